This design comes from an exercise in tuning for a short achievable clock period and few clock cycles on the open sky130 flow, not from production work. Where RTL was checked, it was by simulation tests only, not by an equivalence proof against the original. Runs are listed by start time; runs that overlapped did not see each other's results, and the first one shown may already differ from the original design. The series may have gaps, and a smaller design here may also do less where the tests do not look. Function not checked in run 1: the RTL went through the layout flow alone. No activity file was given, so power comes from the tool's default toggle rates.

$ cat flow/run.sh
#!/bin/bash
set -u
cp standard.sh standard_sh.txt
export SETUP_SLACK_MARGIN=${SETUP_SLACK_MARGIN_OVERRIDE:-6.5}
bash standard.sh synth > synth.log 2>&1 || exit 1
bash standard.sh finish > layout.log 2>&1 || exit 1
$ cat constraint.sdc
create_clock -name core_clock -period 10.0 [get_ports {clk}]
set_input_delay 2.0000 -clock core_clock [delete_from_list [all_inputs] [get_ports {clk}]]
set_output_delay 2.0000 -clock core_clock [all_outputs]
set_load 0.01 [all_outputs]
$ cat design.v
`timescale 1ns / 1ps
module adder #(parameter N = 32)
              (input  logic [N-1:0] a, b,
               input  logic         cin,
               output logic [N-1:0] y);
  localparam int L = $clog2(N);
  logic [N-1:0] g [0:L];
  logic [N-1:0] p [0:L];
  logic [N-1:0] c;
  assign g[0] = a & b;
  assign p[0] = a ^ b;
  genvar k, i;
  generate
    for (k = 0; k < L; k++) begin : lvl
      for (i = 0; i < N; i++) begin : bit_
        if (i >= (1 << k)) begin : comb
          assign g[k+1][i] = g[k][i] | (p[k][i] & g[k][i - (1 << k)]);
          assign p[k+1][i] = p[k][i] & p[k][i - (1 << k)];
        end else begin : pass
          assign g[k+1][i] = g[k][i];
          assign p[k+1][i] = p[k][i];
        end
      end
    end
  endgenerate
  assign c[0] = cin;
  generate
    for (i = 1; i < N; i++) begin : carry
      assign c[i] = g[L][i-1] | (p[L][i-1] & cin);
    end
  endgenerate
  assign y = p[0] ^ c;
endmodule
`timescale 1ns / 1ps
module alu (input  logic [31:0] a, b,
            input  logic [3:0]  op,
            output logic [31:0] y);
  logic [31:0] sum;
  adder #(32) add (a, op[1] ? ~b : b, op[1], sum);
  assign y = op[2] ? (a & b) : op[3] ? (a | b) : sum;
endmodule
module alu_long (input  logic [31:0] a, b,
                 input  logic        sh,
                 output logic [31:0] y);
  logic        lt;
  logic [31:0] nb, gl, pl;
  assign nb = ~b;
  always_comb begin
    gl = a & nb;
    pl = a | nb;
    for (int d = 1; d < 32; d = d * 2)
      for (int k = 0; k < 32; k = k + 2 * d) begin
        gl[k+2*d-1] = gl[k+2*d-1] | (pl[k+2*d-1] & gl[k+d-1]);
        pl[k+2*d-1] = pl[k+2*d-1] & pl[k+d-1];
      end
  end
  assign lt = ~(gl[31] | pl[31]);
  assign y = sh ? ((b[31:5] != 27'd0) ? 32'd0 : (a >> b[4:0])) : {31'd0, lt};
endmodule
`timescale 1ns / 1ps
`timescale 1ns / 1ps
`timescale 1ns / 1ps
`timescale 1ns / 1ps
`timescale 1ns / 1ps
`timescale 1ns / 1ps
module pctarget (input  logic [29:0] pc1,
                 input  logic [15:0] imm,
                 output logic [29:0] y);
  logic [15:0] lo;
  logic [13:0] hi, hiP, hiM;
  logic        c16;
  assign hi = pc1[29:16];
  adder #(14) incr (hi, 14'd1, 1'b0, hiP);
  adder #(14) decr (hi, 14'h3FFF, 1'b0, hiM);
  adder #(16) low (pc1[15:0], imm, 1'b0, lo);
  assign c16 = (pc1[15] & imm[15]) | ((pc1[15] ^ imm[15]) & ~lo[15]);
  assign y = {(imm[15] == c16) ? hi : (c16 ? hiP : hiM), lo};
endmodule
`timescale 1ns / 1ps
module eq32 (input  logic [31:0] a, b,
             output logic        y);
  assign y = (a == b);
endmodule
`timescale 1ns / 1ps
module regfile (input  logic        clk, reset, we,
                input  logic [4:0]  ra1, ra2, ra3, wa,
                input  logic [31:0] wd,
                output logic [31:0] rd1, rd2, rd3);
  logic [31:0] rf [1:31];
  logic [31:1] valid;
  always_ff @(posedge clk, posedge reset)
    if (reset) valid <= '0;
    else if (we) valid[wa] <= 1'b1;
  always_ff @(posedge clk)
    if (we) rf[wa] <= wd;
  assign rd1 = (ra1 != 5'd0 && valid[ra1]) ? rf[ra1] : 32'd0;
  assign rd2 = (ra2 != 5'd0 && valid[ra2]) ? rf[ra2] : 32'd0;
  assign rd3 = (ra3 != 5'd0 && valid[ra3]) ? rf[ra3] : 32'd0;
endmodule
`timescale 1ns / 1ps
`timescale 1ns / 1ps
`timescale 1ns / 1ps
`timescale 1ns / 1ps
`timescale 1ns / 1ps
`timescale 1ns / 1ps
`timescale 1ns / 1ps
`timescale 1ns / 1ps
module top_mips (input  logic        clk, reset,
                 output logic [31:0] imem_addr,
                 input  logic [31:0] imem_rdata,
                 output logic [31:0] dmem_addr, dmem_wdata,
                 output logic        dmem_we,
                 input  logic [31:0] dmem_rdata);
  logic [29:0] pcF;              
  logic        validD, predD;
  logic [31:0] instrD;
  logic [29:0] altD;
  logic        regwriteE, isLoadE, isStoreE, isBeqE, isAddiE, isLongE, predE;
  logic [4:0]  destE;
  logic [5:0]  aluopE;           
  logic [29:0] altE;
  logic [31:0] opAE, opBE, opCE, sdE, negImmE;
  logic        fwdLAE, fwdLBE, fwdCME, fwdSME;
  logic        regwriteM, isLoadM, weM;
  logic [4:0]  destM;
  logic [31:0] aluOutM, cM, wdataM;
  logic        isLongM;
  logic [29:0] pc1F, targetF;
  logic        predF;
  adder #(30) pcinc (pcF, 30'd1, 1'b0, pc1F);
  pctarget tgt (pc1F, imem_rdata[15:0], targetF);
  assign predF = (imem_rdata[31:26] == 6'b000100) &
                 (imem_rdata[15] | (imem_rdata[25:21] == imem_rdata[20:16]));
  logic [5:0] opD, fD;
  logic [4:0] rsD, rtD, rdD, destD;
  logic isRD, isAccD, isAddiD, isLwD, isSwD, isBeqD, useImmD, isLongD, shLtD;
  logic regwriteD, useBD, stall, mispredictE, mispredictD, canResD, eqD;
  logic depA, depB, depC, depMA, depMB, depMC, ldE, fastE;
  logic [5:0] aluopD;
  logic [31:0] resultM, fastM, rfA, rfB, rfC, opAD, opBD, opCD, brAD, brBD, immD;
  assign opD = instrD[31:26];
  assign fD  = instrD[5:0];
  assign rsD = instrD[25:21];
  assign rtD = instrD[20:16];
  assign rdD = instrD[15:11];
  assign isRD    = validD & (opD == 6'b000000);
  assign isAccD  = validD & (opD == 6'b001100);
  assign isAddiD = validD & (opD == 6'b001000);
  assign isLwD   = validD & (opD == 6'b100011);
  assign isSwD   = validD & (opD == 6'b101011);
  assign isBeqD  = validD & (opD == 6'b000100);
  assign useImmD = isAddiD | isLwD | isSwD;
  assign immD    = {{16{instrD[15]}}, instrD[15:0]};
  assign destD     = (isRD | isAccD) ? rdD : rtD;
  assign regwriteD = (isRD | isAccD | isAddiD | isLwD) & (destD != 5'd0);
  assign useBD     = isRD | isAccD | isBeqD;
  always_comb begin
    aluopD = 6'b000001;
    if (isRD | isAccD)
      case (fD)
        6'b100010: aluopD = 6'b000010;
        6'b100100: aluopD = 6'b000100;
        6'b100101: aluopD = 6'b001000;
        6'b101010: aluopD = 6'b010000;
        6'b011110: aluopD = 6'b100000;
        default:   aluopD = 6'b000001;
      endcase
  end
  assign shLtD   = (isRD | isAccD) & (aluopD[4] | aluopD[5]);
  assign isLongD = isAccD | shLtD;
  logic [31:0] sumM;
  adder #(32) accadd (aluOutM, cM, 1'b0, sumM);
  assign fastM   = isLoadM ? dmem_rdata : aluOutM;
  assign resultM = isLoadM ? dmem_rdata : sumM;
  regfile rf (clk, reset, regwriteM, rsD, rtD, rdD, destM, resultM, rfA, rfB, rfC);
  assign depMA = regwriteM & (destM == rsD);
  assign depMB = regwriteM & (destM == rtD);
  assign depMC = regwriteM & (destM == rdD);
  assign opAD = depMA ? resultM : rfA;
  assign opBD = depMB ? resultM : rfB;
  assign opCD = depMC ? resultM : rfC;
  assign brAD = depMA ? fastM : rfA;
  assign brBD = depMB ? fastM : rfB;
  assign ldE   = isLoadE;
  assign fastE = ~isLoadE & ~isLongE;
  assign depA  = regwriteE & (destE == rsD);
  assign depB  = regwriteE & (destE == rtD);
  assign depC  = regwriteE & (destE == rdD);
  assign stall = (ldE & shLtD & (depA | depB)) |
                 (isLongE & ((validD & depA) | (useBD & depB)));
  logic [31:0] aE, bE;
  assign canResD = isBeqD & ~stall &
                   ((rsD == rtD) |
                    (~depA & ~depB & ~(isLongM & (depMA | depMB))) |
                    (isAddiE & depA & (rtD == 5'd0)));
  logic eqAddiD, eqRegD;
  eq32 eqa (aE, negImmE, eqAddiD);
  eq32 eqr (brAD, brBD, eqRegD);
  assign eqD = (rsD == rtD) ? 1'b1 : depA ? eqAddiD : eqRegD;
  assign mispredictD = canResD & (eqD ^ predD);
  logic [31:0] fastE_res, fullE, wdataE;
  logic        eqE;
  assign aE = fwdLAE ? dmem_rdata : opAE;
  assign bE = fwdLBE ? dmem_rdata : opBE;
  logic [31:0] longE;
  alu      exf (aE, bE, aluopE[3:0], fastE_res);
  alu_long exl (opAE, opBE, aluopE[5], longE);
  assign fullE = (aluopE[4] | aluopE[5]) ? longE : fastE_res;
  eq32 eqe (aE, bE, eqE);
  assign mispredictE = isBeqE & (eqE ^ predE);
  always_ff @(posedge clk, posedge reset)
    if (reset) pcF <= 30'd0;
    else if (mispredictE) pcF <= altE;
    else if (mispredictD) pcF <= altD;
    else if (!stall) pcF <= predF ? targetF : pc1F;
  always_ff @(posedge clk, posedge reset)
    if (reset) validD <= 1'b0;
    else if (mispredictE | mispredictD) validD <= 1'b0;
    else if (!stall) validD <= 1'b1;
  always_ff @(posedge clk)
    if (!stall) begin
      instrD <= imem_rdata;
      predD  <= predF;
      altD   <= predF ? pc1F : targetF;
    end
  always_ff @(posedge clk, posedge reset)
    if (reset) begin
      regwriteE <= 1'b0;
      isLoadE   <= 1'b0;
      isStoreE  <= 1'b0;
      isBeqE    <= 1'b0;
      isAddiE   <= 1'b0;
      isLongE   <= 1'b0;
    end else if (mispredictE | stall) begin
      regwriteE <= 1'b0;
      isLoadE   <= 1'b0;
      isStoreE  <= 1'b0;
      isBeqE    <= 1'b0;
      isAddiE   <= 1'b0;
      isLongE   <= 1'b0;
    end else begin
      regwriteE <= regwriteD;
      isLoadE   <= isLwD;
      isStoreE  <= isSwD;
      isBeqE    <= isBeqD & ~canResD;
      isAddiE   <= isAddiD;
      isLongE   <= isLongD;
    end
  always_ff @(posedge clk) begin
    destE   <= destD;
    aluopE  <= aluopD;
    predE   <= predD;
    altE    <= altD;
    opAE    <= (depA & fastE) ? fastE_res : opAD;
    opBE    <= useImmD ? immD : ((depB & fastE) ? fastE_res : opBD);
    opCE    <= ~isAccD ? 32'd0 : ((depC & fastE) ? fastE_res : opCD);
    sdE     <= (depB & fastE) ? fastE_res : opBD;
    negImmE <= -immD;
    fwdLAE  <= depA & ldE;
    fwdLBE  <= depB & ldE & ~useImmD;
    fwdCME  <= depC & ~fastE & isAccD;
    fwdSME  <= depB & ~fastE;
  end
  always_ff @(posedge clk, posedge reset)
    if (reset) begin
      regwriteM <= 1'b0;
      isLoadM   <= 1'b0;
      isLongM   <= 1'b0;
      weM       <= 1'b0;
    end else begin
      regwriteM <= regwriteE;
      isLoadM   <= isLoadE;
      isLongM   <= isLongE;
      weM       <= isStoreE;
    end
  always_ff @(posedge clk) begin
    destM   <= destE;
    aluOutM <= fullE;
    cM      <= fwdCME ? resultM : opCE;
    wdataM  <= fwdSME ? resultM : sdE;
  end
  assign imem_addr  = {pcF, 2'b00};
  assign dmem_addr  = aluOutM;
  assign dmem_wdata = wdataM;
  assign dmem_we    = weM;
endmodule
$ cat config.mk
export PLATFORM = sky130hd
export DESIGN_NAME = top_mips
export DESIGN_NICKNAME = top_mips
export VERILOG_FILES = /design/flow/design.v
export SDC_FILE = /design/flow/constraint.sdc
export NUM_CORES = 4
export LEC_CHECK = 0
export CAP_MARGIN = 20
export CORE_MARGIN = 2
export CORE_UTILIZATION = 40
export SLEW_MARGIN = 20
export SYNTH_HIERARCHICAL = 1
$ cat standard.sh
#!/bin/bash
# synth_recipe.tcl (not shown) runs the flow's synth.tcl, then flattens the netlist and writes it again
# the make line also repeats each setting of config.mk as NAME=value (left out here)
make -C /OpenROAD-flow-scripts/flow DESIGN_CONFIG=/design/flow/config.mk WORK_HOME=/design/flow/orfs CLKGATE_MAP_FILE= SYNTH_SCRIPT=/design/flow/synth_recipe.tcl "${@:-finish}"
==> run notes, run 1 <==
* Detail Route Antenna Nets at 0
* Weighted congestion at the end of routability-driven global placement at 0.962
* Internal cell power at 0.0143 W
* Placed instance area at 0.0921 mm2
* Critical-path maximum fanout at 71
* Max-cap violation count at 0
* Master cell of the clock root buffer: clkbuf_16
* Final setup violation count at 0
* Remaining global-route overflow at 0
* Syn Std Cell Area at 0.0865 mm2
* Type of the worst setup path: reg2reg
* Detailed-routing iteration count for the pre-antenna-repair pass at 9
* Final count of hold timing violations at 0
* Pins Over Slew Limit at 0
* RSZ-0062 raised after global routing: true
* Hpwl dp at 225000 um
* IO buf count at 160
* Buffer levels on the longest clock path at 3
* Average cell area after synthesis at 12.4 um2
* Total wirelength of the detailed-routed design at 376000 um
* Number of rows in the core area at 170
* Clk slew on worst S/H paths at 0.06 ns
* Data required time of the critical path at 10.75 ns
* Initial standard-cell utilization of the core at 40.3%
* Transition time of the tightest slew-check pin at 1.21 ns
* Endpoint type of the worst setup path: register
* Horiz. Die Dim at 469 um
* Number of antenna violations at the first check in global routing at 16
* Average detailed-routed wire length per instance at 35.8 um
* Outcome: complete, no violations
* Total power density per cell area at 203 mW/mm2
* Die height at 469 um
* Clock power share at 29.0%
* Floorplan die area at 0.220 mm2
* Number of clock sinks at 1433
* Area of all placed cells without fillers at 0.107 mm2
* Post-route DRC at 0
* First-pass GRT wire length at 515000 um
* Arrival time of the worst setup path at 6.12 ns
* Leakage power figure at 39.2 nW
* H-tree depth reported by CTS at 4
* Routed vias at 71.0k
* Combinational share of power at 38.0%
* Worst hold slack after final layout at 0.363 ns
* Total negative slack at 0 ns
* Minimum clock period after layout at 5.37 ns
* Core ar. at 0.215 mm2
* CTS tree: yes
* Critical Path Source Type: register
* Via count of the first global-routing pass at 68.3k
* Post-route fraction of the period consumed by the critical path at 53.7%
* Worst max-slew margin expressed relative to the limit at 19.1%
* Util after Layout at 49.6%
* TritonCTS buffer count at 161
* Drt initial violations at 11.7k
* Cell count after synthesis at 6995
* Maximum number of pins on one net before global-route repair at 98
* Switching share of power at 33.8%
* Fraction of layout cells with a size suffix above 1 at 32.7%
* Layout overhead on the synthesized area at 23.2%
* Maximum ir drop on the vdd rail at 0.223 mV
* Sequential Power Share at 32.9%
* Hold/Removal Path Class: reg2reg
* Switching power of the nets at 0.00734 W
* Fin Clk Skew at 0.0393 ns
* Routed via count divided by cell count at 6.76
* Synth warn at 21
* Later-pin clock latency in the skew report at 0.88 ns
* Peak clock frequency supported by timing at 0.186 GHz
* Final nets at 7744
* IO Pins at 163
* GR Util All Layers at 33.0%
[worst paths after layout]
check / start / endpoint / slack [ns] / depth (start not counted)
min reg2reg: altD[5]$_DFFE_PN_ / altE[5]$_DFF_P_ / 0.36 / 0
min in group asynchronous: reset / rf.valid[1]$_DFFE_PP0P_ / 1.62 / 2
max in group asynchronous: reset / isLoadM$_DFF_PP0_ / 7.76 / 3
min: altD[5]$_DFFE_PN_ / altE[5]$_DFF_P_ / 0.36 / 0
max reg2reg: instrD[21]$_DFFE_PN_ / pcF[21]$_DFFE_PP0P_ / 4.63 / 19
max: instrD[21]$_DFFE_PN_ / pcF[21]$_DFFE_PP0P_ / 4.63 / 19
[flip-flops by register name (all words and copies together) (netlist names), 5 cells and up]
register and cells:
rf.rf 992, aluOutM 32, cM 32, instrD 32, negImmE 32, opAE 32
opBE 32, opCE 32, sdE 32, wdataM 32, rf.valid 31, altD 30
altE 30, pcF 30, aluopE 5, destE 5, destM 5
[critical path, stage by stage (launching register included)]
cell	delay (ns)
edfxtp_1	0.46
buf_4	0.19
buf_4	0.14
buf_16	0.18
mux4_2	0.52
mux2i_1	0.08
a2111oi_0	0.73
nor2_2	0.25
nor2_2	0.14
nor2_1	0.07
a21oi_1	0.16
xor2_1	0.11
nor4_2	0.31
nand4_1	0.20
nor2_4	0.23
a221o_2	0.29
xnor2_4	0.15
buf_12	0.22
or3_1	0.31
a31o_1	0.23
[power groups by stage]
stage                     combinational (W)  sequential [W]  clock (W)
after floorplan                     0.00443         0.00719          0
after global placement              0.00599         0.00728          0
after detailed placement            0.00606         0.00729          0
after CTS                           0.00747         0.00714    0.00631
after global routing                0.00871         0.00716    0.00654
final                               0.00825         0.00714    0.00630
[final cells by class]
class	count	area [um2]
Timing Repair Buffer	784	8420
Tap cell	2838	3550
Antenna cell	9	22.5
Fill cell	18300	108000
Multi-Input combinational cell	4992	48600
Sequential cell	1433	39800
Timing Repair inverter	24	180
Inverter	124	549
Clock inverter	101	1190
Clock buffer	191	4330
[per-stage QoR]
stage,setup slack [ns],instances,power [W]
floorplan,5.24,7066,0.0116
global placement,3.02,9731,0.0133
detailed placement,3.04,9733,0.0134
CTS,4.85,10400,0.0209
global route,4.57,10500,0.0224
finish,4.63,10500,0.0217
[what timing repair did]
item,CTS,global route
gates resized for setup,1181,282
setup buffers,299,103
hold buffers,0,0
cloned,43,15
pin swaps,233,162
endpoints found under the setup margin,957,908
[cell usage in the layout (no fill, tap or decap), types with 97 or more instances in the layout]
cell type,instances
a211oi_1,118
a21oi_1,385
dfxtp_1,263
mux4_2,556
nand2_1,236
mux2_4,115
o21ai_0,127
edfxtp_1,1055
nor2_2,100
buf_4,373
xor2_1,169
o22ai_1,110
a21o_1,97
nor2_1,518
mux2i_1,570
a22oi_1,108
buf_6,177
clkbuf_16,169
[layer usage]
metal,global-route usage [%],vias up,part of all wire [%],wire (um)
met5,0.0866,-,0.028,105
met4,19.6,10,7.0,26500
met3,10.2,1335,14,51000
met2,48.7,5433,43,162000
met1,42.5,35700,36,136000
li1,-,28400,-,-
==> run 2: changes to the inputs <==
--- a/design.v
+++ b/design.v
@@ -3,7 +3,7 @@
               (input  logic [N-1:0] a, b,
                input  logic         cin,
                output logic [N-1:0] y);
-  localparam int L = $clog2(N);
+  localparam int L = (N <= 2) ? 1 : (N <= 4) ? 2 : (N <= 8) ? 3 : (N <= 16) ? 4 : (N <= 32) ? 5 : 6;
   logic [N-1:0] g [0:L];
   logic [N-1:0] p [0:L];
   logic [N-1:0] c;
@@ -63,17 +63,17 @@
 `timescale 1ns / 1ps
 `timescale 1ns / 1ps
 `timescale 1ns / 1ps
-module pctarget (input  logic [29:0] pc1,
+module pctarget (input  logic [29:0] pc,
                  input  logic [15:0] imm,
                  output logic [29:0] y);
   logic [15:0] lo;
   logic [13:0] hi, hiP, hiM;
   logic        c16;
-  assign hi = pc1[29:16];
+  assign hi = pc[29:16];
   adder #(14) incr (hi, 14'd1, 1'b0, hiP);
   adder #(14) decr (hi, 14'h3FFF, 1'b0, hiM);
-  adder #(16) low (pc1[15:0], imm, 1'b0, lo);
-  assign c16 = (pc1[15] & imm[15]) | ((pc1[15] ^ imm[15]) & ~lo[15]);
+  adder #(16) low (pc[15:0], imm, 1'b1, lo);
+  assign c16 = (pc[15] & imm[15]) | ((pc[15] ^ imm[15]) & ~lo[15]);
   assign y = {(imm[15] == c16) ? hi : (c16 ? hiP : hiM), lo};
 endmodule
 `timescale 1ns / 1ps
@@ -98,8 +98,58 @@
   assign rd3 = (ra3 != 5'd0 && valid[ra3]) ? rf[ra3] : 32'd0;
 endmodule
 `timescale 1ns / 1ps
+module nextpc (input  logic        isBeqE, predE, eqE,
+               input  logic        canResD, predD, rsEqRtD, eqAddiD,
+               input  logic        stall, predF,
+               input  logic [29:0] altE, altD, pc, target, pc1,
+               output logic        mispE, mispD,
+               output logic [29:0] y);
+  assign mispE = isBeqE & (eqE ^ predE);
+  assign mispD = canResD & ((rsEqRtD | eqAddiD) ^ predD);
+  assign y = mispE ? altE :
+             mispD ? altD :
+             stall ? pc   :
+             predF ? target : pc1;
+endmodule
 `timescale 1ns / 1ps
 `timescale 1ns / 1ps
+module exfwd (input  logic [31:0] opA, opB,
+              input  logic [3:0]  op,           
+              input  logic [31:0] negImm,
+              input  logic [31:0] dA, dB, dC, dImm,
+              input  logic        fA, fB, fC, useImm, isAcc,
+              output logic [31:0] a, fast,
+              output logic        eq, eqNegImm,
+              output logic [31:0] nA, nB, nC, nSD);
+  logic [31:0] b, bx, g, p, gn, pn, c, sum;
+  assign a  = opA;
+  assign b  = opB;
+  assign bx = op[1] ? ~b : b;
+  always_comb begin
+    g = a & bx;
+    p = a ^ bx;
+    for (int d = 1; d < 32; d = d * 2) begin
+      gn = g;
+      pn = p;
+      for (int i = d; i < 32; i++) begin
+        gn[i] = g[i] | (p[i] & g[i-d]);
+        pn[i] = p[i] & p[i-d];
+      end
+      g = gn;
+      p = pn;
+    end
+    c[0] = op[1];
+    for (int i = 1; i < 32; i++) c[i] = g[i-1] | (p[i-1] & op[1]);
+  end
+  assign sum = a ^ bx ^ c;
+  assign fast = op[2] ? (a & b) : op[3] ? (a | b) : sum;
+  assign eq       = (a == b);
+  assign eqNegImm = (a == negImm);
+  assign nA  = fA ? fast : dA;
+  assign nB  = useImm ? dImm : (fB ? fast : dB);
+  assign nC  = ~isAcc ? 32'd0 : (fC ? fast : dC);
+  assign nSD = fB ? fast : dB;
+endmodule
 `timescale 1ns / 1ps
 `timescale 1ns / 1ps
 `timescale 1ns / 1ps
@@ -112,6 +162,8 @@
                  output logic        dmem_we,
                  input  logic [31:0] dmem_rdata);
   logic [29:0] pcF;              
+  logic [29:0] pcOut;            
+  logic [29:0] pcNext;
   logic        validD, predD;
   logic [31:0] instrD;
   logic [29:0] altD;
@@ -120,24 +172,23 @@
   logic [5:0]  aluopE;           
   logic [29:0] altE;
   logic [31:0] opAE, opBE, opCE, sdE, negImmE;
-  logic        fwdLAE, fwdLBE, fwdCME, fwdSME;
+  logic        fwdCME, fwdSME;
   logic        regwriteM, isLoadM, weM;
   logic [4:0]  destM;
-  logic [31:0] aluOutM, cM, wdataM;
-  logic        isLongM;
+  logic [31:0] aluOutM, addrM, cM, wdataM;
   logic [29:0] pc1F, targetF;
   logic        predF;
   adder #(30) pcinc (pcF, 30'd1, 1'b0, pc1F);
-  pctarget tgt (pc1F, imem_rdata[15:0], targetF);
+  pctarget tgt (pcF, imem_rdata[15:0], targetF);
   assign predF = (imem_rdata[31:26] == 6'b000100) &
                  (imem_rdata[15] | (imem_rdata[25:21] == imem_rdata[20:16]));
   logic [5:0] opD, fD;
   logic [4:0] rsD, rtD, rdD, destD;
   logic isRD, isAccD, isAddiD, isLwD, isSwD, isBeqD, useImmD, isLongD, shLtD;
-  logic regwriteD, useBD, stall, mispredictE, mispredictD, canResD, eqD;
+  logic regwriteD, useBD, stall, mispredictE, mispredictD, canResD;
   logic depA, depB, depC, depMA, depMB, depMC, ldE, fastE;
   logic [5:0] aluopD;
-  logic [31:0] resultM, fastM, rfA, rfB, rfC, opAD, opBD, opCD, brAD, brBD, immD;
+  logic [31:0] resultM, rfA, rfB, rfC, opAD, opBD, opCD, immD;
   assign opD = instrD[31:26];
   assign fD  = instrD[5:0];
   assign rsD = instrD[25:21];
@@ -170,7 +221,6 @@
   assign isLongD = isAccD | shLtD;
   logic [31:0] sumM;
   adder #(32) accadd (aluOutM, cM, 1'b0, sumM);
-  assign fastM   = isLoadM ? dmem_rdata : aluOutM;
   assign resultM = isLoadM ? dmem_rdata : sumM;
   regfile rf (clk, reset, regwriteM, rsD, rtD, rdD, destM, resultM, rfA, rfB, rfC);
   assign depMA = regwriteM & (destM == rsD);
@@ -179,40 +229,32 @@
   assign opAD = depMA ? resultM : rfA;
   assign opBD = depMB ? resultM : rfB;
   assign opCD = depMC ? resultM : rfC;
-  assign brAD = depMA ? fastM : rfA;
-  assign brBD = depMB ? fastM : rfB;
   assign ldE   = isLoadE;
   assign fastE = ~isLoadE & ~isLongE;
   assign depA  = regwriteE & (destE == rsD);
   assign depB  = regwriteE & (destE == rtD);
   assign depC  = regwriteE & (destE == rdD);
-  assign stall = (ldE & shLtD & (depA | depB)) |
-                 (isLongE & ((validD & depA) | (useBD & depB)));
-  logic [31:0] aE, bE;
+  assign stall = (ldE | isLongE) & ((validD & depA) | (useBD & depB));
+  logic [31:0] aE, nA, nB, nC, nSD;
+  logic        eqAddiD;
   assign canResD = isBeqD & ~stall &
-                   ((rsD == rtD) |
-                    (~depA & ~depB & ~(isLongM & (depMA | depMB))) |
-                    (isAddiE & depA & (rtD == 5'd0)));
-  logic eqAddiD, eqRegD;
-  eq32 eqa (aE, negImmE, eqAddiD);
-  eq32 eqr (brAD, brBD, eqRegD);
-  assign eqD = (rsD == rtD) ? 1'b1 : depA ? eqAddiD : eqRegD;
-  assign mispredictD = canResD & (eqD ^ predD);
-  logic [31:0] fastE_res, fullE, wdataE;
+                   ((rsD == rtD) | (isAddiE & depA & (rtD == 5'd0)));
+  logic [31:0] fastE_res, fullE, longE;
   logic        eqE;
-  assign aE = fwdLAE ? dmem_rdata : opAE;
-  assign bE = fwdLBE ? dmem_rdata : opBE;
-  logic [31:0] longE;
-  alu      exf (aE, bE, aluopE[3:0], fastE_res);
+  exfwd    exf (opAE, opBE, aluopE[3:0], negImmE,
+                opAD, opBD, opCD, immD, depA & fastE, depB & fastE, depC & fastE,
+                useImmD, isAccD,
+                aE, fastE_res, eqE, eqAddiD, nA, nB, nC, nSD);
   alu_long exl (opAE, opBE, aluopE[5], longE);
   assign fullE = (aluopE[4] | aluopE[5]) ? longE : fastE_res;
-  eq32 eqe (aE, bE, eqE);
-  assign mispredictE = isBeqE & (eqE ^ predE);
+  nextpc npc (isBeqE, predE, eqE, canResD, predD, rsD == rtD, eqAddiD,
+              stall, predF, altE, altD, pcF, targetF, pc1F,
+              mispredictE, mispredictD, pcNext);
   always_ff @(posedge clk, posedge reset)
     if (reset) pcF <= 30'd0;
-    else if (mispredictE) pcF <= altE;
-    else if (mispredictD) pcF <= altD;
-    else if (!stall) pcF <= predF ? targetF : pc1F;
+    else pcF <= pcNext;
+  always_ff @(posedge clk)
+    pcOut <= reset ? 30'd0 : pcNext;
   always_ff @(posedge clk, posedge reset)
     if (reset) validD <= 1'b0;
     else if (mispredictE | mispredictD) validD <= 1'b0;
@@ -251,13 +293,11 @@
     aluopE  <= aluopD;
     predE   <= predD;
     altE    <= altD;
-    opAE    <= (depA & fastE) ? fastE_res : opAD;
-    opBE    <= useImmD ? immD : ((depB & fastE) ? fastE_res : opBD);
-    opCE    <= ~isAccD ? 32'd0 : ((depC & fastE) ? fastE_res : opCD);
-    sdE     <= (depB & fastE) ? fastE_res : opBD;
+    opAE    <= nA;
+    opBE    <= nB;
+    opCE    <= nC;
+    sdE     <= nSD;
     negImmE <= -immD;
-    fwdLAE  <= depA & ldE;
-    fwdLBE  <= depB & ldE & ~useImmD;
     fwdCME  <= depC & ~fastE & isAccD;
     fwdSME  <= depB & ~fastE;
   end
@@ -265,22 +305,20 @@
     if (reset) begin
       regwriteM <= 1'b0;
       isLoadM   <= 1'b0;
-      isLongM   <= 1'b0;
-      weM       <= 1'b0;
     end else begin
       regwriteM <= regwriteE;
       isLoadM   <= isLoadE;
-      isLongM   <= isLongE;
-      weM       <= isStoreE;
     end
   always_ff @(posedge clk) begin
     destM   <= destE;
     aluOutM <= fullE;
+    addrM   <= fastE_res;
+    weM     <= isStoreE;
     cM      <= fwdCME ? resultM : opCE;
     wdataM  <= fwdSME ? resultM : sdE;
   end
-  assign imem_addr  = {pcF, 2'b00};
-  assign dmem_addr  = aluOutM;
+  assign imem_addr  = {pcOut, 2'b00};
+  assign dmem_addr  = addrM;
   assign dmem_wdata = wdataM;
   assign dmem_we    = weM;
 endmodule
==> run notes, run 2 <==
* Outcome: complete, no violations
* GR Util All Layers at 31.4%
* Maximum number of pins on one net before global-route repair at 69
* Switching share of power at 31.8%
* Fin Clk Skew at 0.0387 ns
* Delay contributed by the slowest stage of the critical path at 0.34 ns
* Maximum ir drop on the vdd rail at 0.212 mV
* Max-cap violation count at 0
* Routed via count divided by cell count at 6.71
* Horiz. Die Dim at 469 um
* Remaining global-route overflow at 0
* Largest reg by FF count: rf.rf
* Number of antenna violations at the first check in global routing at 14
* Cell family with the largest share of critical-path delay: compound AO/OA/AOI/OAI gates
* Endpoint type of the worst setup path: register
* Leading cell types in the layout, fill and taps excluded: edfxtp_1 (1055), mux2i_1 (566), mux4_2 (556), nor2_1 (478), a21oi_1 (434)
* Peak clock frequency supported by timing at 0.241 GHz
* Initial standard-cell utilization of the core at 40.3%
* Hold/Removal Path Class: reg2reg
* WP buf/inv at 3
* Clk slew on worst S/H paths at 0.06 ns
* Core ar. at 0.215 mm2
* Syn Std Cell Area at 0.0866 mm2
* Internal cell power at 0.0129 W
* Cell count after synthesis at 6979
* First-pass GRT wire length at 497000 um
* Routed vias at 69.7k
* Minimum clock period after layout at 4.15 ns
* Routing usage on met2 at 45.8%
* CTS tree: yes
* IO buf count at 160
* Type of the worst setup path: in2reg
* Sequence of cells on the critical path: dlygate4sd2_1, ha_4, a21oi_4, o21ai_2, a221o_1, a31o_4, xnor2_4, nor2b_4, buf_12, buf_6, a211o_1, nand2_2, mux2i_1, o21ai_1, mux2i_1, a21oi_1, nor2b_2
* Number of buffers inserted for hold repair after clock tree synthesis at 0
* Fraction of layout cells with a size suffix above 1 at 28.1%
* Average cell area after synthesis at 12.4 um2
* Busiest layer in global routing: met2
* Total wirelength of the detailed-routed design at 363000 um
* Drt initial violations at 11.4k
* Via count of the first global-routing pass at 66.3k
* Sequential Power Share at 39.5%
* Transition time of the tightest slew-check pin at 1.11 ns
* Combinational share of power at 28.2%
* Leading cell type in the layout, fill and taps excluded: edfxtp_1
* Post-route fraction of the period consumed by the critical path at 41.5%
* Final count of hold timing violations at 0
* Master cell of the clock root buffer: clkbuf_16
* Later-pin clock latency in the skew report at 0.86 ns
* CP most frequent cell: mux2i_1
* H-tree depth reported by CTS at 4
* Largest register FFs at 992
* Post-route DRC at 0
* Switching power of the nets at 0.00599 W
* Critical-path maximum fanout at 6
* Buffer levels on the longest clock path at 3
* Clock power share at 32.3%
* Detail Route Antenna Nets at 0
* Fill cell count at 18.6k
* Number of clock sinks at 1492
* Layout overhead on the synthesized area at 20.8%
* Die height at 469 um
* Worst max-slew margin expressed relative to the limit at 26.2%
* Number of rows in the core area at 170
* Final nets at 7708
* Met1 Resource Use GR at 40.8%
* Final setup violation count at 0
* Floorplan die area at 0.220 mm2
* RSZ-0062 raised after global routing: true
* IO Pins at 163
* Critical Path Source Type: input port
* Overall power at 0.0188 W
* Weighted congestion at the end of routability-driven global placement at 0.947
* Average detailed-routed wire length per instance at 34.9 um
* Detailed-routing iteration count for the pre-antenna-repair pass at 6
* Synth warn at 22
* Total power density per cell area at 180 mW/mm2
* TritonCTS buffer count at 166
* Global routing usage on met3 at 9.30%
* Total negative slack at 0 ns
* Slowest stage cell on the critical path: a221o_1
* Leakage power figure at 38.3 nW
* Hpwl dp at 208000 um
* Pins Over Slew Limit at 0
* Arrival time of the worst setup path at 4.92 ns
* Data required time of the critical path at 10.77 ns
-- run 2: cell types whose count changed in the layout (fill, tap and decap cells not counted), moves of 59 or more --
cell      before  now
a21o_1        97   33
buf_4        373  312
inv_1         93  175
dfxtp_1      263  333
buf_6        177   53
a211oi_1     118   35
nand2_1      236  300
mux2_2        71  134
mux2_4       115   56
ha_1          89  184
-- run 2: area by class of cell --
class                           count  area [um2]  share of cell area, %
Multi-Input combinational cell   4859       46100                   44.1
Sequential cell                  1492       40800                   39.1
Timing Repair Buffer              669        7770                   7.43
Clock buffer                      206        4520                   4.32
Tap cell                         2838        3550                   3.40
Inverter                          209         872                  0.834
Clock inverter                     95         752                  0.719
Timing Repair inverter             20         150                  0.144
Antenna cell                        6        15.0                 0.0144
-- run 2: final timing paths --
check,from,to,slack [ns],cells past startpoint
min in group asynchronous,reset,rf.valid[15]$_DFFE_PP0P_,1.87,3
max in group asynchronous,reset,isLoadM$_DFF_PP0_,7.43,3
worst max register to register,aluOutM[10]$_DFF_P_,opBE[25]$_DFF_P_,6.24,15
worst min-delay path,isStoreE$_DFF_PP0_,weM$_DFF_P_,0.35,0
worst min register to register,isStoreE$_DFF_PP0_,weM$_DFF_P_,0.35,0
worst max-delay path,imem_rdata[9],pcOut[26]$_SDFF_PP0_,5.85,17
-- run 2: metrics by stage --
stage	utilization, %	area (um2)	worst slack [ns]	instances	hold slack, ns
after CTS	47.3	102000	5.93	10200	0.348
after global placement	42.8	91900	4.41	9750	0.330
after floorplan	-	87200	5.46	7049	0.324
after detailed placement	42.8	91900	4.42	9751	0.334
after global routing	48.7	105000	5.69	10400	0.351
final	48.7	105000	5.85	10400	0.345
-- run 2: per-layer routing --
metal  wire length (um)  vias up  part of all wire, %
li1                   -    28000                    -
met1             133000    34900                   37
met2             154000     5550                   42
met3              48800     1289                   13
met4              27300       12                  7.5
met5                 80        -                0.022
-- run 2: worst reg2reg max path, delay by kind of cell, from the launching register on --
| kind | cells | cell delay, ns |
|---|---|---|
| muxes | 3 | 1.07 |
| and+or+nand+nor | 1 | 0.27 |
| AOI/OAI and AO/OA | 6 | 0.97 |
| xor gates and xnor gates | 1 | 0.20 |
| adders and majority gates | 1 | 0.28 |
| DFF | 1 | 0.33 |
| buffers and inverters | 3 | 0.53 |
-- run 2: power by group through the flow --
stage	clock (W)	sequential [W]	combinational (W)
floorplan	0	0.00745	0.00305
global placement	0	0.00755	0.00430
detailed placement	0	0.00756	0.00434
CTS	0.00610	0.00743	0.00480
global route	0.00635	0.00747	0.00564
finish	0.00609	0.00744	0.00532
-- run 2: timing repair --
| item | CTS | global route |
|---|---|---|
| setup endpoints to repair | 990 | 862 |
| pin swaps | 99 | 173 |
| resized for setup | 637 | 375 |
| gates cloned | 47 | 27 |
| setup buffers | 140 | 121 |
Testbench counts for the RTL of run 2, summed over its fixed seeds: cycles 60,268.
==> run 3: changes to the inputs <==
--- a/design.v
+++ b/design.v
@@ -61,20 +61,35 @@
 `timescale 1ns / 1ps
 `timescale 1ns / 1ps
 `timescale 1ns / 1ps
+module mux2 #(parameter WIDTH = 8)
+             (input  logic [WIDTH-1:0] d0, d1,
+              input  logic             s,
+              output logic [WIDTH-1:0] y);
+   assign y = s ? d1 : d0;
+endmodule
 `timescale 1ns / 1ps
 `timescale 1ns / 1ps
-module pctarget (input  logic [29:0] pc,
+module pctarget (input  logic [15:0] pc,
                  input  logic [15:0] imm,
-                 output logic [29:0] y);
-  logic [15:0] lo;
-  logic [13:0] hi, hiP, hiM;
-  logic        c16;
-  assign hi = pc[29:16];
-  adder #(14) incr (hi, 14'd1, 1'b0, hiP);
-  adder #(14) decr (hi, 14'h3FFF, 1'b0, hiM);
-  adder #(16) low (pc[15:0], imm, 1'b1, lo);
-  assign c16 = (pc[15] & imm[15]) | ((pc[15] ^ imm[15]) & ~lo[15]);
-  assign y = {(imm[15] == c16) ? hi : (c16 ? hiP : hiM), lo};
+                 output logic [15:0] y);
+  logic [15:0] g, p, gn, pn, c;
+  always_comb begin
+    g = pc & imm;
+    p = pc ^ imm;
+    for (int d = 1; d < 16; d = d * 2) begin
+      gn = g;
+      pn = p;
+      for (int i = d; i < 16; i++) begin
+        gn[i] = g[i] | (p[i] & g[i-d]);
+        pn[i] = p[i] & p[i-d];
+      end
+      g = gn;
+      p = pn;
+    end
+    c[0] = 1'b1;
+    for (int i = 1; i < 16; i++) c[i] = g[i-1] | p[i-1];
+  end
+  assign y = pc ^ imm ^ c;
 endmodule
 `timescale 1ns / 1ps
 module eq32 (input  logic [31:0] a, b,
@@ -82,46 +97,59 @@
   assign y = (a == b);
 endmodule
 `timescale 1ns / 1ps
-module regfile (input  logic        clk, reset, we,
-                input  logic [4:0]  ra1, ra2, ra3, wa,
+module regfile (input  logic        clk, we,
+                input  logic [4:0]  wa,
                 input  logic [31:0] wd,
+                input  logic [31:1] s1, s2, s3,
                 output logic [31:0] rd1, rd2, rd3);
   logic [31:0] rf [1:31];
-  logic [31:1] valid;
-  always_ff @(posedge clk, posedge reset)
-    if (reset) valid <= '0;
-    else if (we) valid[wa] <= 1'b1;
   always_ff @(posedge clk)
     if (we) rf[wa] <= wd;
-  assign rd1 = (ra1 != 5'd0 && valid[ra1]) ? rf[ra1] : 32'd0;
-  assign rd2 = (ra2 != 5'd0 && valid[ra2]) ? rf[ra2] : 32'd0;
-  assign rd3 = (ra3 != 5'd0 && valid[ra3]) ? rf[ra3] : 32'd0;
+  always_comb begin
+    rd1 = 32'd0;
+    rd2 = 32'd0;
+    rd3 = 32'd0;
+    for (int i = 1; i < 32; i++) begin
+      rd1 = rd1 | (rf[i] & {32{s1[i]}});
+      rd2 = rd2 | (rf[i] & {32{s2[i]}});
+      rd3 = rd3 | (rf[i] & {32{s3[i]}});
+    end
+  end
 endmodule
 `timescale 1ns / 1ps
 module nextpc (input  logic        isBeqE, predE, eqE,
-               input  logic        canResD, predD, rsEqRtD, eqAddiD,
-               input  logic        stall, predF,
-               input  logic [29:0] altE, altD, pc, target, pc1,
+               input  logic        canResD, predD, rsEqRtD, eqAddiD, fixD,
+               input  logic        stall, predF, reset,
+               input  logic [29:0] altE, altD, tgtD, pc, pc1,
+               input  logic [15:0] targetLo,
                output logic        mispE, mispD,
-               output logic [29:0] y);
+               output logic [29:0] y, yr);
+  logic        selT;
+  logic [29:0] x, xr, xt;
   assign mispE = isBeqE & (eqE ^ predE);
   assign mispD = canResD & ((rsEqRtD | eqAddiD) ^ predD);
-  assign y = mispE ? altE :
-             mispD ? altD :
-             stall ? pc   :
-             predF ? target : pc1;
+  assign selT  = predF & ~stall & ~mispE & ~mispD & ~fixD;
+  assign x  = mispE ? altE : mispD ? altD : fixD ? tgtD : stall ? pc : pc1;
+  assign xr = reset ? 30'd0 : x;
+  mux2 #(16) my  (x[15:0],  targetLo, selT, y[15:0]);
+  mux2 #(16) myr (xr[15:0], targetLo, selT & ~reset, yr[15:0]);
+  assign y[29:16]  = selT ? pc[29:16] : x[29:16];
+  assign yr[29:16] = (selT & ~reset) ? pc[29:16] : xr[29:16];
 endmodule
 `timescale 1ns / 1ps
 `timescale 1ns / 1ps
 module exfwd (input  logic [31:0] opA, opB,
               input  logic [3:0]  op,           
               input  logic [31:0] negImm,
-              input  logic [31:0] dA, dB, dC, dImm,
+              input  logic [31:0] rA, rB, rC, resM, dImm,
+              input  logic        mA, mB, mC,
               input  logic        fA, fB, fC, useImm, isAcc,
-              output logic [31:0] a, fast,
+              output logic [31:0] a, sum, fast,
               output logic        eq, eqNegImm,
               output logic [31:0] nA, nB, nC, nSD);
-  logic [31:0] b, bx, g, p, gn, pn, c, sum;
+  logic [31:0] b, bx, g, p, gn, pn, c, logicv;
+  logic [31:0] eA, eB, eC, eS, iA, iB, iC, iS;
+  logic        isLogic;
   assign a  = opA;
   assign b  = opB;
   assign bx = op[1] ? ~b : b;
@@ -142,13 +170,23 @@
     for (int i = 1; i < 32; i++) c[i] = g[i-1] | (p[i-1] & op[1]);
   end
   assign sum = a ^ bx ^ c;
-  assign fast = op[2] ? (a & b) : op[3] ? (a | b) : sum;
+  assign isLogic = op[2] | op[3];
+  assign logicv  = op[2] ? (a & b) : (a | b);
+  assign fast    = isLogic ? logicv : sum;
   assign eq       = (a == b);
   assign eqNegImm = (a == negImm);
-  assign nA  = fA ? fast : dA;
-  assign nB  = useImm ? dImm : (fB ? fast : dB);
-  assign nC  = ~isAcc ? 32'd0 : (fC ? fast : dC);
-  assign nSD = fB ? fast : dB;
+  assign eA = (fA & isLogic) ? logicv : rA;
+  assign eB = useImm ? dImm : ((fB & isLogic) ? logicv : rB);
+  assign eC = ~isAcc ? 32'd0 : ((fC & isLogic) ? logicv : rC);
+  assign eS = (fB & isLogic) ? logicv : rB;
+  mux2 #(32) ia (eA, resM, mA & ~fA, iA);
+  mux2 #(32) ib (eB, resM, mB & ~fB & ~useImm, iB);
+  mux2 #(32) ic (eC, resM, mC & ~fC & isAcc, iC);
+  mux2 #(32) is (eS, resM, mB & ~fB, iS);
+  mux2 #(32) ma (iA, sum, fA & ~isLogic, nA);
+  mux2 #(32) mb (iB, sum, fB & ~isLogic & ~useImm, nB);
+  mux2 #(32) mc (iC, sum, fC & ~isLogic & isAcc, nC);
+  mux2 #(32) ms (iS, sum, fB & ~isLogic, nSD);
 endmodule
 `timescale 1ns / 1ps
 `timescale 1ns / 1ps
@@ -166,7 +204,9 @@
   logic [29:0] pcNext;
   logic        validD, predD;
   logic [31:0] instrD;
-  logic [29:0] altD;
+  logic [31:1] selAD, selBD, selCD;  
+  logic [29:0] pcD, pc1D, altD, tgtD;
+  logic        fixD;
   logic        regwriteE, isLoadE, isStoreE, isBeqE, isAddiE, isLongE, predE;
   logic [4:0]  destE;
   logic [5:0]  aluopE;           
@@ -176,10 +216,11 @@
   logic        regwriteM, isLoadM, weM;
   logic [4:0]  destM;
   logic [31:0] aluOutM, addrM, cM, wdataM;
-  logic [29:0] pc1F, targetF;
+  logic [29:0] pc1F;
+  logic [15:0] targetF;
   logic        predF;
   adder #(30) pcinc (pcF, 30'd1, 1'b0, pc1F);
-  pctarget tgt (pcF, imem_rdata[15:0], targetF);
+  pctarget tgt (pcF[15:0], imem_rdata[15:0], targetF);
   assign predF = (imem_rdata[31:26] == 6'b000100) &
                  (imem_rdata[15] | (imem_rdata[25:21] == imem_rdata[20:16]));
   logic [5:0] opD, fD;
@@ -188,7 +229,7 @@
   logic regwriteD, useBD, stall, mispredictE, mispredictD, canResD;
   logic depA, depB, depC, depMA, depMB, depMC, ldE, fastE;
   logic [5:0] aluopD;
-  logic [31:0] resultM, rfA, rfB, rfC, opAD, opBD, opCD, immD;
+  logic [31:0] resultM, rfA, rfB, rfC, immD;
   assign opD = instrD[31:26];
   assign fD  = instrD[5:0];
   assign rsD = instrD[25:21];
@@ -222,13 +263,30 @@
   logic [31:0] sumM;
   adder #(32) accadd (aluOutM, cM, 1'b0, sumM);
   assign resultM = isLoadM ? dmem_rdata : sumM;
-  regfile rf (clk, reset, regwriteM, rsD, rtD, rdD, destM, resultM, rfA, rfB, rfC);
+  regfile rf (clk, regwriteM, destM, resultM, selAD, selBD, selCD, rfA, rfB, rfC);
+  logic [31:1] valid, validNext, ohA, ohB, ohC;
+  logic [4:0]  raN, rbN, rcN;
+  assign raN = stall ? rsD : imem_rdata[25:21];
+  assign rbN = stall ? rtD : imem_rdata[20:16];
+  assign rcN = stall ? rdD : imem_rdata[15:11];
+  always_comb
+    for (int i = 1; i < 32; i++) begin
+      ohA[i] = (raN == i);
+      ohB[i] = (rbN == i);
+      ohC[i] = (rcN == i);
+      validNext[i] = valid[i] | (regwriteM & (destM == i));
+    end
+  always_ff @(posedge clk, posedge reset)
+    if (reset) valid <= '0;
+    else valid <= validNext;
+  always_ff @(posedge clk) begin
+    selAD <= ohA & validNext;
+    selBD <= ohB & validNext;
+    selCD <= ohC & validNext;
+  end
   assign depMA = regwriteM & (destM == rsD);
   assign depMB = regwriteM & (destM == rtD);
   assign depMC = regwriteM & (destM == rdD);
-  assign opAD = depMA ? resultM : rfA;
-  assign opBD = depMB ? resultM : rfB;
-  assign opCD = depMC ? resultM : rfC;
   assign ldE   = isLoadE;
   assign fastE = ~isLoadE & ~isLongE;
   assign depA  = regwriteE & (destE == rsD);
@@ -241,30 +299,39 @@
                    ((rsD == rtD) | (isAddiE & depA & (rtD == 5'd0)));
   logic [31:0] fastE_res, fullE, longE;
   logic        eqE;
+  logic [31:0] sumE;
   exfwd    exf (opAE, opBE, aluopE[3:0], negImmE,
-                opAD, opBD, opCD, immD, depA & fastE, depB & fastE, depC & fastE,
+                rfA, rfB, rfC, resultM, immD, depMA, depMB, depMC,
+                depA & fastE, depB & fastE, depC & fastE,
                 useImmD, isAccD,
-                aE, fastE_res, eqE, eqAddiD, nA, nB, nC, nSD);
+                aE, sumE, fastE_res, eqE, eqAddiD, nA, nB, nC, nSD);
   alu_long exl (opAE, opBE, aluopE[5], longE);
   assign fullE = (aluopE[4] | aluopE[5]) ? longE : fastE_res;
-  nextpc npc (isBeqE, predE, eqE, canResD, predD, rsD == rtD, eqAddiD,
-              stall, predF, altE, altD, pcF, targetF, pc1F,
-              mispredictE, mispredictD, pcNext);
+  logic [29:0] pcNextR;
+  nextpc npc (isBeqE, predE, eqE, canResD, predD, rsD == rtD, eqAddiD, fixD,
+              stall, predF, reset, altE, altD, tgtD, pcF, pc1F, targetF,
+              mispredictE, mispredictD, pcNext, pcNextR);
   always_ff @(posedge clk, posedge reset)
     if (reset) pcF <= 30'd0;
     else pcF <= pcNext;
   always_ff @(posedge clk)
-    pcOut <= reset ? 30'd0 : pcNext;
+    pcOut <= pcNextR;
   always_ff @(posedge clk, posedge reset)
     if (reset) validD <= 1'b0;
-    else if (mispredictE | mispredictD) validD <= 1'b0;
+    else if (mispredictE | mispredictD | fixD) validD <= 1'b0;
     else if (!stall) validD <= 1'b1;
   always_ff @(posedge clk)
     if (!stall) begin
       instrD <= imem_rdata;
       predD  <= predF;
-      altD   <= predF ? pc1F : targetF;
+      pcD    <= pcF;
+      pc1D   <= pc1F;
     end
+  adder #(30) tgtd (pcD, immD[29:0], 1'b1, tgtD);
+  assign altD = predD ? pc1D : tgtD;
+  logic [16:0] lo17D;
+  assign lo17D = {1'b0, pcD[15:0]} + {1'b0, immD[15:0]} + 17'd1;
+  assign fixD  = isBeqD & predD & ~stall & (lo17D[16] ^ immD[15]);
   always_ff @(posedge clk, posedge reset)
     if (reset) begin
       regwriteE <= 1'b0;
@@ -312,7 +379,7 @@
   always_ff @(posedge clk) begin
     destM   <= destE;
     aluOutM <= fullE;
-    addrM   <= fastE_res;
+    addrM   <= sumE;
     weM     <= isStoreE;
     cM      <= fwdCME ? resultM : opCE;
     wdataM  <= fwdSME ? resultM : sdE;
==> flow/run.sh (replaced) <==
#!/bin/bash
set -u
export SETUP_SLACK_MARGIN=6.5
export BUFFER_PORTS_ARGS="-buffer_cell sky130_fd_sc_hd__buf_4"
bash standard.sh synth > synth.log 2>&1 || exit 1
bash standard.sh finish > layout.log 2>&1 || exit 1
==> run notes, run 3 <==
* Fill cell count at 19.4k
* First-pass GRT wire length at 506000 um
* Util after Layout at 46.2%
* Total wirelength of the detailed-routed design at 365000 um
* Maximum ir drop on the vdd rail at 0.160 mV
* Largest register FFs at 992
* Setup slack after placement at 4.55 ns
* Fin Clk Skew at 0.0379 ns
* Arrival time of the worst setup path at 4.39 ns
* Syn Std Cell Area at 0.0865 mm2
* Number of buffers inserted for hold repair after clock tree synthesis at 0
* Via count of the first global-routing pass at 67.8k
* Weighted congestion at the end of routability-driven global placement at 0.990
* Die height at 469 um
* Horiz. Die Dim at 469 um
* Post-route DRC at 0
* Total power density per cell area at 196 mW/mm2
* Routed via count divided by cell count at 6.82
* Core ar. at 0.215 mm2
* Remaining global-route overflow at 0
* Leading cell types in the layout, fill and taps excluded: a22oi_1 (1162), edfxtp_1 (1085), buf_4 (419), dfxtp_1 (415), a21oi_1 (323)
* Minimum clock period after layout at 3.69 ns
* Critical path startpoint: imem_rdata[27]
* Transition time of the tightest slew-check pin at 1.18 ns
* Data required time of the critical path at 10.70 ns
* Hpwl dp at 231000 um
* Cell count after synthesis at 7558
* Final nets at 8023
* Initial standard-cell utilization of the core at 40.3%
* Leakage power figure at 35.7 nW
* CTS tree: yes
* Clk slew on worst S/H paths at 0.06 ns
* Maximum number of pins on one net before global-route repair at 101
* Endpoint type of the worst setup path: register
* Worst r2r dst: pcOut[8]$_DFF_P_
* Worst max-slew margin expressed relative to the limit at 21.3%
* Termination of the worst setup path: pcOut[11]$_DFF_P_
* IO buf count at 160
* IO Pins at 163
* GR Util All Layers at 31.6%
* Average detailed-routed wire length per instance at 34.0 um
* Drt initial violations at 12.9k
* Fraction of layout cells with a size suffix above 1 at 20.2%
* Depth of the most critical reg-to-reg path at 14
* Final setup violation count at 0
* Detail Route Antenna Nets at 0
* Floorplan die area at 0.220 mm2
* TritonCTS buffer count at 174
* Type of the worst setup path: in2reg
* Layout overhead on the synthesized area at 14.8%
* Worst R2R Setup Slack at 6.32 ns
* Final count of hold timing violations at 0
* Number of antenna violations at the first check in global routing at 13
* Total negative slack at 0 ns
* Average cell area after synthesis at 11.4 um2
* Peak clock frequency supported by timing at 0.271 GHz
* Number of rows in the core area at 170
* Leading cell type in the layout, fill and taps excluded: a22oi_1
* Master cell of the clock root buffer: clkbuf_16
* RSZ-0062 raised after global routing: true
* H-tree depth reported by CTS at 4
* Pins Over Slew Limit at 0
* Routed vias at 73.2k
* Post-route fraction of the period consumed by the critical path at 36.9%
* Synth warn at 17
* Hold/Removal Path Class: reg2reg
* Later-pin clock latency in the skew report at 0.84 ns
* Buffer levels on the longest clock path at 3
* Outcome: complete, no violations
* Worst reg2reg startpoint: isLoadE$_DFF_PP0_
* Critical-path maximum fanout at 8
* Critical Path Source Type: input port
* Largest reg by FF count: rf.rf
* Number of clock sinks at 1615
* Final critical-path setup slack at 6.31 ns
* Detailed-routing iteration count for the pre-antenna-repair pass at 10
* Max-cap violation count at 0
-- run 3: cell count changes in the layout (fill, tap and decap cells not counted), sizes merged, moves of 162 or more --
cell,previous run,this run
a22oi,109,1163
nand4,18,215
or4,4,166
a21oi,516,343
nor2,599,337
nand3,99,276
mux4,559,28
mux2i,577,136
mux2,191,383
-- run 3: how the worst min path moves through the flow --
| stage | end | slack (ns) | from | depth (start not counted) |
|---|---|---|---|---|
| after floorplan | weM$_DFF_P_ | 0.32 | isStoreE$_DFF_PP0_ | 0 |
| after global placement | weM$_DFF_P_ | 0.37 | isStoreE$_DFF_PP0_ | 0 |
| after detailed placement | weM$_DFF_P_ | 0.34 | isStoreE$_DFF_PP0_ | 0 |
| after CTS | weM$_DFF_P_ | 0.37 | isStoreE$_DFF_PP0_ | 0 |
| after global routing | weM$_DFF_P_ | 0.37 | isStoreE$_DFF_PP0_ | 0 |
| final | weM$_DFF_P_ | 0.37 | isStoreE$_DFF_PP0_ | 0 |
-- run 3: repair_timing --
action | CTS | global route
gates resized for setup | 219 | 151
cloned | 27 | 7
pin swaps | 18 | 39
endpoints found under the setup margin | 802 | 322
setup buffers | 80 | 41
-- run 3: cell type report --
class | count | area [um2] | share of cell area, %
multi-input combinational | 5203 | 41000 | 41.3
tap | 2838 | 3550 | 3.58
timing repair inverter | 17 | 128 | 0.129
antenna | 8 | 20.0 | 0.0202
sequential | 1615 | 43600 | 43.9
timing repair buffer | 474 | 4120 | 4.15
inverter | 247 | 1020 | 1.03
clock inverter | 105 | 1080 | 1.09
clock buffer | 219 | 4760 | 4.80
-- run 3: power by group --
group          internal, W  leakage (nW)  switching [W]  total [W]
clock              0.00385          2.86        0.00286    0.00671
combinational      0.00183          18.1        0.00274    0.00457
sequential         0.00779          14.8       0.000398    0.00819
total               0.0135          35.7        0.00600     0.0195
-- run 3: worst max-delay path, stage by stage --
cell	delay, ns
buf_6	0.09
or4b_4	0.54
nor4_4	0.38
nor3b_4	0.27
a21bo_4	0.27
nor3_4	0.27
buf_6	0.25
mux2_4	0.31
-- run 3: through the flow --
| stage | hold slack [ns] | total power, W | cells | instance area (um2) |
|---|---|---|---|---|
| 2_1_floorplan | 0.324 | 0.0109 | 7595 | 86700 |
| 4_1_cts | 0.371 | 0.0191 | 10700 | 98100 |
| 3_3_place_gp | 0.365 | 0.0122 | 10200 | 90300 |
| 3_5_place_dp | 0.336 | 0.0123 | 10200 | 90300 |
| 5_1_grt | 0.374 | 0.0201 | 10700 | 99300 |
| 6_report | 0.373 | 0.0195 | 10700 | 99300 |
-- run 3: routing by layer --
metal / vias up / track usage (%) / wire length (um)
met5: - / 0 / 85
met4: 10 / 18.6 / 27400
met3: 1113 / 5.98 / 42300
met2: 5806 / 47.8 / 158000
met1: 35900 / 42.1 / 137000
li1: 30400 / - / -
Testbench counts for the RTL of run 3, summed over its fixed seeds: cycles 60,268.
==> run 4: changes to the inputs <==
--- a/design.v
+++ b/design.v
@@ -68,6 +68,13 @@
    assign y = s ? d1 : d0;
 endmodule
 `timescale 1ns / 1ps
+module predsel (input  logic [31:0] instr,
+                input  logic        en,
+                output logic        pred, sel);
+  assign pred = (instr[31:26] == 6'b000100) &
+                (instr[15] | (instr[25:21] == instr[20:16]));
+  assign sel  = pred & en;
+endmodule
 `timescale 1ns / 1ps
 module pctarget (input  logic [15:0] pc,
                  input  logic [15:0] imm,
@@ -119,27 +126,29 @@
 `timescale 1ns / 1ps
 module nextpc (input  logic        isBeqE, predE, eqE,
                input  logic        canResD, predD, rsEqRtD, eqAddiD, fixD,
-               input  logic        stall, predF, reset,
+               input  logic        stall, reset,
+               input  logic [31:0] instrF,
                input  logic [29:0] altE, altD, tgtD, pc, pc1,
                input  logic [15:0] targetLo,
                output logic        mispE, mispD,
                output logic [29:0] y, yr);
-  logic        selT;
+  logic        selT, selTr, predF, predFr;
   logic [29:0] x, xr, xt;
   assign mispE = isBeqE & (eqE ^ predE);
   assign mispD = canResD & ((rsEqRtD | eqAddiD) ^ predD);
-  assign selT  = predF & ~stall & ~mispE & ~mispD & ~fixD;
+  predsel ps  (instrF, ~stall & ~mispE & ~mispD & ~fixD, predF, selT);
+  predsel psr (instrF, ~stall & ~mispE & ~mispD & ~fixD & ~reset, predFr, selTr);
   assign x  = mispE ? altE : mispD ? altD : fixD ? tgtD : stall ? pc : pc1;
   assign xr = reset ? 30'd0 : x;
   mux2 #(16) my  (x[15:0],  targetLo, selT, y[15:0]);
-  mux2 #(16) myr (xr[15:0], targetLo, selT & ~reset, yr[15:0]);
+  mux2 #(16) myr (xr[15:0], targetLo, selTr, yr[15:0]);
   assign y[29:16]  = selT ? pc[29:16] : x[29:16];
-  assign yr[29:16] = (selT & ~reset) ? pc[29:16] : xr[29:16];
+  assign yr[29:16] = selTr ? pc[29:16] : xr[29:16];
 endmodule
 `timescale 1ns / 1ps
 `timescale 1ns / 1ps
-module exfwd (input  logic [31:0] opA, opB,
-              input  logic [3:0]  op,           
+module exfwd (input  logic [31:0] opA, opB, lng,
+              input  logic [5:0]  op,           
               input  logic [31:0] negImm,
               input  logic [31:0] rA, rB, rC, resM, dImm,
               input  logic        mA, mB, mC,
@@ -148,7 +157,7 @@
               output logic        eq, eqNegImm,
               output logic [31:0] nA, nB, nC, nSD);
   logic [31:0] b, bx, g, p, gn, pn, c, logicv;
-  logic [31:0] eA, eB, eC, eS, iA, iB, iC, iS;
+  logic [31:0] eB, eC, iA, iB, iC, iS;
   logic        isLogic;
   assign a  = opA;
   assign b  = opB;
@@ -170,23 +179,21 @@
     for (int i = 1; i < 32; i++) c[i] = g[i-1] | (p[i-1] & op[1]);
   end
   assign sum = a ^ bx ^ c;
-  assign isLogic = op[2] | op[3];
-  assign logicv  = op[2] ? (a & b) : (a | b);
-  assign fast    = isLogic ? logicv : sum;
-  assign eq       = (a == b);
-  assign eqNegImm = (a == negImm);
-  assign eA = (fA & isLogic) ? logicv : rA;
-  assign eB = useImm ? dImm : ((fB & isLogic) ? logicv : rB);
-  assign eC = ~isAcc ? 32'd0 : ((fC & isLogic) ? logicv : rC);
-  assign eS = (fB & isLogic) ? logicv : rB;
-  mux2 #(32) ia (eA, resM, mA & ~fA, iA);
+  assign isLogic = op[2] | op[3] | op[4] | op[5];
+  assign logicv  = op[2] ? (a & b) : op[3] ? (a | b) : lng;
+  mux2 #(32) mf (sum, logicv, isLogic, fast);
+  eq32 eqab (a, b, eq);           
+  eq32 eqni (a, negImm, eqNegImm);
+  assign eB = useImm ? dImm : rB;
+  assign eC = isAcc ? rC : 32'd0;
+  mux2 #(32) ia (rA, resM, mA & ~fA, iA);
   mux2 #(32) ib (eB, resM, mB & ~fB & ~useImm, iB);
   mux2 #(32) ic (eC, resM, mC & ~fC & isAcc, iC);
-  mux2 #(32) is (eS, resM, mB & ~fB, iS);
-  mux2 #(32) ma (iA, sum, fA & ~isLogic, nA);
-  mux2 #(32) mb (iB, sum, fB & ~isLogic & ~useImm, nB);
-  mux2 #(32) mc (iC, sum, fC & ~isLogic & isAcc, nC);
-  mux2 #(32) ms (iS, sum, fB & ~isLogic, nSD);
+  mux2 #(32) is (rB, resM, mB & ~fB, iS);
+  mux2 #(32) ma (iA, fast, fA, nA);
+  mux2 #(32) mb (iB, fast, fB & ~useImm, nB);
+  mux2 #(32) mc (iC, fast, fC & isAcc, nC);
+  mux2 #(32) ms (iS, fast, fB, nSD);
 endmodule
 `timescale 1ns / 1ps
 `timescale 1ns / 1ps
@@ -259,7 +266,7 @@
       endcase
   end
   assign shLtD   = (isRD | isAccD) & (aluopD[4] | aluopD[5]);
-  assign isLongD = isAccD | shLtD;
+  assign isLongD = isAccD;
   logic [31:0] sumM;
   adder #(32) accadd (aluOutM, cM, 1'b0, sumM);
   assign resultM = isLoadM ? dmem_rdata : sumM;
@@ -292,7 +299,18 @@
   assign depA  = regwriteE & (destE == rsD);
   assign depB  = regwriteE & (destE == rtD);
   assign depC  = regwriteE & (destE == rdD);
-  assign stall = (ldE | isLongE) & ((validD & depA) | (useBD & depB));
+  logic       stallR, stallNext, useBF;
+  logic [5:0] opF;
+  assign opF   = imem_rdata[31:26];
+  assign useBF = (opF == 6'b000000) | (opF == 6'b001100) | (opF == 6'b000100);
+  assign stallNext = ~stall & ~mispredictE & ~mispredictD & ~fixD &
+                     regwriteD & (isLwD | isLongD) &
+                     ((imem_rdata[25:21] == destD) |
+                      (useBF & (imem_rdata[20:16] == destD)));
+  always_ff @(posedge clk, posedge reset)
+    if (reset) stallR <= 1'b0;
+    else stallR <= stallNext;
+  assign stall = stallR;
   logic [31:0] aE, nA, nB, nC, nSD;
   logic        eqAddiD;
   assign canResD = isBeqD & ~stall &
@@ -300,16 +318,16 @@
   logic [31:0] fastE_res, fullE, longE;
   logic        eqE;
   logic [31:0] sumE;
-  exfwd    exf (opAE, opBE, aluopE[3:0], negImmE,
+  alu_long exl (opAE, opBE, aluopE[5], longE);
+  exfwd    exf (opAE, opBE, longE, aluopE, negImmE,
                 rfA, rfB, rfC, resultM, immD, depMA, depMB, depMC,
                 depA & fastE, depB & fastE, depC & fastE,
                 useImmD, isAccD,
                 aE, sumE, fastE_res, eqE, eqAddiD, nA, nB, nC, nSD);
-  alu_long exl (opAE, opBE, aluopE[5], longE);
-  assign fullE = (aluopE[4] | aluopE[5]) ? longE : fastE_res;
+  assign fullE = fastE_res;
   logic [29:0] pcNextR;
   nextpc npc (isBeqE, predE, eqE, canResD, predD, rsD == rtD, eqAddiD, fixD,
-              stall, predF, reset, altE, altD, tgtD, pcF, pc1F, targetF,
+              stall, reset, imem_rdata, altE, altD, tgtD, pcF, pc1F, targetF,
               mispredictE, mispredictD, pcNext, pcNextR);
   always_ff @(posedge clk, posedge reset)
     if (reset) pcF <= 30'd0;
==> flow/run.sh (replaced) <==
#!/bin/bash
set -u
export SETUP_SLACK_MARGIN=7
export BUFFER_PORTS_ARGS="-buffer_cell sky130_fd_sc_hd__buf_4"
bash standard.sh synth > synth.log 2>&1 || exit 1
bash standard.sh finish > layout.log 2>&1 || exit 1
==> run notes, run 4 <==
* Final setup violation count at 0
* Pins Over Slew Limit at 0
* Worst max-slew margin expressed relative to the limit at 24.1%
* GR Util All Layers at 32.0%
* Post-route fraction of the period consumed by the critical path at 35.3%
* Largest register FFs at 992
* Drt initial violations at 12.5k
* Clk slew on worst S/H paths at 0.06 ns
* Layout overhead on the synthesized area at 22.0%
* First-pass GRT wire length at 491000 um
* Worst reg2reg startpoint: aluopE[1]$_SDFF_PP0_
* Total wirelength of the detailed-routed design at 357000 um
* Detail Route Antenna Nets at 0
* Type of the worst setup path: reg2reg
* Hold/Removal Path Class: reg2reg
* Transition time of the tightest slew-check pin at 1.13 ns
* H-tree depth reported by CTS at 4
* Source of the worst hold timing path: isStoreE$_DFF_PP0_
* Average detailed-routed wire length per instance at 34.4 um
* IO buf count at 160
* Maximum ir drop on the vdd rail at 0.172 mV
* Critical path startpoint: aluopE[1]$_SDFF_PP0_
* Leading cell types in the layout, fill and taps excluded: a22oi_1 (1155), edfxtp_1 (1085), buf_4 (385), mux2_4 (315), dfxtp_1 (296)
* Final count of hold timing violations at 0
* Fin Clk Skew at 0.0473 ns
* Arrival time of the worst setup path at 4.25 ns
* Critical-path maximum fanout at 5
* Cell count after synthesis at 7011
* Floorplan die area at 0.212 mm2
* Synth warn at 17
* WP depth at 12
* CP most frequent cell: mux2_4
* Initial standard-cell utilization of the core at 40.3%
* Fill cell count at 17.9k
* Horiz. Die Dim at 461 um
* IO Pins at 163
* Area of all placed cells without fillers at 0.102 mm2
* Remaining global-route overflow at 0
* Buffer levels on the longest clock path at 3
* Cell family with the largest share of critical-path delay: compound AO/OA/AOI/OAI gates
* Final nets at 7643
* Leakage power figure at 36.7 nW
* Minimum clock period after layout at 3.53 ns
* Fraction of layout cells with a size suffix above 1 at 28.5%
* Worst R2R Setup Slack at 6.47 ns
* Endpoint type of the worst setup path: register
* Largest reg by FF count: rf.rf
* Routed vias at 70.3k
* Maximum number of pins on one net before global-route repair at 72
* Termination of the worst setup path: opAE[26]$_DFF_P_
* Post-route DRC at 0
* Master cell of the clock root buffer: clkbuf_16
* Hpwl dp at 218000 um
* Via count of the first global-routing pass at 67.1k
* Routed via count divided by cell count at 6.79
* Area used by multi-input combinational logic at 0.0409 mm2
* Core ar. at 0.207 mm2
* Number of rows in the core area at 167
* Average cell area after synthesis at 11.9 um2
* Delay contributed by the slowest stage of the critical path at 0.50 ns
* Worst r2r dst: opAE[26]$_DFF_P_
* Number of clock sinks at 1616
* Total power density per cell area at 197 mW/mm2
* Die height at 461 um
* Total area of sequential cells at 0.0439 mm2
* Depth of the most critical reg-to-reg path at 12
* TritonCTS buffer count at 175
* Syn Std Cell Area at 0.0834 mm2
* Data required time of the critical path at 10.72 ns
* Total negative slack at 0 ns
* Placed instance area at 0.0881 mm2
* Sequence of cells on the critical path: buf_16, buf_6, xor2_4, ha_4, o211ai_1, or3_4, a21o_1, a2111o_1, or2b_4, a311oi_4, mux2_4, mux2_4
* Weighted congestion at the end of routability-driven global placement at 0.990
* Critical Path Source Type: register
* Later-pin clock latency in the skew report at 0.86 ns
* RSZ-0062 raised after global routing: true
* Detailed-routing iteration count for the pre-antenna-repair pass at 13
* Number of antenna violations at the first check in global routing at 13
* Peak clock frequency supported by timing at 0.283 GHz
* CTS tree: yes
* Leading cell type in the layout, fill and taps excluded: a22oi_1
* Number of buffers inserted for hold repair after clock tree synthesis at 0
* Slowest stage cell on the critical path: a2111o_1
* Max-cap violation count at 0
* Outcome: complete, no violations
* WP buf/inv at 2
run 4: changes by cell type in the layout (fill, tap and decap cells not counted), sizes merged, moves of 54 or more:
cell	delta
o21ai	-174
buf	+154
nor3	+63
or4	-63
ha	-62
nor2	-59
a21oi	-56
inv	-54
run 4: layout make-up:
type                       count  area share, %
sequential                  1616           43.2
multi-input combinational   4806           40.2
timing repair buffer         628           6.25
clock buffer                 221           4.78
tap                         2788           3.43
inverter                     162          0.958
clock inverter               105          0.931
timing repair inverter        25          0.263
antenna                        6         0.0148
run 4: worst min path at each step:
stage	cells after the start	to	slack [ns]
after floorplan	0	weM$_DFF_P_	0.32
after global placement	0	weM$_DFF_P_	0.39
after detailed placement	0	weM$_DFF_P_	0.37
after CTS	0	weM$_DFF_P_	0.41
after global routing	0	weM$_DFF_P_	0.41
final	0	weM$_DFF_P_	0.40
run 4: per-layer routing:
layer | GRT usage [%] | vias to the layer above | part of all wire (%)
met5 | 0.0459 | - | 0.017
met4 | 22.3 | 8 | 8.7
met3 | 6.69 | 1324 | 11
met2 | 47.8 | 5523 | 43
met1 | 41.4 | 34500 | 37
li1 | - | 29000 | -
run 4: stage by stage:
step / setup WS [ns] / std cells / total power (W) / util [%] / hold slack (ns)
CTS: 6.51 / 10300 / 0.0195 / 47.9 / 0.405
detailed placement: 5.38 / 9691 / 0.0123 / 42.6 / 0.369
finish: 6.47 / 10400 / 0.0200 / 49.1 / 0.402
global route: 6.41 / 10400 / 0.0207 / 49.1 / 0.413
global placement: 5.46 / 9691 / 0.0122 / 42.6 / 0.388
floorplan: 6.37 / 7048 / 0.0110 / - / 0.324
run 4: what timing repair did:
action,in CTS,in global routing
cloned,34,20
pin swaps,140,104
endpoints found under the setup margin,835,726
buffers inserted,200,80
resized for setup,788,334
run 4: worst register-to-register path, delay by kind of cell, from the launching register on:
family,cells,cell delay (ns)
compound gates,4,1.01
xor+xnor,1,0.15
fa+ha+maj,1,0.28
buf+inv,2,0.28
flops,1,0.40
mux,2,0.59
simple gates,2,0.69
run 4: report_power, final:
group	switching, W	total (W)	leakage (nW)	internal, W
logic	0.00287	0.00515	19.0	0.00228
registers	0.000427	0.00823	14.8	0.00780
clock network	0.00288	0.00664	2.85	0.00377
total	0.00617	0.0200	36.7	0.0139
Testbench counts for the RTL of run 4, summed over its fixed seeds: cycles 59,725.
==> run 5: changes to the inputs <==
--- a/design.v
+++ b/design.v
@@ -2,41 +2,73 @@
 module adder #(parameter N = 32)
               (input  logic [N-1:0] a, b,
                input  logic         cin,
-               output logic [N-1:0] y);
+               output logic [N-1:0] y,
+               output logic         co);
   localparam int L = (N <= 2) ? 1 : (N <= 4) ? 2 : (N <= 8) ? 3 : (N <= 16) ? 4 : (N <= 32) ? 5 : 6;
   logic [N-1:0] g [0:L];
-  logic [N-1:0] p [0:L];
-  logic [N-1:0] c;
-  assign g[0] = a & b;
-  assign p[0] = a ^ b;
+  logic [N-1:0] t [0:L];
+  logic [N-1:0] x, c;
+  assign x = a ^ b;
   genvar k, i;
   generate
+    pg_in0 cin0 (a[0], b[0], cin, g[0][0], t[0][0]);
+    for (i = 1; i < N; i++) begin : lvl0
+      pg_in u (a[i], b[i], g[0][i], t[0][i]);
+    end
     for (k = 0; k < L; k++) begin : lvl
       for (i = 0; i < N; i++) begin : bit_
         if (i >= (1 << k)) begin : comb
-          assign g[k+1][i] = g[k][i] | (p[k][i] & g[k][i - (1 << k)]);
-          assign p[k+1][i] = p[k][i] & p[k][i - (1 << k)];
+          if (k % 2 == 0) begin : fromInv
+            pg_oai u (g[k][i], t[k][i], g[k][i - (1 << k)], t[k][i - (1 << k)],
+                         g[k+1][i], t[k+1][i]);
+          end else begin : fromTrue
+            pg_aoi u (g[k][i], t[k][i], g[k][i - (1 << k)], t[k][i - (1 << k)],
+                         g[k+1][i], t[k+1][i]);
+          end
         end else begin : pass
-          assign g[k+1][i] = g[k][i];
-          assign p[k+1][i] = p[k][i];
+          pg_inv u (g[k][i], t[k][i], g[k+1][i], t[k+1][i]);
         end
       end
     end
   endgenerate
-  assign c[0] = cin;
   generate
-    for (i = 1; i < N; i++) begin : carry
-      assign c[i] = g[L][i-1] | (p[L][i-1] & cin);
+    if (L % 2 == 1) begin : truePol
+      assign c  = {g[L][N-2:0], cin};
+      assign y  = x ^ c;
+      assign co = g[L][N-1];
+    end else begin : invPol
+      assign c  = {g[L][N-2:0], ~cin};
+      assign y  = ~(x ^ c);
+      assign co = ~g[L][N-1];
     end
   endgenerate
-  assign y = p[0] ^ c;
+endmodule
+module pg_in (input logic a, b, output logic gn, tn);
+  assign gn = ~(a & b);
+  assign tn = ~(a | b);
+endmodule
+module pg_in0 (input logic a, b, cin, output logic gn, tn);
+  assign gn = ~((a & b) | ((a | b) & cin));
+  assign tn = ~(a | b);
+endmodule
+module pg_oai (input logic gnh, tnh, gnl, tnl, output logic g, t);
+  assign g = ~(gnh & (tnh | gnl));
+  assign t = ~(tnh | tnl);
+endmodule
+module pg_aoi (input logic gh, th, gl, tl, output logic gn, tn);
+  assign gn = ~(gh | (th & gl));
+  assign tn = ~(th & tl);
+endmodule
+module pg_inv (input logic g, t, output logic gn, tn);
+  assign gn = ~g;
+  assign tn = ~t;
 endmodule
 `timescale 1ns / 1ps
 module alu (input  logic [31:0] a, b,
             input  logic [3:0]  op,
             output logic [31:0] y);
   logic [31:0] sum;
-  adder #(32) add (a, op[1] ? ~b : b, op[1], sum);
+  adder #(32) add (a, op[1] ? ~b : b, op[1], sum, );
   assign y = op[2] ? (a & b) : op[3] ? (a | b) : sum;
 endmodule
 module alu_long (input  logic [31:0] a, b,
@@ -78,25 +110,9 @@
 `timescale 1ns / 1ps
 module pctarget (input  logic [15:0] pc,
                  input  logic [15:0] imm,
-                 output logic [15:0] y);
-  logic [15:0] g, p, gn, pn, c;
-  always_comb begin
-    g = pc & imm;
-    p = pc ^ imm;
-    for (int d = 1; d < 16; d = d * 2) begin
-      gn = g;
-      pn = p;
-      for (int i = d; i < 16; i++) begin
-        gn[i] = g[i] | (p[i] & g[i-d]);
-        pn[i] = p[i] & p[i-d];
-      end
-      g = gn;
-      p = pn;
-    end
-    c[0] = 1'b1;
-    for (int i = 1; i < 16; i++) c[i] = g[i-1] | p[i-1];
-  end
-  assign y = pc ^ imm ^ c;
+                 output logic [15:0] y,
+                 output logic        co);
+  adder #(16) add (pc, imm, 1'b1, y, co);
 endmodule
 `timescale 1ns / 1ps
 module eq32 (input  logic [31:0] a, b,
@@ -110,18 +126,50 @@
                 input  logic [31:1] s1, s2, s3,
                 output logic [31:0] rd1, rd2, rd3);
   logic [31:0] rf [1:31];
+  logic [1023:0] flat;             
   always_ff @(posedge clk)
     if (we) rf[wa] <= wd;
   always_comb begin
-    rd1 = 32'd0;
-    rd2 = 32'd0;
-    rd3 = 32'd0;
-    for (int i = 1; i < 32; i++) begin
-      rd1 = rd1 | (rf[i] & {32{s1[i]}});
-      rd2 = rd2 | (rf[i] & {32{s2[i]}});
-      rd3 = rd3 | (rf[i] & {32{s3[i]}});
-    end
+    flat[31:0] = 32'd0;
+    for (int i = 1; i < 32; i++) flat[32*i +: 32] = rf[i];
   end
+  rdport p1 (flat, {s1, 1'b0}, rd1);
+  rdport p2 (flat, {s2, 1'b0}, rd2);
+  rdport p3 (flat, {s3, 1'b0}, rd3);
+endmodule
+module rdport (input  logic [1023:0] rf,
+               input  logic [31:0] s,
+               output logic [31:0] y);
+  genvar j, i;
+  generate
+    for (j = 0; j < 32; j++) begin : bit_
+      logic [15:0] l1;
+      logic [3:0]  l2;
+      logic [1:0]  l3;
+      for (i = 0; i < 16; i++) begin : a
+        rd_ao22n u (rf[64*i + j], s[2*i], rf[64*i + 32 + j], s[2*i+1], l1[i]);
+      end
+      for (i = 0; i < 4; i++) begin : b
+        rd_nand4 u (l1[4*i], l1[4*i+1], l1[4*i+2], l1[4*i+3], l2[i]);
+      end
+      for (i = 0; i < 2; i++) begin : c
+        rd_nor2 u (l2[2*i], l2[2*i+1], l3[i]);
+      end
+      rd_nand2 d (l3[0], l3[1], y[j]);
+    end
+  endgenerate
+endmodule
+module rd_ao22n (input logic a, sa, b, sb, output logic y);
+  assign y = ~((a & sa) | (b & sb));
+endmodule
+module rd_nand4 (input logic a, b, c, d, output logic y);
+  assign y = ~(a & b & c & d);
+endmodule
+module rd_nor2 (input logic a, b, output logic y);
+  assign y = ~(a | b);
+endmodule
+module rd_nand2 (input logic a, b, output logic y);
+  assign y = ~(a & b);
 endmodule
 `timescale 1ns / 1ps
 module nextpc (input  logic        isBeqE, predE, eqE,
@@ -132,22 +180,29 @@
                input  logic [15:0] targetLo,
                output logic        mispE, mispD,
                output logic [29:0] y, yr);
-  logic        selT, selTr, predF, predFr;
-  logic [29:0] x, xr, xt;
+  logic        selT, selTr, predF, predFr, misp;
+  logic [29:0] x0, x0r, tgt, yN, yNr, yM, yMr, altEr, altDr;
   assign mispE = isBeqE & (eqE ^ predE);
   assign mispD = canResD & ((rsEqRtD | eqAddiD) ^ predD);
-  predsel ps  (instrF, ~stall & ~mispE & ~mispD & ~fixD, predF, selT);
-  predsel psr (instrF, ~stall & ~mispE & ~mispD & ~fixD & ~reset, predFr, selTr);
-  assign x  = mispE ? altE : mispD ? altD : fixD ? tgtD : stall ? pc : pc1;
-  assign xr = reset ? 30'd0 : x;
-  mux2 #(16) my  (x[15:0],  targetLo, selT, y[15:0]);
-  mux2 #(16) myr (xr[15:0], targetLo, selTr, yr[15:0]);
-  assign y[29:16]  = selT ? pc[29:16] : x[29:16];
-  assign yr[29:16] = selTr ? pc[29:16] : xr[29:16];
+  assign misp  = mispE | mispD;
+  predsel ps  (instrF, ~stall & ~fixD, predF, selT);
+  predsel psr (instrF, ~stall & ~fixD & ~reset, predFr, selTr);
+  assign x0    = fixD ? tgtD : stall ? pc : pc1;
+  assign x0r   = reset ? 30'd0 : x0;
+  assign altEr = reset ? 30'd0 : altE;
+  assign altDr = reset ? 30'd0 : altD;
+  assign tgt   = {pc[29:16], targetLo};
+  mux2 #(30) mn  (x0,    tgt,   selT,  yN);
+  mux2 #(30) mm  (altD,  altE,  mispE, yM);
+  mux2 #(30) my  (yN,    yM,    misp,  y);
+  mux2 #(30) mnr (x0r,   tgt,   selTr, yNr);
+  mux2 #(30) mmr (altDr, altEr, mispE, yMr);
+  mux2 #(30) myr (yNr,   yMr,   misp,  yr);
 endmodule
 `timescale 1ns / 1ps
 `timescale 1ns / 1ps
-module exfwd (input  logic [31:0] opA, opB, lng,
+module exfwd (input  logic [31:0] opA, opB, lng, ld,
+              input  logic        isLd,
               input  logic [5:0]  op,           
               input  logic [31:0] negImm,
               input  logic [31:0] rA, rB, rC, resM, dImm,
@@ -156,32 +211,18 @@
               output logic [31:0] a, sum, fast,
               output logic        eq, eqNegImm,
               output logic [31:0] nA, nB, nC, nSD);
-  logic [31:0] b, bx, g, p, gn, pn, c, logicv;
+  logic [31:0] b, bx, logicv;
   logic [31:0] eB, eC, iA, iB, iC, iS;
   logic        isLogic;
   assign a  = opA;
   assign b  = opB;
   assign bx = op[1] ? ~b : b;
-  always_comb begin
-    g = a & bx;
-    p = a ^ bx;
-    for (int d = 1; d < 32; d = d * 2) begin
-      gn = g;
-      pn = p;
-      for (int i = d; i < 32; i++) begin
-        gn[i] = g[i] | (p[i] & g[i-d]);
-        pn[i] = p[i] & p[i-d];
-      end
-      g = gn;
-      p = pn;
-    end
-    c[0] = op[1];
-    for (int i = 1; i < 32; i++) c[i] = g[i-1] | (p[i-1] & op[1]);
-  end
-  assign sum = a ^ bx ^ c;
+  adder #(32) add (a, bx, op[1], sum, );
   assign isLogic = op[2] | op[3] | op[4] | op[5];
   assign logicv  = op[2] ? (a & b) : op[3] ? (a | b) : lng;
-  mux2 #(32) mf (sum, logicv, isLogic, fast);
+  logic [31:0] f0;
+  mux2 #(32) mf (sum, logicv, isLogic, f0);
+  mux2 #(32) ml (f0, ld, isLd, fast);        
   eq32 eqab (a, b, eq);           
   eq32 eqni (a, negImm, eqNegImm);
   assign eB = useImm ? dImm : rB;
@@ -213,21 +254,24 @@
   logic [31:0] instrD;
   logic [31:1] selAD, selBD, selCD;  
   logic [29:0] pcD, pc1D, altD, tgtD;
-  logic        fixD;
-  logic        regwriteE, isLoadE, isStoreE, isBeqE, isAddiE, isLongE, predE;
+  logic        fixD, fixRegD;
+  logic        regwriteE, isLoadE, isBeqE, isAddiE, isLongE, predE;
   logic [4:0]  destE;
   logic [5:0]  aluopE;           
   logic [29:0] altE;
-  logic [31:0] opAE, opBE, opCE, sdE, negImmE;
-  logic        fwdCME, fwdSME;
-  logic        regwriteM, isLoadM, weM;
+  logic [31:0] opAE, opBE, opCE, negImmE;
+  logic        fwdCME;
+  logic [31:0] addrE, wdataE;    
+  logic        weE;
+  logic        regwriteM, isLongM;
   logic [4:0]  destM;
-  logic [31:0] aluOutM, addrM, cM, wdataM;
+  logic [31:0] aluOutM, cM;
   logic [29:0] pc1F;
   logic [15:0] targetF;
   logic        predF;
-  adder #(30) pcinc (pcF, 30'd1, 1'b0, pc1F);
-  pctarget tgt (pcF[15:0], imem_rdata[15:0], targetF);
+  adder #(30) pcinc (pcF, 30'd1, 1'b0, pc1F, );
+  logic        c16F;
+  pctarget tgt (pcF[15:0], imem_rdata[15:0], targetF, c16F);
   assign predF = (imem_rdata[31:26] == 6'b000100) &
                  (imem_rdata[15] | (imem_rdata[25:21] == imem_rdata[20:16]));
   logic [5:0] opD, fD;
@@ -267,9 +311,7 @@
   end
   assign shLtD   = (isRD | isAccD) & (aluopD[4] | aluopD[5]);
   assign isLongD = isAccD;
-  logic [31:0] sumM;
-  adder #(32) accadd (aluOutM, cM, 1'b0, sumM);
-  assign resultM = isLoadM ? dmem_rdata : sumM;
+  adder #(32) accadd (aluOutM, cM, 1'b0, resultM, );
   regfile rf (clk, regwriteM, destM, resultM, selAD, selBD, selCD, rfA, rfB, rfC);
   logic [31:1] valid, validNext, ohA, ohB, ohC;
   logic [4:0]  raN, rbN, rcN;
@@ -295,22 +337,34 @@
   assign depMB = regwriteM & (destM == rtD);
   assign depMC = regwriteM & (destM == rdD);
   assign ldE   = isLoadE;
-  assign fastE = ~isLoadE & ~isLongE;
+  assign fastE = ~isLongE;
   assign depA  = regwriteE & (destE == rsD);
   assign depB  = regwriteE & (destE == rtD);
   assign depC  = regwriteE & (destE == rdD);
-  logic       stallR, stallNext, useBF;
+  logic       stallR, stallNext, stallS, stallN, useBF, memF, swF, memD;
   logic [5:0] opF;
-  assign opF   = imem_rdata[31:26];
+  logic [4:0] rsF, rtF;
+  assign opF  = imem_rdata[31:26];
+  assign rsF  = imem_rdata[25:21];
+  assign rtF  = imem_rdata[20:16];
   assign useBF = (opF == 6'b000000) | (opF == 6'b001100) | (opF == 6'b000100);
-  assign stallNext = ~stall & ~mispredictE & ~mispredictD & ~fixD &
-                     regwriteD & (isLwD | isLongD) &
-                     ((imem_rdata[25:21] == destD) |
-                      (useBF & (imem_rdata[20:16] == destD)));
+  assign swF   = (opF == 6'b101011);
+  assign memF  = (opF == 6'b100011) | swF;
+  assign memD  = isLwD | isSwD;
+  assign stallS = memD & isLongE & depA;
+  assign stallN = (isLongD & regwriteD &
+                   ((~memF & (rsF == destD)) | (useBF & (rtF == destD)) |
+                    (swF & (rtF == destD)))) |
+                  (memF & regwriteD & (rsF == destD)) |
+                  (memF & isLongE & regwriteE & (rsF == destE));
+  assign stallNext = ~mispredictE & ~mispredictD & ~fixD &
+                     (stall ? stallS : stallN);
   always_ff @(posedge clk, posedge reset)
     if (reset) stallR <= 1'b0;
     else stallR <= stallNext;
   assign stall = stallR;
+  logic [31:0] aguD;
+  adder #(32) agu (depMA ? aluOutM : rfA, immD, 1'b0, aguD, );
   logic [31:0] aE, nA, nB, nC, nSD;
   logic        eqAddiD;
   assign canResD = isBeqD & ~stall &
@@ -319,7 +373,7 @@
   logic        eqE;
   logic [31:0] sumE;
   alu_long exl (opAE, opBE, aluopE[5], longE);
-  exfwd    exf (opAE, opBE, longE, aluopE, negImmE,
+  exfwd    exf (opAE, opBE, longE, dmem_rdata, isLoadE, aluopE, negImmE,
                 rfA, rfB, rfC, resultM, immD, depMA, depMB, depMC,
                 depA & fastE, depB & fastE, depC & fastE,
                 useImmD, isAccD,
@@ -343,32 +397,28 @@
       instrD <= imem_rdata;
       predD  <= predF;
       pcD    <= pcF;
+      fixRegD <= predF & (c16F ^ imem_rdata[15]);
       pc1D   <= pc1F;
     end
-  adder #(30) tgtd (pcD, immD[29:0], 1'b1, tgtD);
+  adder #(30) tgtd (pcD, immD[29:0], 1'b1, tgtD, );
   assign altD = predD ? pc1D : tgtD;
-  logic [16:0] lo17D;
-  assign lo17D = {1'b0, pcD[15:0]} + {1'b0, immD[15:0]} + 17'd1;
-  assign fixD  = isBeqD & predD & ~stall & (lo17D[16] ^ immD[15]);
+  assign fixD = validD & fixRegD & ~stall;
   always_ff @(posedge clk, posedge reset)
     if (reset) begin
       regwriteE <= 1'b0;
       isLoadE   <= 1'b0;
-      isStoreE  <= 1'b0;
       isBeqE    <= 1'b0;
       isAddiE   <= 1'b0;
       isLongE   <= 1'b0;
     end else if (mispredictE | stall) begin
       regwriteE <= 1'b0;
       isLoadE   <= 1'b0;
-      isStoreE  <= 1'b0;
       isBeqE    <= 1'b0;
       isAddiE   <= 1'b0;
       isLongE   <= 1'b0;
     end else begin
       regwriteE <= regwriteD;
       isLoadE   <= isLwD;
-      isStoreE  <= isSwD;
       isBeqE    <= isBeqD & ~canResD;
       isAddiE   <= isAddiD;
       isLongE   <= isLongD;
@@ -381,29 +431,29 @@
     opAE    <= nA;
     opBE    <= nB;
     opCE    <= nC;
-    sdE     <= nSD;
     negImmE <= -immD;
     fwdCME  <= depC & ~fastE & isAccD;
-    fwdSME  <= depB & ~fastE;
+  end
+  always_ff @(posedge clk) begin
+    addrE  <= aguD;
+    wdataE <= nSD;
+    weE    <= isSwD & ~stall & ~mispredictE;
   end
   always_ff @(posedge clk, posedge reset)
     if (reset) begin
       regwriteM <= 1'b0;
-      isLoadM   <= 1'b0;
+      isLongM   <= 1'b0;
     end else begin
       regwriteM <= regwriteE;
-      isLoadM   <= isLoadE;
+      isLongM   <= isLongE;
     end
   always_ff @(posedge clk) begin
     destM   <= destE;
     aluOutM <= fullE;
-    addrM   <= sumE;
-    weM     <= isStoreE;
     cM      <= fwdCME ? resultM : opCE;
-    wdataM  <= fwdSME ? resultM : sdE;
   end
   assign imem_addr  = {pcOut, 2'b00};
-  assign dmem_addr  = addrM;
-  assign dmem_wdata = wdataM;
-  assign dmem_we    = weM;
+  assign dmem_addr  = addrE;
+  assign dmem_wdata = wdataE;
+  assign dmem_we    = weE;
 endmodule
==> run notes, run 5 <==
* Sequence of cells on the critical path: buf_6
* Largest register FFs at 992
* Pins Over Slew Limit at 0
* Via count of the first global-routing pass at 76.4k
* Number of rows in the core area at 181
* Delay contributed by the slowest stage of the critical path at 0.43 ns
* H-tree depth reported by CTS at 4
* IO buf count at 160
* Transition time of the tightest slew-check pin at 1.24 ns
* Peak clock frequency supported by timing at 0.292 GHz
* Average cell area after synthesis at 12.7 um2
* Detail Route Antenna Nets at 0
* Floorplan die area at 0.249 mm2
* Core ar. at 0.244 mm2
* Hpwl dp at 274000 um
* Arrival time of the worst setup path at 1.43 ns
* Synth warn at 18
* Layout overhead on the synthesized area at 21.8%
* Syn Std Cell Area at 0.0982 mm2
* Final nets at 8733
* CTS tree: yes
* GR Util All Layers at 34.3%
* Fraction of layout cells with a size suffix above 1 at 52.4%
* Average detailed-routed wire length per instance at 36.9 um
* IO Pins at 163
* Horiz. Die Dim at 499 um
* Critical-path maximum fanout at 1
* Minimum clock period after layout at 3.43 ns
* Global routing usage on met3 at 12.9%
* Final count of hold timing violations at 0
* RSZ-0062 raised after global routing: true
* Largest reg by FF count: rf.rf
* TritonCTS buffer count at 179
* Fin Clk Skew at 0.0561 ns
* Number of clock sinks at 1582
* Post-route fraction of the period consumed by the critical path at 34.3%
* Initial standard-cell utilization of the core at 40.3%
* Hold/Removal Path Class: reg2reg
* Worst hold slack after final layout at 0.455 ns
* Leakage power figure at 40.9 nW
* First-pass GRT wire length at 603000 um
* Number of antenna violations at the first check in global routing at 31
* Routing usage on met2 at 48.4%
* Post-route DRC at 0
* Maximum number of pins on one net before global-route repair at 61
* Routed vias at 79.1k
* Detailed-routing iteration count for the pre-antenna-repair pass at 8
* Maximum ir drop on the vdd rail at 0.200 mV
* Slowest stage cell on the critical path: dfxtp_4
* Master cell of the clock root buffer: clkbuf_16
* Outcome: complete, no violations
* Util after Layout at 49.1%
* Met1 Resource Use GR at 43.7%
* Routed via count divided by cell count at 6.56
* Cell family with the largest share of critical-path delay: flip-flops
* Number of buffers inserted for hold repair after clock tree synthesis at 0
* Weighted congestion at the end of routability-driven global placement at 0.991
* Drt initial violations at 10.2k
* Total negative slack at 0 ns
* Non-filler instance count after layout at 12.0k
* Total wirelength of the detailed-routed design at 445000 um
* Busiest layer in global routing: met2
* WP buf/inv at 1
* Endpoint type of the worst setup path: primary output
* # placed instances at 11.3k
* Later-pin clock latency in the skew report at 0.91 ns
* Overall power at 0.0220 W
* Worst max-slew margin expressed relative to the limit at 17.2%
* Max-cap violation count at 0
* Die height at 499 um
* Leading cell type in the layout, fill and taps excluded: a22oi_2
* Remaining global-route overflow at 0
* Clk slew on worst S/H paths at 0.06 ns
* Type of the worst setup path: reg2out
* Final setup violation count at 0
* Data required time of the critical path at 8.00 ns
* Leading cell types in the layout, fill and taps excluded: a22oi_2 (1537), edfxtp_1 (1086), mux2_4 (520), nand2_1 (471), nor2_1 (449)
* Cell count after synthesis at 7721
* Buffer levels on the longest clock path at 3
* Critical Path Source Type: register
* Total power density per cell area at 184 mW/mm2
## run 5: power breakdown
| part | switching (W) | internal (W) |
|---|---|---|
| combinational | 0.00371 | 0.00307 |
| clock | 0.00291 | 0.00399 |
| sequential | 0.000596 | 0.00773 |
## run 5: per-layer routing
layer	wire length [um]	share of wire [%]
met1	172000	39
met2	182000	41
met3	57000	13
met4	33800	7.6
met5	435	0.098
## run 5: layout make-up
| cell class | instances | area (um2) |
|---|---|---|
| sequential | 1582 | 43500 |
| clock inverter | 96 | 1120 |
| fill | 21100 | 124000 |
| antenna | 36 | 90.1 |
| timing repair buffer | 646 | 7250 |
| tap | 3202 | 4010 |
| clock buffer | 232 | 4950 |
| inverter | 255 | 975 |
| multi-input combinational | 5999 | 57800 |
## run 5: path summary, 6_finish.rpt
| check | startpoint | endpoint | slack (ns) | cells after the start |
|---|---|---|---|---|
| min in group asynchronous | reset | pcF[21]$_DFF_PP0_ | 1.47 | 2 |
| max in group asynchronous | reset | stallR$_DFF_PP0_ | 7.25 | 3 |
| worst max register to register | selBD[7]$_DFF_P_ | opBE[14]$_DFF_P_ | 6.58 | 8 |
| worst max-delay path | addrE[31]$_DFF_P_ | dmem_addr[31] | 6.57 | 1 |
| worst min register to register | opCE[19]$_DFF_P_ | cM[19]$_DFF_P_ | 0.46 | 1 |
| worst min-delay path | opCE[19]$_DFF_P_ | cM[19]$_DFF_P_ | 0.46 | 1 |
## run 5: what timing repair did
item | 4_1_cts | 5_1_grt
resized for setup | 1045 | 190
pin swaps | 176 | 119
buffers inserted | 240 | 71
gates cloned | 20 | 6
setup endpoints to repair | 399 | 412
hold endpoints to repair | 0 | 0
## run 5: stage by stage
stage               setup WS [ns]  instance area [um2]
finish                       6.57               120000
global route                 6.56               120000
CTS                          6.57               118000
detailed placement           5.74               105000
global placement             5.71               105000
floorplan                    5.82                99600
Testbench counts for the RTL of run 5, summed over its fixed seeds: cycles 58,683.
==> run 6: changes to the inputs <==
--- a/config.mk
+++ b/config.mk
@@ -8,5 +8,7 @@
 export CAP_MARGIN = 20
 export CORE_MARGIN = 2
 export CORE_UTILIZATION = 40
+export CTS_CLUSTER_DIAMETER = 80
+export CTS_CLUSTER_SIZE = 30
 export SLEW_MARGIN = 20
 export SYNTH_HIERARCHICAL = 1
==> run notes, run 6 <==
* Outcome: complete, no violations
* Pins Over Slew Limit at 0
* Leading cell type in the layout, fill and taps excluded: a22oi_2
* Drt initial violations at 10.5k
* Minimum clock period after layout at 3.41 ns
* Hold/Removal Path Class: reg2reg
* Layout overhead on the synthesized area at 20.3%
* Overall power at 0.0202 W
* Fin Clk Skew at 0.105 ns
* Endpoint type of the worst setup path: register
* Maximum number of pins on one net before global-route repair at 61
* Clk slew on worst S/H paths at 0.11 ns
* Util after Layout at 48.5%
* Horiz. Die Dim at 499 um
* Maximum ir drop on the vdd rail at 0.138 mV
* Routed vias at 78.7k
* Initial standard-cell utilization of the core at 40.3%
* IO buf count at 160
* Critical-path maximum fanout at 20
* Largest reg by FF count: rf.rf
* Peak clock frequency supported by timing at 0.293 GHz
* Leakage power figure at 40.2 nW
* WP buf/inv at 1
* Slowest stage cell on the critical path: nor2_1
* Average cell area after synthesis at 12.7 um2
* Type of the worst setup path: reg2reg
* Buffer levels on the longest clock path at 3
* Final nets at 8674
* Transition time of the tightest slew-check pin at 1.24 ns
* Floorplan die area at 0.249 mm2
* Fill cell count at 21.2k
* Weighted congestion at the end of routability-driven global placement at 0.991
* Cell count after synthesis at 7721
* GR Util All Layers at 34.1%
* IO Pins at 163
* Post-route DRC at 0
* Leading cell types in the layout, fill and taps excluded: a22oi_2 (1536), edfxtp_1 (1086), mux2_4 (522), nor2_1 (464), nand2_1 (458)
* First-pass GRT wire length at 602000 um
* CTS tree: yes
* CP most frequent cell: mux2_4
* Synth warn at 18
* Number of clock sinks at 1582
* Post-route fraction of the period consumed by the critical path at 34.1%
* Number of antenna violations at the first check in global routing at 37
* Number of buffers inserted for hold repair after clock tree synthesis at 0
* Sequence of cells on the critical path: buf_4, a22oi_2, nand4_1, nor2_1, nand2_1, mux2_2, mux2_4, mux2_4
* Remaining global-route overflow at 0
* Area used by multi-input combinational logic at 0.0583 mm2
* Largest register FFs at 992
* Total power density per cell area at 171 mW/mm2
* Later-pin clock latency in the skew report at 0.85 ns
* Worst R2R Setup Slack at 6.59 ns
* Delay contributed by the slowest stage of the critical path at 0.75 ns
* Max-cap violation count at 0
* Average detailed-routed wire length per instance at 37.2 um
* Total area of sequential cells at 0.0435 mm2
* Final count of hold timing violations at 0
* Fraction of layout cells with a size suffix above 1 at 52.3%
* Worst max-slew margin expressed relative to the limit at 17.4%
* Via count of the first global-routing pass at 75.9k
* Total wirelength of the detailed-routed design at 443000 um
* TritonCTS buffer count at 103
* Number of rows in the core area at 181
* Master cell of the clock root buffer: clkbuf_16
* Detailed-routing iteration count for the pre-antenna-repair pass at 8
* Final setup violation count at 0
* RSZ-0062 raised after global routing: true
* Arrival time of the worst setup path at 4.13 ns
* Total negative slack at 0 ns
* Cell family with the largest share of critical-path delay: simple AND/OR/NAND/NOR gates
* Syn Std Cell Area at 0.0982 mm2
* Data required time of the critical path at 10.72 ns
* Die height at 499 um
* Detail Route Antenna Nets at 0
* Hpwl dp at 274000 um
* Critical Path Source Type: register
* H-tree depth reported by CTS at 3
* Core ar. at 0.244 mm2
* Routed via count divided by cell count at 6.60
run 6: where the power goes:
part / switching [W] / total (W) / internal [W]
Combinational: 0.00372 / 0.00680 / 0.00308
Clock: 0.00286 / 0.00508 / 0.00222
Sequential: 0.000595 / 0.00831 / 0.00772
run 6: worst paths after layout:
check,from,endpoint,depth (start not counted)
max,selBD[7]$_DFF_P_,opBE[14]$_DFF_P_,8
min,destE[2]$_DFF_P_,destM[2]$_DFF_P_,0
max reg2reg,selBD[7]$_DFF_P_,opBE[14]$_DFF_P_,8
min reg2reg,destE[2]$_DFF_P_,destM[2]$_DFF_P_,0
max in group asynchronous,reset,stallR$_DFF_PP0_,3
min in group asynchronous,reset,pcF[20]$_DFF_PP0_,2
run 6: timing repair:
item	CTS	global route
pin swaps	177	86
buffers inserted	280	51
endpoints found under the setup margin	397	411
resized for setup	1154	177
cloned	17	6
run 6: worst register-to-register path: stages, from the launching register on:
cell and delay (ns):
dfxtp_4 0.48, buf_4 0.37, a22oi_2 0.22, nand4_1 0.13, nor2_1 0.75, nand2_1 0.45, mux2_2 0.39, mux2_4 0.27
mux2_4 0.26
run 6: stage by stage:
step | std cells | worst slack, ns | area [um2] | hold slack [ns]
CTS | 11800 | 6.61 | 117000 | 0.422
detailed placement | 11300 | 5.74 | 105000 | 0.441
floorplan | 8013 | 5.82 | 99600 | 0.329
global placement | 11300 | 5.71 | 105000 | 0.440
global route | 11900 | 6.59 | 118000 | 0.455
finish | 11900 | 6.59 | 118000 | 0.451
run 6: routing by layer:
metal	wire length, um	up-vias	GRT usage, %
met4	33400	16	21.4
met3	57900	1405	11.9
li1	-	31900	-
met2	183000	5701	48.6
met5	195	-	0.135
met1	169000	39600	44.0
run 6: final cells by class:
class                           instances  share of cell area (%)
Sequential cell                      1582                    36.8
Multi-Input combinational cell       5999                    49.3
Clock inverter                         88                    1.13
Timing Repair Buffer                  663                    6.28
Antenna cell                           29                  0.0614
Inverter                              255                   0.831
Clock buffer                          106                    2.19
Tap cell                             3202                    3.39
==> run 7: changes to the inputs <==
==> flow/run.sh (replaced) <==
#!/bin/bash
set -u
export SETUP_SLACK_MARGIN=7.5
export BUFFER_PORTS_ARGS="-buffer_cell sky130_fd_sc_hd__buf_4"
bash standard.sh synth > synth.log 2>&1 || exit 1
bash standard.sh finish > layout.log 2>&1 || exit 1
--- a/config.mk
+++ b/config.mk
@@ -8,7 +8,5 @@
 export CAP_MARGIN = 20
 export CORE_MARGIN = 2
 export CORE_UTILIZATION = 40
-export CTS_CLUSTER_DIAMETER = 80
-export CTS_CLUSTER_SIZE = 30
 export SLEW_MARGIN = 20
 export SYNTH_HIERARCHICAL = 1
==> run notes, run 7 <==
* Delay contributed by the slowest stage of the critical path at 0.87 ns
* Combinational share of power at 32.4%
* Worst max-slew margin expressed relative to the limit at 28.5%
* Worst hold slack after final layout at 0.453 ns
* Cell count after synthesis at 7721
* RSZ-0062 raised after global routing: true
* Peak clock frequency supported by timing at 0.288 GHz
* Switching share of power at 33.5%
* Total power density per cell area at 183 mW/mm2
* Number of buffers inserted for hold repair after clock tree synthesis at 0
* CP most frequent cell: mux2_4
* Setup slack after placement at 5.53 ns
* Arrival time of the worst setup path at 4.23 ns
* Via count of the first global-routing pass at 76.9k
* Initial standard-cell utilization of the core at 40.3%
* GR Util All Layers at 34.2%
* Routed vias at 79.4k
* Post-route fraction of the period consumed by the critical path at 34.8%
* Slowest stage cell on the critical path: nor2_1
* Outcome: complete, no violations
* Cell family with the largest share of critical-path delay: simple AND/OR/NAND/NOR gates
* Average cell area after synthesis at 12.7 um2
* Switching power of the nets at 0.00743 W
* Total wirelength of the detailed-routed design at 443000 um
* Remaining global-route overflow at 0
* WP buf/inv at 1
* Data required time of the critical path at 10.75 ns
* Leakage power figure at 41.6 nW
* CTS tree: yes
* Layout overhead on the synthesized area at 23.7%
* Fin Clk Skew at 0.0747 ns
* Average detailed-routed wire length per instance at 36.7 um
* Number of rows in the core area at 181
* Fraction of layout cells with a size suffix above 1 at 54.9%
* Max-cap violation count at 0
* Clock power share at 30.3%
* Post-route DRC at 0
* Detail Route Antenna Nets at 0
* Largest register FFs at 992
* Critical-path maximum fanout at 32
* Detailed-routing iteration count for the pre-antenna-repair pass at 8
* Maximum number of pins on one net before global-route repair at 65
* Total negative slack at 0 ns
* Final count of hold timing violations at 0
* Leading cell type in the layout, fill and taps excluded: a22oi_2
* Sequence of cells on the critical path: buf_4, a22oi_2, nand4_1, nor2_1, nand2_1, mux2_2, mux2_4, mux2_4
* Minimum clock period after layout at 3.48 ns
* Final nets at 8782
* Routed via count divided by cell count at 6.57
* Master cell of the clock root buffer: clkbuf_16
* Core ar. at 0.244 mm2
* First-pass GRT wire length at 602000 um
* Number of clock sinks at 1582
* Syn Std Cell Area at 0.0982 mm2
* Leading cell types in the layout, fill and taps excluded: a22oi_2 (1537), edfxtp_1 (1086), mux2_4 (530), nand2_1 (432), nand4_1 (394)
* Transition time of the tightest slew-check pin at 1.07 ns
* Hold/Removal Path Class: reg2reg
* Endpoint type of the worst setup path: register
* Drt initial violations at 10.7k
* Weighted congestion at the end of routability-driven global placement at 1.02
* H-tree depth reported by CTS at 4
* Hpwl dp at 274000 um
* IO buf count at 160
* Final critical-path setup slack at 6.52 ns
* Floorplan die area at 0.249 mm2
* Number of antenna violations at the first check in global routing at 30
* Final setup violation count at 0
* Buffer levels on the longest clock path at 3
* Internal cell power at 0.0148 W
* Later-pin clock latency in the skew report at 0.88 ns
* Synth warn at 18
* Type of the worst setup path: reg2reg
* Sequential Power Share at 37.3%
* Largest reg by FF count: rf.rf
* TritonCTS buffer count at 181
* Pins Over Slew Limit at 0
* Critical Path Source Type: register
* Horiz. Die Dim at 499 um
* Die height at 499 um
* Clk slew on worst S/H paths at 0.06 ns
* Overall power at 0.0222 W
* IO Pins at 163
* Maximum ir drop on the vdd rail at 0.197 mV
## run 7: per-stage QoR
| stage | util (%) | std cells | area, um2 |
|---|---|---|---|
| after floorplan | - | 8013 | 101000 |
| after global placement | 43.6 | 11300 | 106000 |
| after detailed placement | 43.7 | 11300 | 106000 |
| after CTS | 49.0 | 12000 | 119000 |
| after global routing | 49.8 | 12100 | 121000 |
| final | 49.9 | 12100 | 121000 |
## run 7: timing repair
item                       4_1_cts  5_1_grt
buffers inserted               256       88
setup endpoints to repair     2071      860
gates resized for setup       1088      295
cloned                          40        6
pin swaps                      208      135
## run 7: path summary, 6_finish.rpt
path                                       start                 to  slack (ns)  cells after the start
worst max-delay path            selBD[4]$_DFF_P_   opBE[26]$_DFF_P_        6.52                      8
worst min-delay path             opCE[1]$_DFF_P_      cM[1]$_DFF_P_        0.45                      1
worst max register to register  selBD[4]$_DFF_P_   opBE[26]$_DFF_P_        6.52                      8
worst min register to register   opCE[1]$_DFF_P_      cM[1]$_DFF_P_        0.45                      1
max in group asynchronous                  reset  pcF[21]$_DFF_PP0_        7.64                      4
min in group asynchronous                  reset  pcF[10]$_DFF_PP0_        1.64                      3
## run 7: final cells by class
cell class	count	area (um2)
clock inverter	101	958
antenna	13	32.5
inverter	255	1030
tap	3202	4010
clock buffer	238	4930
fill	21000	122000
timing repair buffer	687	7880
sequential	1582	43600
multi-input combinational	6005	59100
## run 7: layer usage
layer / part of all wire, % / routed length (um) / GRT usage [%]
met1: 39 / 171000 / 44.1
met2: 42 / 185000 / 49.2
met3: 12 / 53700 / 11.0
met4: 7.5 / 33000 / 21.9
met5: 0.086 / 379 / 0.424
## run 7: power by group through the flow
stage               clock network [W]  registers, W  logic (W)
floorplan                           0       0.00822    0.00446
global placement                    0       0.00835    0.00629
detailed placement                  0       0.00836    0.00637
CTS                           0.00676       0.00826    0.00677
global route                  0.00701       0.00831    0.00751
finish                        0.00672       0.00827    0.00720
==> run 8: changes to the inputs <==
--- a/design.v
+++ b/design.v
@@ -64,13 +64,6 @@
   assign tn = ~t;
 endmodule
 `timescale 1ns / 1ps
-module alu (input  logic [31:0] a, b,
-            input  logic [3:0]  op,
-            output logic [31:0] y);
-  logic [31:0] sum;
-  adder #(32) add (a, op[1] ? ~b : b, op[1], sum, );
-  assign y = op[2] ? (a & b) : op[3] ? (a | b) : sum;
-endmodule
 module alu_long (input  logic [31:0] a, b,
                  input  logic        sh,
                  output logic [31:0] y);
@@ -263,7 +256,7 @@
   logic        fwdCME;
   logic [31:0] addrE, wdataE;    
   logic        weE;
-  logic        regwriteM, isLongM;
+  logic        regwriteM;
   logic [4:0]  destM;
   logic [31:0] aluOutM, cM;
   logic [29:0] pc1F;
@@ -276,9 +269,9 @@
                  (imem_rdata[15] | (imem_rdata[25:21] == imem_rdata[20:16]));
   logic [5:0] opD, fD;
   logic [4:0] rsD, rtD, rdD, destD;
-  logic isRD, isAccD, isAddiD, isLwD, isSwD, isBeqD, useImmD, isLongD, shLtD;
+  logic isRD, isAccD, isAddiD, isLwD, isSwD, isBeqD, useImmD, isLongD;
   logic regwriteD, useBD, stall, mispredictE, mispredictD, canResD;
-  logic depA, depB, depC, depMA, depMB, depMC, ldE, fastE;
+  logic depA, depB, depC, depMA, depMB, depMC, fastE;
   logic [5:0] aluopD;
   logic [31:0] resultM, rfA, rfB, rfC, immD;
   assign opD = instrD[31:26];
@@ -309,7 +302,6 @@
         default:   aluopD = 6'b000001;
       endcase
   end
-  assign shLtD   = (isRD | isAccD) & (aluopD[4] | aluopD[5]);
   assign isLongD = isAccD;
   adder #(32) accadd (aluOutM, cM, 1'b0, resultM, );
   regfile rf (clk, regwriteM, destM, resultM, selAD, selBD, selCD, rfA, rfB, rfC);
@@ -336,7 +328,6 @@
   assign depMA = regwriteM & (destM == rsD);
   assign depMB = regwriteM & (destM == rtD);
   assign depMC = regwriteM & (destM == rdD);
-  assign ldE   = isLoadE;
   assign fastE = ~isLongE;
   assign depA  = regwriteE & (destE == rsD);
   assign depB  = regwriteE & (destE == rtD);
@@ -440,13 +431,8 @@
     weE    <= isSwD & ~stall & ~mispredictE;
   end
   always_ff @(posedge clk, posedge reset)
-    if (reset) begin
-      regwriteM <= 1'b0;
-      isLongM   <= 1'b0;
-    end else begin
-      regwriteM <= regwriteE;
-      isLongM   <= isLongE;
-    end
+    if (reset) regwriteM <= 1'b0;
+    else regwriteM <= regwriteE;
   always_ff @(posedge clk) begin
     destM   <= destE;
     aluOutM <= fullE;
==> flow/run.sh (replaced) <==
#!/bin/bash
set -u
export SETUP_SLACK_MARGIN=7
export BUFFER_PORTS_ARGS="-buffer_cell sky130_fd_sc_hd__buf_4"
bash standard.sh synth > synth.log 2>&1 || exit 1
bash standard.sh finish > layout.log 2>&1 || exit 1
==> run notes, run 8 <==
* Maximum number of pins on one net before global-route repair at 61
* Source of the worst hold timing path: opCE[19]$_DFF_P_
* Leading cell types in the layout, fill and taps excluded: a22oi_2 (1537), edfxtp_1 (1086), mux2_4 (520), nand2_1 (471), nor2_1 (449)
* Transition time of the tightest slew-check pin at 1.24 ns
* Weighted congestion at the end of routability-driven global placement at 0.991
* Hold/Removal Path Class: reg2reg
* Average detailed-routed wire length per instance at 36.9 um
* Total power density per cell area at 184 mW/mm2
* Clock power share at 31.4%
* Critical Path Source Type: register
* Arrival time of the worst setup path at 1.43 ns
* Worst max-slew margin expressed relative to the limit at 17.2%
* Worst hold slack after final layout at 0.455 ns
* IO buf count at 160
* Depth of the most critical reg-to-reg path at 8
* Cell depth of the worst min-delay path at 1
* Minimum clock period after layout at 3.43 ns
* Syn Std Cell Area at 0.0982 mm2
* Hpwl dp at 274000 um
* Remaining global-route overflow at 0
* WP buf/inv at 1
* Final nets at 8733
* Detail Route Antenna Nets at 0
* Switching power of the nets at 0.00722 W
* Via count of the first global-routing pass at 76.4k
* Total negative slack at 0 ns
* Worst r2r dst: opBE[14]$_DFF_P_
* Average cell area after synthesis at 12.7 um2
* Initial standard-cell utilization of the core at 40.3%
* Buffer levels on the longest clock path at 3
* Fraction of layout cells with a size suffix above 1 at 52.4%
* H-tree depth reported by CTS at 4
* Placed instance area at 0.105 mm2
* Pins Over Slew Limit at 0
* Final setup violation count at 0
* # placed instances at 11.3k
* Core ar. at 0.244 mm2
* Area of all placed cells without fillers at 0.120 mm2
* Routed via count divided by cell count at 6.56
* Outcome: complete, no violations
* Leakage power figure at 40.9 nW
* Floorplan die area at 0.249 mm2
* Fin Clk Skew at 0.0561 ns
* Cell family with the largest share of critical-path delay: flip-flops
* Drt initial violations at 10.2k
* Cell count after synthesis at 7721
* Internal cell power at 0.0148 W
* Layout overhead on the synthesized area at 21.8%
* Die height at 499 um
* Worst Hold Endpoint: cM[19]$_DFF_P_
* Largest register FFs at 992
* Worst reg2reg startpoint: selBD[7]$_DFF_P_
* Number of antenna violations at the first check in global routing at 31
* Delay contributed by the slowest stage of the critical path at 0.43 ns
* Later-pin clock latency in the skew report at 0.91 ns
* GR Util All Layers at 34.3%
* Slowest stage cell on the critical path: dfxtp_4
* Final count of hold timing violations at 0
* CTS tree: yes
* Largest reg by FF count: rf.rf
* Post-route DRC at 0
* RSZ-0062 raised after global routing: true
* Data required time of the critical path at 8.00 ns
* Type of the worst setup path: reg2out
* Switching share of power at 32.8%
* Overall power at 0.0220 W
* Number of rows in the core area at 181
* Master cell of the clock root buffer: clkbuf_16
* Total wirelength of the detailed-routed design at 445000 um
* Endpoint type of the worst setup path: primary output
* Sequence of cells on the critical path: buf_6
* Detailed-routing iteration count for the pre-antenna-repair pass at 8
* Max-cap violation count at 0
* First-pass GRT wire length at 603000 um
* Combinational share of power at 30.8%
* Critical-path maximum fanout at 1
* Synth warn at 18
* Leading cell type in the layout, fill and taps excluded: a22oi_2
* Clk slew on worst S/H paths at 0.06 ns
* Sequential Power Share at 37.8%
* Horiz. Die Dim at 499 um
* Post-route fraction of the period consumed by the critical path at 34.3%
* Maximum ir drop on the vdd rail at 0.200 mV
* Number of clock sinks at 1582
* Worst R2R Setup Slack at 6.58 ns
* Routed vias at 79.1k
* TritonCTS buffer count at 179
* IO Pins at 163
* Peak clock frequency supported by timing at 0.292 GHz
* Non-filler instance count after layout at 12.0k
[run 8: changes by cell type in the layout (fill, tap and decap cells not counted), moves of 16 or more]
cell / previous run / this run
buf_6: 180 / 153
dfxtp_1: 154 / 187
dfxtp_2: 151 / 134
dfxtp_4: 122 / 106
diode_2: 13 / 36
inv_1: 201 / 223
nand2_1: 432 / 471
nand2_2: 100 / 81
nand2_4: 45 / 26
nor2_1: 367 / 449
nor2_2: 165 / 118
nor2_4: 205 / 170
o21ai_2: 314 / 339
o21ai_4: 69 / 45
[run 8: routing by layer]
layer	vias to the layer above	GRT usage [%]	routed length, um
met2	5654	48.4	182000
met5	-	0.945	435
met1	39800	43.7	172000
met3	1499	12.9	57000
met4	18	22.1	33800
li1	32100	-	-
[run 8: timing repair]
action | in CTS | in global routing
setup endpoints to repair | 399 | 412
pin swaps | 176 | 119
endpoints found under the hold margin | 0 | 0
gates resized for setup | 1045 | 190
gates cloned | 20 | 6
hold buffers | 0 | 0
setup buffers | 240 | 71
[run 8: worst max path at each step]
stage | depth (start not counted) | end | startpoint
floorplan | 11 | pcOut[27]$_DFF_P_ | instrD[15]$_DFFE_PN_
global placement | 8 | pcOut[6]$_DFF_P_ | imem_rdata[19]
detailed placement | 11 | regwriteE$_DFF_PP0_ | opAE[24]$_DFF_P_
CTS | 1 | dmem_addr[31] | addrE[31]$_DFF_P_
global route | 1 | dmem_addr[31] | addrE[31]$_DFF_P_
finish | 1 | dmem_addr[31] | addrE[31]$_DFF_P_
[run 8: through the flow]
stage / setup WS (ns) / util [%]
final: 6.57 / 49.1
after global routing: 6.56 / 49.1
after CTS: 6.57 / 48.4
after detailed placement: 5.74 / 43.1
after global placement: 5.71 / 43.1
after floorplan: 5.82 / -
[run 8: cell type report]
| type | count | area (um2) |
|---|---|---|
| Antenna cell | 36 | 90.1 |
| Sequential cell | 1582 | 43500 |
| Tap cell | 3202 | 4010 |
| Fill cell | 21100 | 124000 |
| Multi-Input combinational cell | 5999 | 57800 |
| Clock buffer | 232 | 4950 |
| Clock inverter | 96 | 1120 |
| Timing Repair Buffer | 646 | 7250 |
| Inverter | 255 | 975 |
[run 8: power groups by stage]
stage / Clock [W] / Sequential (W) / Combinational, W
final: 0.00690 / 0.00833 / 0.00678
after global routing: 0.00720 / 0.00836 / 0.00708
after CTS: 0.00692 / 0.00831 / 0.00649
after detailed placement: 0 / 0.00839 / 0.00619
after global placement: 0 / 0.00838 / 0.00612
after floorplan: 0 / 0.00820 / 0.00440
Testbench counts for the RTL of run 8, summed over its fixed seeds: cycles 58,683.

==> re-timing with driven ports <==
Ports are ideal in the flow. The routed layouts listed here were re-timed in OpenROAD. Step 1 assumes that a clkbuf_16 drives the clock port and a buf_2 every other input. Step 2 adds t to the input delays and takes it off the output delays; t is the mean of the earliest and latest rising clock arrival at the registers after step 1. Input paths then give back, and output paths get back, about the clock's delay inside the block. Slacks: no drivers / after step 1 / after step 2; pairs: no drivers / after step 1.
run | t (ns) | slack for setup (ns) | worst setup path at the end | worst data-port slew with drivers (ns)
run 1 | 0.941 | 4.629 / 4.629 / 4.264 | input to register | 0.11
run 2 | 0.942 | 5.849 / 5.920 / 4.979 | input to register | 0.05
run 3 | 0.917 | 6.308 / 6.323 / 5.455 | input to register | 0.19
run 4 | 0.925 | 6.469 / 6.469 / 5.957 | input to register | 0.08
run 5 | 0.968 | 6.574 / 6.480 / 5.866 | input to register | 0.20
run 6 | 0.908 | 6.589 / 6.556 / 5.857 | input to register | 0.20
run 7 | 0.941 | 6.522 / 6.510 / 6.012 | input to register | 0.12
run 8 | 0.968 | 6.574 / 6.480 / 5.866 | input to register | 0.20
After both steps every run listed still meets setup and hold. The setup slack of run 2, which loses most, moves by +0.071 ns with the drivers and by -0.870 ns with both steps.
